Context: an optimization exercise on an open-source flow, tuned for small area and a short achievable clock period. The choices shown serve that exercise and are no tape-out recipe. Function was checked by simulation only, so behaviour that the tests miss may differ from the original. Runs are listed by start time; runs that overlapped did not see each other's results, and the first one shown may already differ from the original design. The series may have gaps, and a smaller design here may also do less where the tests do not look. Power is estimated from default activity; no workload was simulated.

==> flow/run.sh <==
#!/bin/bash
# synth_recipe.tcl (not shown) runs the flow's synth.tcl, then flattens the netlist and writes it again
# the make line also repeats each setting of config.mk as NAME=value (left out here)
make -C /OpenROAD-flow-scripts/flow DESIGN_CONFIG=/design/flow/config.mk WORK_HOME=/design/flow/orfs CLKGATE_MAP_FILE= SYNTH_SCRIPT=/design/flow/synth_recipe.tcl finish
==> flow/config.mk <==
export PLATFORM = sky130hd
export DESIGN_NAME = cpu
export DESIGN_NICKNAME = cpu
export VERILOG_FILES = /design/flow/design.v
export SDC_FILE = /design/flow/constraint.sdc
export NUM_CORES = 4
export LEC_CHECK = 0
export CAP_MARGIN = 20
export CORE_MARGIN = 5
export CORE_UTILIZATION = 40
export PLACE_DENSITY = 0.6
export SLEW_MARGIN = 20
==> flow/constraint.sdc <==
create_clock -name core_clock -period 14.0 [get_ports {clk}]
set_input_delay 2.8000 -clock core_clock [delete_from_list [all_inputs] [get_ports {clk}]]
set_output_delay 2.8000 -clock core_clock [all_outputs]
set_load 0.01 [all_outputs]
==> flow/design.v <==
`timescale 1ns / 1ps
module pc(
    input clk,
    input rst,
    input [31:0] inPC,
    output reg [31:0] outPC,
    output reg [31:0] outPC4
    );
    always @(posedge clk or posedge rst) 
    begin
        if (rst) begin
            outPC <= 32'h00000000;
            outPC4 <= 32'h00000000;
        end else begin
            outPC <= inPC;
            outPC4 <= inPC + 32'h00000004;
        end
    end
endmodule
`timescale 1ns / 1ps
module RegFile(
    input clk,
    input rst,
    input RegW,
    input [4:0] Rs1,
    input [4:0] Rs2,
    input [4:0] Rd,
    input [31:0] Wd,
    output [31:0] rd1,
    output [31:0] rd2
    );
    reg [31:0] Registers [31:0];
    assign rd1 = Registers[Rs1];
    assign rd2 = Registers[Rs2];   
    always @(posedge clk or posedge rst) begin
        if (rst) begin
            Registers[0] <= 32'b0; 
            Registers[1] <= 32'b0;
            Registers[2] <= 32'b0;
            Registers[3] <= 32'b0;
            Registers[4] <= 32'b0;
            Registers[5] <= 32'b0;
            Registers[6] <= 32'b0;
            Registers[7] <= 32'b0;
            Registers[8] <= 32'b0;
            Registers[9] <= 32'b0;
            Registers[10] <= 32'b0;
            Registers[11] <= 32'b0;
            Registers[12] <= 32'b0;
            Registers[13] <= 32'b0;
            Registers[14] <= 32'b0;
            Registers[15] <= 32'b0;
            Registers[16] <= 32'b0;
            Registers[17] <= 32'b0;
            Registers[18] <= 32'b0;
            Registers[19] <= 32'b0;
            Registers[20] <= 32'b0;
            Registers[21] <= 32'b0;
            Registers[22] <= 32'b0;
            Registers[23] <= 32'b0;
            Registers[24] <= 32'b0;
            Registers[25] <= 32'b0;
            Registers[26] <= 32'b0;
            Registers[27] <= 32'b0;
            Registers[28] <= 32'b0;
            Registers[29] <= 32'b0;
            Registers[30] <= 32'b0;
            Registers[31] <= 32'b0;
        end
        else if (RegW && Rd != 5'b00000) begin
            Registers[Rd] <= Wd;
        end
    end
endmodule
`timescale 1ns / 1ps
module immGen(
    input [31:0] ins,
    input [2:0] sel,
    output reg [31:0] imm31_0
);
    always @(*) begin
        case (sel)
            3'b000: imm31_0 = {{20{ins[31]}}, ins[31:20]};
            3'b001: imm31_0 = {{20{ins[31]}}, ins[31:25], ins[11:7]};
            3'b010: imm31_0 = {{19{ins[31]}}, ins[31], ins[7], ins[30:25], ins[11:8], 1'b0};
            3'b011: imm31_0 = {ins[31:12], 12'b0};
            3'b100: imm31_0 = {{11{ins[31]}}, ins[31], ins[19:12], ins[20], ins[30:21], 1'b0};
            default: imm31_0 = 32'b0;
        endcase
    end
endmodule
`timescale 1ns / 1ps
module mux2to1(
    input [31:0] in0,
    input [31:0] in1,
    input sel,
    output [31:0] out
    );
    assign out = (sel) ? in1 : in0;
endmodule
`timescale 1ns / 1ps
module alu(
    input [31:0] op1,
    input [31:0] op2,
    input [3:0] alu_sel,
    output reg [31:0] alu_out,
    output zero,
    output reg carry,
    output reg overflow
);
    reg [31:0] add_result, logic_result, shift_result, cmp_result;
    reg add_carry, add_overflow;
    reg cmp_zero, cmp_lt;
    wire [31:0] B_in = op2 ^ {32{alu_sel[0]}};  
    wire [32:0] sum = {1'b0, op1} + {1'b0, B_in} + alu_sel[0];
    always @(*) begin
        add_result = sum[31:0];
        add_carry = sum[32];
        add_overflow = (op1[31] == B_in[31]) && (add_result[31] != op1[31]);
    end
    always @(*) begin
        case (alu_sel[1:0])
            2'b00: logic_result = op1 & op2;
            2'b01: logic_result = op1 | op2;
            2'b10: logic_result = op1 ^ op2;
            default: logic_result = 32'd0;
        endcase
    end
    always @(*) begin
        case (alu_sel[1:0])
            2'b00: shift_result = op1 << op2[4:0];
            2'b01: shift_result = op1 >> op2[4:0];
            2'b10: shift_result = $signed(op1) >>> op2[4:0];
            default: shift_result = 32'd0;
        endcase
    end
    always @(*) begin
        cmp_lt = (alu_sel[0] == 1'b0) ? (op1 < op2) : ($signed(op1) < $signed(op2));
        cmp_zero = (op1 == op2);
        cmp_result = {31'd0, cmp_lt};  
    end
    always @(*) begin
        case (alu_sel[3:2])
            2'b00: alu_out = add_result;
            2'b01: alu_out = logic_result;
            2'b10: alu_out = shift_result;
            2'b11: alu_out = cmp_result;
            default: alu_out = 32'd0;
        endcase
    end
    assign zero = (alu_out == 32'd0);
    always @(*) begin
        carry = (alu_sel[3:2] == 2'b00) ? add_carry : 1'b0;
        overflow = (alu_sel[3:2] == 2'b00) ? add_overflow : 1'b0;
    end
endmodule
`timescale 1ns / 1ps
module Branch(
    input [31:0] dataA,          
    input [31:0] dataB,          
    input brUn,                  
    output brEq,                 
    output brLt  
    );
    wire signed [31:0] signedA = dataA;   
    wire signed [31:0] signedB = dataB;   
    wire brEq_t;                          
    wire brLt_signed_t;                   
    wire brLt_unsigned_t;                 
    assign brEq_t = (dataA == dataB);
    assign brLt_signed_t = (signedA < signedB);     
    assign brLt_unsigned_t = (dataA < dataB);       
    assign brLt = brUn ? brLt_unsigned_t : brLt_signed_t;
    assign brEq = brEq_t;
endmodule
`timescale 1ns / 1ps
module ctrl_unit(
    input wire [6:0] opcode,
    output reg branch, MemRead, MemtoReg, MemWrite, ALUsrc, RegWrite, ResultSrc,
    output reg [3:0] ALUop,
    output reg [2:0] immsel,
    input wire [2:0] funct3,
    input wire [6:0] funct7,
    input wire [4:0] rs1, rs2,
    input wire brEq, brLt    
    );
    always @(*) begin
    branch = 0;
    immsel = 3'b000;
    MemRead = 0;
    MemtoReg = 0;
    MemWrite = 0;
    ALUsrc = 0;
    ResultSrc = 0;
    RegWrite = 0;
    ALUop = 4'b0000;
    case (opcode)
        7'b0110011: begin   
            MemRead = 0;
            MemtoReg = 0;
            ALUsrc = 0;     
            RegWrite = 1;   
            case (funct3)
                3'b000: begin   
                    case (funct7)
                        7'b0000000: ALUop = 4'b0000;   
                        7'b0100000: ALUop = 4'b0001;   
                    endcase
                end
                3'b100: ALUop = 4'b0110;  
                3'b110: ALUop = 4'b0101;  
                3'b111: ALUop = 4'b0100;  
                3'b001: ALUop = 4'b1000;  
                3'b101: begin
                    case (funct7)
                        7'b0000000: ALUop = 4'b1001;  
                        7'b0100000: ALUop = 4'b1010;  
                    endcase
                end
                3'b010: ALUop = 4'b1101;  
                3'b011: ALUop = 4'b1110;  
                default: ALUop = 4'bxxxx;   
            endcase
        end
        7'b0010011: begin  
            MemRead = 0;
            MemtoReg = 0;
            ALUsrc = 1;      
            RegWrite = 1;    
            ALUop = 4'b0000;
            immsel = 3'b000;
            case (funct3)
                3'b000: ALUop = 4'b0000;   
                3'b100: ALUop = 4'b0110;  
                3'b110: ALUop = 4'b0101;  
                3'b111: ALUop = 4'b0100;  
                3'b001: ALUop = 4'b1000;  
                3'b101: begin
                    case (funct7)
                        7'b0000000: ALUop = 4'b1001;  
                        7'b0100000: ALUop = 4'b1010;  
                    endcase
                end
                3'b010: ALUop = 4'b1101;  
                3'b011: ALUop = 4'b1110;  
                default: ALUop = 4'bxxxx;   
            endcase
        end
        7'b0000011: begin  
            MemRead = 1;
            MemtoReg = 1;
            ALUsrc = 1;
            RegWrite = 1;
            ResultSrc = 1;
            ALUop = 4'b0000;
            immsel = 3'b000;  
        end
        7'b0100011: begin  
            MemWrite = 1;
            ALUsrc = 1;
            ALUop = 4'b0000;  
            immsel = 3'b001;  
        end
        7'b0110111: begin  
            MemtoReg = 0;
            MemWrite = 0;
            ALUsrc = 1;
            RegWrite = 1;
            ResultSrc = 1;
            ALUop = 4'b0000;
            immsel = 3'b011;  
        end
        7'b1100011: begin  
            ALUsrc = 0;     
            RegWrite = 0;
            MemRead = 0;
            MemWrite = 0;
            ALUop = 4'b0000;   
            immsel = 3'b010;   
            case (funct3)
                3'b000: if (brEq) branch = 1;  
                3'b001: if (!brEq) branch = 1;  
                3'b100: if (brLt) branch = 1;  
                3'b101: if (!brLt || brEq) branch = 1;  
                3'b110: if (brLt) branch = 1;  
                3'b111: if (!brLt || brEq) branch = 1;  
                default: branch = 0;  
            endcase
        end
        default: begin
            branch = 0;
            MemRead = 0;
            MemtoReg = 0;
            MemWrite = 0;
            ALUsrc = 0;
            RegWrite = 0;
            ResultSrc = 0;
            ALUop = 4'b0000;
        end
    endcase
end
endmodule
`timescale 1ns / 1ps
module cpu( 
    input clk,
    input reset,
    output [31:0] imem_addr,
    input  [31:0] imem_rdata,
    output        dmem_re,
    output        dmem_we,
    output [31:0] dmem_addr,
    output [31:0] dmem_wdata,
    input  [31:0] dmem_rdata
    );
    wire [31:0] PCp4, outPC;              
    wire [31:0] instruction;              
    wire [31:0] alu_result, mem_data;     
    wire [31:0] read_data1, read_data2;   
    wire [31:0] imm_out, bsel;            
    wire [3:0] ALUop;                     
    wire [31:0] ResultMux;
    wire branch, MemRead, MemtoReg, MemWrite, ALUsrc, RegWrite, ResultSrc;  
    wire zero, carry, overflow, PCSrc;    
    wire brEq, brLt;                      
    wire brUn;                            
    wire [2:0] immsel;                    
    wire [31:0] pc_in, pc_out;
    wire [6:0] opcode = instruction[6:0];
    wire [2:0] funct3 = instruction[14:12];
    wire [6:0] funct7 = instruction[31:25];
    wire [4:0] rs1 = instruction[19:15];
    wire [4:0] rs2 = instruction[24:20];
    wire [4:0] rd = instruction[11:7];
    pc program_counter (
        .clk(clk),
        .rst(reset),
        .inPC(pc_in),
        .outPC(outPC)
    );
    assign PCp4 = outPC + 4;
    assign PCSrc = branch;  
    assign brUn = funct3[1];  
    assign pc_in = PCSrc ? (outPC + imm_out) : PCp4;
    assign imem_addr = outPC;
    assign instruction = imem_rdata;
    RegFile reg_file (
        .clk(clk),
        .rst(reset),
        .Rs1(rs1),
        .Rs2(rs2),
        .Rd(rd),
        .RegW(RegWrite),
        .Wd(ResultMux),   
        .rd1(read_data1),
        .rd2(read_data2)
    );
    immGen immgen (
        .ins(instruction),
        .sel(immsel),
        .imm31_0(imm_out)
    );
    mux2to1 ALUsrc_m2_1 (
        .in0(read_data2),
        .in1(imm_out),
        .sel(ALUsrc),
        .out(bsel)
    );
     alu alu_inst (
        .op1(read_data1),
        .op2(bsel),
        .alu_sel(ALUop),
        .alu_out(alu_result),
        .zero(zero),
        .carry(carry),
        .overflow(overflow)
    );
    assign dmem_re = MemRead;
    assign dmem_we = MemWrite;
    assign dmem_addr = alu_result;
    assign dmem_wdata = read_data2;
    assign mem_data = dmem_rdata;
    wire [31:0] ext_data = MemtoReg ? mem_data : imm_out;  
    mux2to1 DMEM_m2_1 (
        .in0(alu_result),
        .in1(ext_data),
        .sel(ResultSrc),
        .out(ResultMux)
    );
     Branch brancher_inst (
        .dataA(read_data1),
        .dataB(read_data2),
        .brUn(brUn),      
        .brEq(brEq),      
        .brLt(brLt)       
    );
    ctrl_unit cu (
        .opcode(opcode),
        .funct3(funct3),
        .funct7(funct7),
        .branch(branch),
        .MemRead(MemRead),
        .MemtoReg(MemtoReg),
        .MemWrite(MemWrite),
        .ALUsrc(ALUsrc),
        .RegWrite(RegWrite),
        .ALUop(ALUop),
        .immsel(immsel),
        .ResultSrc(ResultSrc),
        .brEq(brEq),     
        .brLt(brLt)      
    );
endmodule
==> results of run 1 <==
stage by stage:
| stage | setup WS [ps] | util, % | TNS [ps] | total power, mW | instances |
|---|---|---|---|---|---|
| 6_report | 240 | 45.3 | 0 | 7.60 | 10263 |
| 5_1_grt | 245 | 45.3 | 0 | 7.78 | 10249 |
| 4_1_cts | 683 | 45.3 | 0 | 7.57 | 10244 |
| 3_5_place_dp | 711 | 42.8 | 0 | 4.28 | 10032 |
| 3_3_place_gp | 805 | 42.8 | 0 | 4.27 | 10032 |
| 2_1_floorplan | -3360 | - | -3549780 | 3.83 | 8181 |
sequential cells by signal (all words and copies together) (netlist names):
| name | count |
|---|---|
| reg_file.Registers | 1024 |
| program_counter.outPC | 32 |
layer usage:
layer	track usage [%]	share of wire, %	vias to the layer above
met4	28.8	9.1	10
met5	0	0.033	-
met3	12.1	13	1672
met1	52.4	37	33761
met2	58.7	40	5889
li1	-	-	29222
cells by family (layout without fill, tap and decap cells):
family | Yosys count | after routing | synth area share [%]
compound gates | 2318 | 2318 | 21.9
fa+ha+maj | 192 | 192 | 3.71
xor+xnor | 109 | 109 | 1.47
flops | 1056 | 1056 | 40.6
mux | 46 | 46 | 0.846
buf+inv | 937 | 826 | 6.06
simple gates | 3523 | 3523 | 25.4
other cells | 0 | 18 | 0
final cells by class:
cell class / count / area, sq um / share of cell area, %
antenna: 18 / 45.0 / 0.0613
clock inverter: 52 / 778 / 1.06
sequential: 1056 / 26400 / 35.9
timing repair buffer: 468 / 4170 / 5.67
clock buffer: 160 / 3280 / 4.46
multi-input combinational: 6188 / 35600 / 48.4
tap: 2175 / 2720 / 3.70
inverter: 146 / 552 / 0.750
cell usage after synthesis (all sizes together), types with 12 or more instances:
| cell type | n |
|---|---|
| o22ai | 20 |
| a31oi | 53 |
| a221oi | 26 |
| nor2 | 466 |
| nand4 | 300 |
| nand3b | 15 |
| a22o | 20 |
| and3 | 71 |
| and2 | 30 |
| inv | 145 |
| xor2 | 39 |
| nand3 | 1099 |
| a22oi | 414 |
| nor4 | 100 |
| a222oi | 19 |
| dfrtp | 1056 |
| nor2b | 27 |
| a31o | 13 |
| o21ai | 1044 |
| o211ai | 49 |
| a221o | 14 |
| o221ai | 12 |
| ha | 190 |
| nand2 | 1207 |
| clkbuf | 495 |
| mux2i | 29 |
| nor3 | 119 |
| a21oi | 398 |
| a21o | 36 |
| nand2b | 24 |
| buf | 296 |
| a211oi | 29 |
| xnor2 | 70 |
| o21a | 18 |
| a2111oi | 22 |
| mux2 | 12 |
how the worst min path moves through the flow:
stage	from	end	slack, ps	cells past startpoint
5_1_grt	reg_file.Registers[0][9]	reg_file.Registers[0][9]	410	0
4_1_cts	reg_file.Registers[0][6]	reg_file.Registers[0][6]	400	0
3_3_place_gp	reg_file.Registers[0][28]	reg_file.Registers[0][28]	390	0
2_1_floorplan	reg_file.Registers[0][31]	reg_file.Registers[0][31]	450	1
6_report	reg_file.Registers[0][11]	reg_file.Registers[0][11]	410	0
3_5_place_dp	reg_file.Registers[0][11]	reg_file.Registers[0][11]	390	0
worst max-delay path: stages:
cell and delay (ps):
clkdlybuf4s50_1 930, or3b_1 780, nor2_4 880, buf_4 550, a22oi_1 160, nand2_1 100
nor4_1 60, a31oi_1 520, a21oi_1 300, xnor2_1 200, ha_1 410, a21o_1 220
a21o_1 170, a21oi_1 170, o21ai_0 200, a21o_1 230, a21oi_1 170, o21ai_0 160
or2_1 320, a211oi_1 410, xnor2_1 270, a21o_1 330, clkdlybuf4s50_1 590
power groups by stage:
stage | registers (mW) | clock network (mW) | logic (mW)
finish | 3.20 | 3.33 | 1.07
global route | 3.20 | 3.46 | 1.12
CTS | 3.19 | 3.33 | 1.04
detailed placement | 3.25 | 0 | 1.03
global placement | 3.25 | 0 | 1.02
floorplan | 3.24 | 0 | 0.596
==> flow_metrics.tcl, run 1 <==
set metrics [dict create \
    status "no timing/DRC/antenna violations" \
    critPathCaptureType "primary output" \
    viasPerCell 6.87 \
    post-cts-setup-buffers 0 \
    tightest_slew_ps 1220 \
    yosys_warnings 6 \
    core_area_sq_mm 0.162 \
    area_growth_pct 13.0 \
    ys_seq_elements 1056 \
    fmaxAchievable_ghz 0.0727 \
    synth_ff_type "dfrtp_1" \
    avgRoutedWirePerCell_um 35.2 \
    vdd_drop_max_uv 101 \
    grt_max_degree 168 \
    vias 70554 \
    powerDensity_mw_per_mm2 103 \
    p_leak_nw 31.2 \
    synthCells 8181 \
    ff2ff_path_depth 25 \
    worstSkewPairLatency_ps 800 \
    cp-endpoint "dmem_addr[31]" \
    dp_hpwl_um 239000 \
    syn_nets 8439 \
    slew_violations 0 \
    antenna_found_initial 23 \
    critPathKind "in2out" \
    finClkSkew_ps 48.6 \
    synth_top_area_share_pct 40.6 \
    cts.clk_slew.worst_paths_ps 60 \
    synthDistinctLibCells 109 \
    grt_pass1_vias 65113 \
    start_util_pct 40.1 \
    rrSetupSlack_ps 6760 \
    path_max_fanout 22 \
    required_ps 11200 \
    numCtsBuffers 115 \
    whs_ps 407 \
    h-tree-depth 3 \
    dieHeight_um 413 \
    clock_sinks 1056 \
    ios 164 \
    die_x_um 413 \
    synth_area_leaders "dfrtp_1 41%, nand3_1 8.4%, o21ai_0 7.5%" \
    hold_viol 0 \
    cts-hold-fix-buffers 0 \
    period_share_pct 98.3 \
    wl_um 362000 \
    switching_share_pct 29.4 \
    finalCriticalPeriod_ps 13760 \
    place_area_sq_mm 0.0694 \
    synth-edff-count 0 \
    final_antenna_net_count 0 \
    synth.avg_cell_area_sq_um 7.96 \
    yosysSeqAreaShare_pct 40.6 \
    start_kind "input port" \
    async_flop_share_pct 100 \
    hp-class "reg2reg" \
    die_area_sq_mm 0.171 \
    clockPowerShare_pct 43.8 \
    r2r-end "reg_file.Registers[7][28]" \
    cts_buffer_depth 3 \
    yosysTopAreaCell "dfrtp_1" \
    power_frac_seq_pct 42.1 \
    fillCellCount 16196 \
    r2r-start "reg_file.Registers[3][0]" \
    grt_first_pass_wirelength_um 502000 \
    max_cap_viol_count 0 \
    crit_arrival_ps 10960 \
    setup_violations 0 \
    gp_congestion 1.03 \
    synth_area_sq_mm 0.0651 \
    ctsResizeCount 0 \
    internal-power_mw 5.37 \
    fin_nets 8233 \
    first_pass_iters 9 \
    cts_tree "built" \
    p_sw_mw 2.23 \
    gr-total-overflow 0 \
    layout.cells.most_common_list "1180 x nand2_1, 1091 x nand3_1, 1056 x dfrtp_1, 966 x o21ai_0, 423 x nor2_1" \
    drt_iter0_markers 12539 \
    relSlewSlack_pct 18.4 \
    cts-root-buf "clkbuf_16" \
    startpoint "imem_rdata[22]" \
    drive_above_1_share_pct 9.08 \
    rows 148 \
    pwr-share-comb_pct 14.1 \
    grt_usage_pct 40.8 \
    final_area_sq_mm 0.0735 \
    rsz0062_at_grt "false" \
    final_common_cell "nand2_1" \
    drc 0 \
    portBuffers 163 \
]
==> inputs of run 2 (changes only) <==
==> flow/design.v (replaced) <==
`timescale 1ns / 1ps
module cpu(
    input clk,
    input reset,
    output [31:0] imem_addr,
    input  [31:0] imem_rdata,
    output        dmem_re,
    output        dmem_we,
    output [31:0] dmem_addr,
    output [31:0] dmem_wdata,
    input  [31:0] dmem_rdata
    );
    wire [31:0] ins = imem_rdata;
    wire [6:0] opcode = ins[6:0];
    wire [2:0] funct3 = ins[14:12];
    wire [6:0] funct7 = ins[31:25];
    wire [4:0] rs1 = ins[19:15];
    wire [4:0] rs2 = ins[24:20];
    wire [4:0] rd  = ins[11:7];
    wire is_op    = (opcode == 7'b0110011);
    wire is_opimm = (opcode == 7'b0010011);
    wire is_load  = (opcode == 7'b0000011);
    wire is_store = (opcode == 7'b0100011);
    wire is_lui   = (opcode == 7'b0110111);
    wire is_br    = (opcode == 7'b1100011);
    wire [31:0] imm_i = {{20{ins[31]}}, ins[31:20]};
    wire [31:0] imm_s = {{20{ins[31]}}, ins[31:25], ins[11:7]};
    wire [31:0] imm_b = {{20{ins[31]}}, ins[7], ins[30:25], ins[11:8], 1'b0};
    wire [31:0] imm_u = {ins[31:12], 12'b0};
    reg [31:1] pc;
    assign imem_addr = {pc, 1'b0};
    wire [31:0] xq [1:31];
    wire [31:1] xv;
    reg [31:0] rv1, rv2;
    integer k;
    always @(*) begin
        rv1 = 32'd0;
        rv2 = 32'd0;
        for (k = 1; k < 32; k = k + 1) begin
            rv1 = rv1 | (xq[k] & {32{xv[k] && rs1 == k}});
            rv2 = rv2 | (xq[k] & {32{xv[k] && rs2 == k}});
        end
    end
    assign dmem_re = is_load;
    assign dmem_we = is_store;
    assign dmem_addr = rv1 + (ins[5] ? imm_s : imm_i);
    assign dmem_wdata = rv2;
    wire [31:0] op2 = ins[5] ? rv2 : imm_i;
    wire f7_zero = (funct7 == 7'b0000000);
    wire f7_alt  = (funct7 == 7'b0100000);
    wire sub = ins[5] & f7_alt;
    wire [31:0] sum = sub ? (rv1 - op2) : (rv1 + op2);
    wire lt  = ($signed(rv1) < $signed(op2));
    wire ltu = (rv1 < op2);
    wire sh_left = ~funct3[2];
    wire [31:0] rv1_rev;
    genvar b;
    generate
        for (b = 0; b < 32; b = b + 1) begin : rev_in
            assign rv1_rev[b] = rv1[31 - b];
        end
    endgenerate
    wire [31:0] sh0 = sh_left ? rv1_rev : rv1;
    wire fill = f7_alt & rv1[31] & ~sh_left;
    wire [4:0] shamt = op2[4:0];
    wire [31:0] sh1 = shamt[0] ? {fill, sh0[31:1]} : sh0;
    wire [31:0] sh2 = shamt[1] ? {{2{fill}}, sh1[31:2]} : sh1;
    wire [31:0] sh3 = shamt[2] ? {{4{fill}}, sh2[31:4]} : sh2;
    wire [31:0] sh4 = shamt[3] ? {{8{fill}}, sh3[31:8]} : sh3;
    wire [31:0] shr = shamt[4] ? {{16{fill}}, sh4[31:16]} : sh4;
    wire [31:0] shl;
    generate
        for (b = 0; b < 32; b = b + 1) begin : rev_out
            assign shl[b] = shr[31 - b];
        end
    endgenerate
    reg [31:0] alu;
    always @(*) begin
        case (funct3)
            3'b000: alu = sum;
            3'b001: alu = shl;
            3'b010: alu = {31'd0, lt};
            3'b011: alu = {31'd0, ltu};
            3'b100: alu = rv1 ^ op2;
            3'b101: alu = (f7_zero | f7_alt) ? shr : (rv1 + op2);
            3'b110: alu = rv1 | op2;
            default: alu = rv1 & op2;
        endcase
    end
    wire [31:0] wd = is_load ? dmem_rdata : (is_lui ? imm_u : alu);
    wire we = (is_op | is_opimm | is_load | is_lui) & (rd != 5'd0);
    wire beq  = (rv1 == rv2);
    wire blt  = ($signed(rv1) < $signed(rv2));
    wire bltu = (rv1 < rv2);
    reg cond;
    always @(*) begin
        case (funct3)
            3'b000: cond = beq;
            3'b001: cond = ~beq;
            3'b100: cond = blt;
            3'b101: cond = ~blt;
            3'b110: cond = bltu;
            3'b111: cond = ~bltu;
            default: cond = 1'b0;
        endcase
    end
    wire taken = is_br & cond;
    wire [31:1] pc_next = taken ? (pc + imm_b[31:1]) : (pc + 31'd2);
    always @(posedge clk or posedge reset) begin
        if (reset) pc <= 31'd0;
        else pc <= pc_next;
    end
    genvar r;
    generate
        for (r = 1; r < 32; r = r + 1) begin : regs
            reg v;
            reg [31:0] q;
            always @(posedge clk or posedge reset) begin
                if (reset) v <= 1'b0;
                else if (we && rd == r) v <= 1'b1;
            end
            always @(posedge clk) begin
                if (we && rd == r) q <= wd;
            end
            assign xq[r] = q;
            assign xv[r] = v;
        end
    endgenerate
endmodule
--- a/flow/config.mk
+++ b/flow/config.mk
@@ -9,4 +9,5 @@
 export CORE_MARGIN = 5
 export CORE_UTILIZATION = 40
 export PLACE_DENSITY = 0.6
+export SETUP_SLACK_MARGIN = 4
 export SLEW_MARGIN = 20
==> run 2 against run 1 <==
Net effect:
- highest routed layer unchanged
- sequential cell count fell by 2
- core utilization rose by 3.1 points
- via count fell by 13%
- sequential share of layout area rose by 7.9 points
- synthesized area fell by 9.2%
- the layout now fails its checks (max-capacitance violations, max-slew violations)
- power rose by 3.9%
- synthesized cell count fell by 34%
- critical path depth fell by 4
- worst setup slack improved by 3300 ps
- register-to-register slack got worse by 840 ps
- cell area fell by 2.9%
==> flow_metrics.tcl, run 2 <==
set metrics [dict create \
    gp_congestion 1.04 \
    max_stage_delay_ps 440 \
    start_util_pct 40.1 \
    cts_tree "built" \
    critPathCaptureType "primary output" \
    power_frac_seq_pct 45.5 \
    internal-power_mw 5.68 \
    finClkSkew_ps 106 \
    violations "max-capacitance violations, max-slew violations" \
    ys_seq_elements 1054 \
    synth-edff-count 992 \
    final_antenna_net_count 0 \
    die_area_sq_mm 0.156 \
    dp_hpwl_um 233000 \
    tightest_slew_ps 2790 \
    synth_area_sq_mm 0.0591 \
    fin_nets 6015 \
    crit_arrival_ps 7640 \
    path_max_fanout 9 \
    p_sw_mw 2.22 \
    switching_share_pct 28.1 \
    async_flop_share_pct 5.88 \
    top_regs "regs.q (992), pc (31), regs.v (31)" \
    grt_pass1_vias 55761 \
    final_common_cell "edfxtp_1" \
    syn_nets 5679 \
    synth_area_leaders "edfxtp_1 50%, a22oi_1 4.5%, ha_1 4.0%" \
    numCtsBuffers 111 \
    synthCells 5419 \
    layout.cells.most_common_list "992 x edfxtp_1, 452 x nand3_1, 409 x buf_4, 345 x a22oi_1, 340 x nand2_1" \
    cts-hold-fix-buffers 0 \
    synthDistinctLibCells 99 \
    rsz0062_at_grt "true" \
    critPathKind "in2out" \
    preCtsSetupSlack_ps 1160 \
    pwr-share-comb_pct 15.7 \
    synth_top_area_share_pct 50.4 \
    drc 0 \
    fmaxAchievable_ghz 0.0958 \
    clockPowerShare_pct 38.9 \
    hp-class "reg2reg" \
    drt_iter0_markers 14535 \
    largest_reg_flops 992 \
    rows 141 \
    finalCriticalPeriod_ps 10440 \
    multi_input_area_sq_mm 0.0269 \
    area_growth_pct 20.8 \
    grt_max_degree 63 \
    first_pass_iters 15 \
    die_x_um 394 \
    cts.clk_slew.worst_paths_ps 60 \
    p_leak_nw 25.1 \
    worst_slack_ps 3560 \
    regMostFlops "regs.q" \
    avgRoutedWirePerCell_um 47.6 \
    yosysSeqAreaShare_pct 53.0 \
    core_area_sq_mm 0.147 \
    dieHeight_um 394 \
    cts_buffer_depth 3 \
    synth_ff_type "edfxtp_1" \
    powerDensity_mw_per_mm2 111 \
    relSlewSlack_pct -88.2 \
    setup_violations 0 \
    h-tree-depth 3 \
    crit_chain "buf_16, and3_4, buf_6, and2_2, buf_4, a2111oi_1, nand4_1, or3_1, buf_4, ha_1, or3_1, a211oi_2, nor3_2, a221o_1, o41ai_4, o21ai_2, o41ai_2, xnor2_1, buf_2" \
    synth.avg_cell_area_sq_um 10.9 \
    drive_above_1_share_pct 18.0 \
    max_cap_viol_count 1 \
    finalPower_mw 7.89 \
    grt_first_pass_wirelength_um 488000 \
    yosysMostFrequentCell "edfxtp_1" \
    vias 61327 \
    clock_sinks 1054 \
    start_kind "input port" \
    required_ps 11200 \
    period_share_pct 74.5 \
    cts-root-buf "clkbuf_16" \
    worstSkewPairLatency_ps 790 \
    portBuffers 162 \
    yosys-top-cells-count "992 x edfxtp_1, 461 x nand3_1, 353 x a22oi_1" \
    status "complete, but fails checks" \
    viasPerCell 7.84 \
    fillCellCount 13295 \
    vdd_drop_max_uv 127 \
    hold_viol 0 \
    wl_um 373000 \
    gr-total-overflow 0 \
    ios 164 \
    yosysTopAreaCell "edfxtp_1" \
    antenna_found_initial 35 \
    crit_slowest_cell "a2111oi_1" \
    grt_usage_pct 45.4 \
    yosys_warnings 1 \
    tns_ps 0 \
    slew_violations 3 \
    seq_area_sq_mm 0.0313 \
]
-- run 2: layout make-up --
cell class,instances,area share [%]
Multi-Input combinational cell,3781,37.7
Timing Repair Buffer,654,8.88
Antenna cell,44,0.154
Sequential cell,1054,43.9
Inverter,153,0.809
Clock inverter,70,1.02
Clock buffer,137,4.16
Tap cell,1930,3.38
-- run 2: worst paths after layout --
kind | startpoint | end | slack, ps | cells past startpoint
worst max register to register | regs[17].v | regs[2].q[0] | 5920 | 21
worst min register to register | pc[31] | pc[31] | 480 | 1
worst min-delay path | pc[31] | pc[31] | 480 | 1
worst max-delay path | imem_rdata[19] | dmem_addr[31] | 3560 | 19
max in group asynchronous | reset | regs[16].v | 10600 | 3
min in group asynchronous | reset | pc[19] | 2640 | 3
-- run 2: cell families after synthesis --
family	Yosys count	share of synthesized area (%)
buffers and inverters	591	4.14
adder cells (fa/ha/maj)	194	4.16
AO/OA/AOI/OAI	1394	17.1
multiplexers	114	2.52
other	1	0.00634
XOR/XNOR	112	1.66
flip-flops	1054	53.0
AND/OR/NAND/NOR	1959	17.4
-- run 2: through the flow --
stage | cell area, sq um | hold WS, ps | cells | utilization (%)
3_5_place_dp | 64400 | 481 | 7402 | 43.7
2_1_floorplan | 59100 | 504 | 5419 | -
5_1_grt | 71300 | 516 | 7794 | 48.4
3_3_place_gp | 64400 | 460 | 7402 | 43.7
6_report | 71400 | 482 | 7823 | 48.5
4_1_cts | 70700 | 490 | 7751 | 48.0
-- run 2: power groups by stage --
stage | Combinational [mW] | Clock [mW] | Sequential (mW)
3_5_place_dp | 1.09 | 0 | 3.65
2_1_floorplan | 0.597 | 0 | 3.65
3_3_place_gp | 1.09 | 0 | 3.65
4_1_cts | 1.16 | 3.05 | 3.59
6_report | 1.24 | 3.07 | 3.59
5_1_grt | 1.27 | 3.19 | 3.59
-- run 2: repair_timing --
action | CTS | global route
buffers inserted | 120 | 26
cloned | 22 | 2
resized for setup | 358 | 75
pin swaps | 68 | 29
endpoints found under the setup margin | 739 | 219
-- run 2: critical path: cells and delay by family --
family                     cells  cell delay [ps]
AOI/OAI and AO/OA              6             1710
xor gates and xnor gates       1              160
adders and majority gates      1              270
buffers and inverters          5             1000
and+or+nand+nor                6             1640
-- run 2: routing by layer --
metal / track usage (%) / share of wire (%) / vias up
met3: 22.4 / 17 / 2312
met1: 54.1 / 34 / 29710
met2: 62.5 / 39 / 6953
li1: - / - / 22325
met4: 34.1 / 10 / 27
met5: 2.31 / 0.23 / -
==> inputs of run 3 (changes only) <==
--- a/flow/design.v
+++ b/flow/design.v
@@ -1,3 +1,11 @@
+`timescale 1ns / 1ps
+module addr_add(
+    input [31:0] base,
+    input [31:0] offset,
+    output [31:0] addr
+    );
+    assign addr = base + offset;
+endmodule
 `timescale 1ns / 1ps
 module cpu(
     input clk,
@@ -43,13 +51,13 @@
     end
     assign dmem_re = is_load;
     assign dmem_we = is_store;
-    assign dmem_addr = rv1 + (ins[5] ? imm_s : imm_i);
+    addr_add addr_adder (.base(rv1), .offset(ins[5] ? imm_s : imm_i), .addr(dmem_addr));
     assign dmem_wdata = rv2;
     wire [31:0] op2 = ins[5] ? rv2 : imm_i;
     wire f7_zero = (funct7 == 7'b0000000);
     wire f7_alt  = (funct7 == 7'b0100000);
     wire sub = ins[5] & f7_alt;
-    wire [31:0] sum = sub ? (rv1 - op2) : (rv1 + op2);
+    wire [31:0] sum = rv1 + (op2 ^ {32{sub}}) + {31'd0, sub};
     wire lt  = ($signed(rv1) < $signed(op2));
     wire ltu = (rv1 < op2);
     wire sh_left = ~funct3[2];
@@ -82,7 +90,7 @@
             3'b010: alu = {31'd0, lt};
             3'b011: alu = {31'd0, ltu};
             3'b100: alu = rv1 ^ op2;
-            3'b101: alu = (f7_zero | f7_alt) ? shr : (rv1 + op2);
+            3'b101: alu = (f7_zero | f7_alt) ? shr : sum;
             3'b110: alu = rv1 | op2;
             default: alu = rv1 & op2;
         endcase
==> flow/flow/run.sh (new file) <==
#!/bin/bash
# The standard layout (standard.sh, ORFS synth to finish) with one change:
# repair_timing does not clone gates (SKIP_GATE_CLONING=1). Cloned gates could
# be legalised far from their loads, leaving long nets that break max slew.
set -euo pipefail
bash standard.sh SKIP_GATE_CLONING=1 finish > standard_flow.log 2>&1
==> flow/standard.sh (new file) <==
#!/bin/bash
# synth_recipe.tcl (not shown) runs the flow's synth.tcl, then flattens the netlist and writes it again
# the make line also repeats each setting of config.mk as NAME=value (left out here)
make -C /OpenROAD-flow-scripts/flow DESIGN_CONFIG=/design/flow/config.mk WORK_HOME=/design/flow/orfs CLKGATE_MAP_FILE= SYNTH_SCRIPT=/design/flow/synth_recipe.tcl "${@:-finish}"
--- a/flow/config.mk
+++ b/flow/config.mk
@@ -8,6 +8,7 @@
 export CAP_MARGIN = 20
 export CORE_MARGIN = 5
 export CORE_UTILIZATION = 40
-export PLACE_DENSITY = 0.6
+export PLACE_DENSITY = 0.5
 export SETUP_SLACK_MARGIN = 4
 export SLEW_MARGIN = 20
+export SYNTH_HIERARCHICAL = 1
removed: flow/run.sh
==> run 3 against run 2 <==
Net effect:
- the run now finishes clean
- worst setup slack improved by 200 ps
- maximum frequency rose by 2.0%
- first-iteration DRC count fell by 18%
- critical path type unchanged
- largest cell class unchanged
==> flow_metrics.tcl, run 3 <==
set metrics [dict create \
    synthCells 5238 \
    async_flop_share_pct 5.88 \
    drt_iter0_markers 11871 \
    wl_um 343000 \
    drive_above_1_share_pct 17.3 \
    grt_max_degree 63 \
    dieHeight_um 394 \
    p_sw_mw 2.26 \
    rsz0062_at_grt "true" \
    grt_pass1_vias 52643 \
    muxShareOfSynthArea_pct 2.79 \
    synth_area_sq_mm 0.0591 \
    whs_ps 467 \
    rows 141 \
    cts.clk_slew.worst_paths_ps 60 \
    p_leak_nw 26.0 \
    regMostFlops "regs.q" \
    die_area_sq_mm 0.155 \
    yosys_warnings 7 \
    hp-class "reg2reg" \
    synth_top_family_by_area "compound AO/OA/AOI/OAI gates" \
    cts-hold-fix-buffers 0 \
    synth_xor_area_share_pct 1.54 \
    fin_nets 5774 \
    finalCriticalPeriod_ps 10230 \
    rrSetupSlack_ps 6480 \
    synth_top_area_share_pct 50.4 \
    synth_area_leaders "edfxtp_1 50%, a22oi_1 5.0%, ha_1 4.7%" \
    synthDistinctLibCells 108 \
    period_share_pct 73.1 \
    tightest_slew_ps 1150 \
    layout.cells.most_common_list "992 x edfxtp_1, 392 x a22oi_1, 359 x nand2_1, 322 x buf_4, 300 x and3_1" \
    first_pass_iters 15 \
    area_growth_pct 19.6 \
    worstSkewPairLatency_ps 810 \
    core_area_sq_mm 0.147 \
    syn_nets 5527 \
    portBuffers 162 \
    die_x_um 394 \
    synth_fa_ha_area_share_pct 4.76 \
    power_frac_seq_pct 44.6 \
    final_antenna_net_count 0 \
    slew_violations 0 \
    synth-edff-count 992 \
    crit_arrival_ps 7430 \
    yosysTopAreaCell "edfxtp_1" \
    synth.avg_cell_area_sq_um 11.3 \
    largest_reg_flops 992 \
    clockPowerShare_pct 39.7 \
    finClkSkew_ps 83.6 \
    synth_compound_area_share_pct 18.1 \
    pwr-share-comb_pct 15.8 \
    grt_first_pass_wirelength_um 452000 \
    cts_buffer_depth 3 \
    powerDensity_mw_per_mm2 114 \
    numCtsBuffers 113 \
    h-tree-depth 3 \
    ios 164 \
    relSlewSlack_pct 22.9 \
    tns_ps 0 \
    antenna_found_initial 35 \
    grt_usage_pct 41.9 \
    vias 57891 \
    cts-root-buf "clkbuf_16" \
    ys_seq_elements 1054 \
    required_ps 11200 \
    start_kind "input port" \
    fmaxAchievable_ghz 0.0977 \
    gp_congestion 1.01 \
    final_common_cell "edfxtp_1" \
    dp_hpwl_um 211000 \
    status "no timing/DRC/antenna violations" \
    synthSimpleGateAreaFrac_pct 15.7 \
    drc 0 \
    yosys-top-cells-count "992 x edfxtp_1, 395 x a22oi_1, 361 x nand2_1" \
    path_max_fanout 18 \
    switching_share_pct 27.9 \
    cts_tree "built" \
    yosysSeqAreaShare_pct 53.1 \
    clock_sinks 1054 \
    hold_viol 0 \
    avgRoutedWirePerCell_um 45.3 \
    max_cap_viol_count 0 \
    synth_ff_type "edfxtp_1" \
    viasPerCell 7.65 \
    start_util_pct 40.1 \
    vdd_drop_max_uv 120 \
    setup_violations 0 \
    gr-total-overflow 0 \
    top_regs "regs.q (992), pc (31), regs.v (31)" \
    critPathKind "in2out" \
    yosysMostFrequentCell "edfxtp_1" \
    internal-power_mw 5.82 \
    critPathCaptureType "primary output" \
]
[run 3: final timing paths]
check                               start        endpoint  depth (start not counted)
setup / recovery           imem_rdata[17]   dmem_addr[31]                         19
hold / removal                     pc[31]          pc[31]                          1
setup reg to reg               regs[10].v  regs[17].q[28]                         24
hold reg to reg                    pc[31]          pc[31]                          1
max in group asynchronous           reset       regs[9].v                          3
min in group asynchronous           reset          pc[31]                          3
[run 3: timing repair]
item | in CTS | in global routing
gates resized for setup | 323 | 92
pin swaps | 49 | 34
gates cloned | 0 | 0
setup buffers | 100 | 26
hold endpoints to repair | 0 | 0
setup endpoints to repair | 633 | 248
[run 3: routing by layer]
layer	vias to the layer above	track usage [%]	part of all wire, %
met5	-	0.616	0.12
met2	6371	58.9	40
met4	14	29.8	9.6
li1	21488	-	-
met3	1880	18.8	16
met1	28138	50.9	35
[run 3: cell families after synthesis]
logic type	count (synthesis)
AND/OR/NAND/NOR	1720
XOR/XNOR	104
AO/OA/AOI/OAI	1437
buffers and inverters	569
other	1
flip-flops	1054
adder cells (fa/ha/maj)	223
multiplexers	130
[run 3: modules after synthesis, one instance, submodules excluded]
module,flip-flops and latches,cells inside,area (sq um)
addr_add,0,241,1740
cpu,1054,4997,57300
[run 3: layout make-up]
cell class	count	area, sq um
timing repair buffer	555	5160
antenna	55	138
sequential	1054	31300
clock buffer	141	2940
multi-input combinational	3615	27100
tap	1930	2410
fill	13228	76700
clock inverter	73	968
inverter	146	574
[run 3: power by group through the flow]
stage	registers [mW]	logic (mW)	clock network [mW]
after detailed placement	3.66	1.16	0
after global routing	3.60	1.32	3.34
after CTS	3.60	1.21	3.21
after floorplan	3.66	0.634	0
after global placement	3.66	1.15	0
final	3.60	1.27	3.20
[run 3: critical path, cell delays in order]
cell and delay [ps]:
buf_16 160, buf_16 170, and3_1 140, buf_4 240, and2_1 220, buf_6 250, a2111oi_2 530, nand4_1 140
or3_4 510, ha_2 490, nand2_1 90, o21ai_0 280, a22o_1 230, a311oi_4 60, buf_4 160, buf_6 110
o311a_1 270, or3_1 370, buf_2 150
[run 3: per-stage QoR]
| step | power (mW) | area [sq um] | setup WS, ps | util, % | cells |
|---|---|---|---|---|---|
| 2_1_floorplan | 4.30 | 59100 | 4370 | - | 5238 |
| 3_3_place_gp | 4.82 | 63900 | 1690 | 43.4 | 7172 |
| 3_5_place_dp | 4.82 | 63900 | 1680 | 43.4 | 7174 |
| 4_1_cts | 8.01 | 69900 | 3950 | 47.4 | 7488 |
| 5_1_grt | 8.26 | 70500 | 3780 | 47.9 | 7520 |
| 6_report | 8.08 | 70700 | 3770 | 48.0 | 7569 |
==> inputs of run 4 (changes only) <==
==> flow/flow/run.sh (replaced) <==
#!/bin/bash
# The standard layout (standard.sh: ORFS from synthesis to finish) with
# three settings changed:
#  - repair_timing does not clone gates (SKIP_GATE_CLONING=1): a clone can be
#    legalised far from its loads, leaving a long net that breaks max slew;
#  - clock tree: no dummy loads, and clkbuf_8 as the clock buffer;
#  - ports are buffered with buf_1 (repair_timing upsizes the critical ones).
set -euo pipefail
bash standard.sh SKIP_GATE_CLONING=1 \
  "CTS_ARGS=-sink_clustering_enable -repair_clock_nets -dont_use_dummy_load -buf_list sky130_fd_sc_hd__clkbuf_8" \
  "BUFFER_PORTS_ARGS=-buffer_cell sky130_fd_sc_hd__buf_1" \
  finish > standard_flow.log 2>&1
==> run 4 against run 3 <==
Net effect:
- power fell by 11%
- via count fell by 1.1%
- core utilization fell by 1.8 points
- critical path type is now in2reg
- critical endpoint is now regs[18].q[28]
==> flow_metrics.tcl, run 4 <==
set metrics [dict create \
    core_area_sq_mm 0.147 \
    yosys_warnings 7 \
    yosysMostFrequentCell "edfxtp_1" \
    ys_seq_elements 1054 \
    drt_iter0_markers 11153 \
    wl_um 345000 \
    required_ps 14640 \
    h-tree-depth 4 \
    rsz0062_at_grt "true" \
    synth_area_leaders "edfxtp_1 50%, a22oi_1 5.0%, ha_1 4.7%" \
    fillCellCount 13566 \
    powerDensity_mw_per_mm2 105 \
    vias 57247 \
    gr-total-overflow 0 \
    critPathCaptureType "flip-flop" \
    largest_reg_flops 992 \
    p_leak_nw 24.9 \
    final_common_cell "edfxtp_1" \
    fin_nets 5814 \
    grt_pass1_vias 53096 \
    slew_violations 0 \
    numCtsBuffers 182 \
    regMostFlops "regs.q" \
    start_kind "input port" \
    crit_arrival_ps 10680 \
    cts-root-buf "clkbuf_8" \
    first_pass_iters 12 \
    hold_viol 0 \
    synth.avg_cell_area_sq_um 11.3 \
    yosysSeqAreaShare_pct 53.1 \
    r2r-start "regs[10].v" \
    cts.clk_slew.worst_paths_ps 50 \
    clock_sinks 1054 \
    grt_first_pass_wirelength_um 454000 \
    die_x_um 394 \
    viasPerCell 7.64 \
    start_util_pct 40.1 \
    tightest_slew_ps 1200 \
    layout.cells.most_common_list "992 x edfxtp_1, 391 x a22oi_1, 360 x nand2_1, 299 x and3_1, 284 x buf_4" \
    cp-endpoint "regs[18].q[28]" \
    top_regs "regs.q (992), pc (31), regs.v (31)" \
    grt_max_degree 63 \
    place_area_sq_mm 0.0629 \
    finalCriticalPeriod_ps 10050 \
    vdd_drop_max_uv 98.4 \
    startpoint "imem_rdata[23]" \
    max_cap_viol_count 0 \
    fmaxAchievable_ghz 0.0996 \
    hp-class "reg2reg" \
    area_growth_pct 15.2 \
    cts_tree "built" \
    r2r-end "regs[18].q[28]" \
    grt_usage_pct 42.2 \
    period_share_pct 71.8 \
    cts-hold-fix-buffers 0 \
    dieHeight_um 394 \
    async_flop_share_pct 5.88 \
    rrSetupSlack_ps 6070 \
    tns_ps 0 \
    antenna_found_initial 31 \
    synth-edff-count 992 \
    final_antenna_net_count 0 \
    dp_hpwl_um 209000 \
    die_area_sq_mm 0.155 \
    rows 141 \
    synth_ff_type "edfxtp_1" \
    path_max_fanout 31 \
    whs_ps 473 \
    drive_above_1_share_pct 16.7 \
    relSlewSlack_pct 20.1 \
    gp_congestion 1.03 \
    drc 0 \
    synth_area_sq_mm 0.0591 \
    setup_violations 0 \
    critPathKind "in2reg" \
    cts_buffer_depth 3 \
    syn_nets 5527 \
    portBuffers 162 \
    yosysTopAreaCell "edfxtp_1" \
    synthCells 5238 \
    worstSkewPairLatency_ps 990 \
    yosys-top-cells-count "992 x edfxtp_1, 395 x a22oi_1, 361 x nand2_1" \
    synth_top_area_share_pct 50.4 \
    final_area_sq_mm 0.0681 \
    finClkSkew_ps 175 \
    synthDistinctLibCells 108 \
    status "no timing/DRC/antenna violations" \
    ff2ff_path_depth 21 \
    ios 164 \
    avgRoutedWirePerCell_um 46.1 \
]
==> run 4: changes by cell type in the layout (fill, tap and decap cells not counted), moves of 11 or more <==
cell | previous run | this run
clkinv_1 | 21 | 2
clkbuf_1 | 27 | 0
diode_2 | 55 | 36
clkdlybuf4s50_1 | 136 | 0
buf_4 | 322 | 284
bufinv_16 | 17 | 0
clkinv_2 | 14 | 0
buf_1 | 0 | 146
clkbuf_16 | 113 | 0
a2111oi_2 | 39 | 28
clkbuf_8 | 3 | 183
==> run 4: through the flow <==
stage	utilization, %	cells	worst slack, ps	power [mW]
CTS	45.4	7400	3970	7.08
detailed placement	42.7	7163	2290	4.76
global route	46.2	7460	3940	7.34
finish	46.2	7489	3960	7.16
floorplan	-	5238	4370	4.30
global placement	42.7	7161	2320	4.76
==> run 4: how the worst min path moves through the flow <==
stage | start | endpoint | slack (ps) | cells past startpoint
5_1_grt | pc[31] | pc[31] | 490 | 1
3_5_place_dp | pc[31] | pc[31] | 460 | 1
2_1_floorplan | regs[4].v | regs[4].v | 450 | 1
3_3_place_gp | pc[31] | pc[31] | 460 | 1
6_report | pc[31] | pc[31] | 470 | 1
4_1_cts | pc[31] | pc[31] | 470 | 1
==> run 4: power breakdown <==
| group | leakage [nW] | switching (mW) | internal [mW] |
|---|---|---|---|
| registers | 9.79 | 0.0491 | 3.56 |
| logic | 13.8 | 0.824 | 0.384 |
| clock network | 1.31 | 1.20 | 1.14 |
| total | 24.9 | 2.08 | 5.08 |
==> run 4: metal layers <==
layer  vias to the layer above  part of all wire (%)  track usage, %
met5                         -                 0.025               0
met4                         8                   9.0            28.1
met3                      1780                    16            18.5
met2                      5925                    40            59.5
met1                     28083                    35            52.3
li1                      21451                     -               -
==> run 4: modules after synthesis, one instance, submodules excluded <==
module / area (sq um) / cells inside
cpu: 57300 / 4997
addr_add: 1740 / 241
==> run 4: what timing repair did <==
item | 4_1_cts | 5_1_grt
setup buffers | 55 | 52
hold endpoints to repair | 0 | 0
gates resized for setup | 254 | 121
setup endpoints to repair | 123 | 138
pin swaps | 26 | 48
==> run 4: kinds of logic after synthesis <==
kind of cell | synth area share [%]
AND/OR/NAND/NOR | 15.7
AO/OA/AOI/OAI | 18.1
flip-flops | 53.1
buffers and inverters | 4.07
adder cells (fa/ha/maj) | 4.76
multiplexers | 2.79
XOR/XNOR | 1.54
other | 0.00635
==> run 4: final cells by class <==
class / count / area, sq um / share of cell area [%]
timing repair buffer: 526 / 4100 / 6.03
sequential: 1054 / 31300 / 46.0
inverter: 146 / 559 / 0.822
antenna: 36 / 90.1 / 0.132
tap: 1930 / 2410 / 3.55
clock buffer: 182 / 2500 / 3.68
multi-input combinational: 3615 / 27000 / 39.7
==> run 4: worst max-delay path, stage by stage <==
cell	delay [ps]
clkbuf_2	90
buf_4	390
or3b_2	700
nor3_4	690
buf_4	360
a222oi_1	140
nand4_1	130
nor4_1	60
nand4_1	550
inv_1	380
o31ai_1	850
ha_1	340
nand2_1	140
or4_1	520
a211oi_1	330
nor2_1	170
o211ai_1	190
buf_4	180
a2111oi_4	80
o41ai_2	490
xor2_1	240
a221oi_1	130
a21oi_2	230
buf_4	380
==> inputs of run 5 (changes only) <==
--- a/flow/design.v
+++ b/flow/design.v
@@ -1,3 +1,20 @@
+`timescale 1ns / 1ps
+module RegFile(
+    input [32*31-1:0] q,
+    input [31:1] v,
+    input [4:0] rs,
+    output [31:0] rd
+    );
+    wire [31:0] x [0:31];
+    assign x[0] = 32'd0;
+    genvar k;
+    generate
+        for (k = 1; k < 32; k = k + 1) begin : g
+            assign x[k] = v[k] ? q[(k-1)*32 +: 32] : 32'd0;
+        end
+    endgenerate
+    assign rd = x[rs];
+endmodule
 `timescale 1ns / 1ps
 module addr_add(
     input [31:0] base,
@@ -37,18 +54,11 @@
     wire [31:0] imm_u = {ins[31:12], 12'b0};
     reg [31:1] pc;
     assign imem_addr = {pc, 1'b0};
-    wire [31:0] xq [1:31];
+    wire [32*31-1:0] xq;
     wire [31:1] xv;
-    reg [31:0] rv1, rv2;
-    integer k;
-    always @(*) begin
-        rv1 = 32'd0;
-        rv2 = 32'd0;
-        for (k = 1; k < 32; k = k + 1) begin
-            rv1 = rv1 | (xq[k] & {32{xv[k] && rs1 == k}});
-            rv2 = rv2 | (xq[k] & {32{xv[k] && rs2 == k}});
-        end
-    end
+    wire [31:0] rv1, rv2;
+    RegFile rport1 (.q(xq), .v(xv), .rs(rs1), .rd(rv1));
+    RegFile rport2 (.q(xq), .v(xv), .rs(rs2), .rd(rv2));
     assign dmem_re = is_load;
     assign dmem_we = is_store;
     addr_add addr_adder (.base(rv1), .offset(ins[5] ? imm_s : imm_i), .addr(dmem_addr));
@@ -130,7 +140,7 @@
             always @(posedge clk) begin
                 if (we && rd == r) q <= wd;
             end
-            assign xq[r] = q;
+            assign xq[(r-1)*32 +: 32] = q;
             assign xv[r] = v;
         end
     endgenerate
==> run 5 against run 4 <==
Net effect:
- worst setup slack worse by 230 ps
- first-iteration DRC count shrank 9.0%
- synthesized cell count decreased by 6.3%
- synthesized area down 2.2%
- via count is 6.1% lower
- sequential share of layout area increased by 0.75 points
- non-clock buffer count is 13 higher
- combinational power down 18%
- die area down 2.1%
- wire length is 5.7% lower
- largest cell class unchanged
==> flow_metrics.tcl, run 5 <==
set metrics [dict create \
    status "no timing/DRC/antenna violations" \
    powerDensity_mw_per_mm2 103 \
    gr-total-overflow 0 \
    hold_viol 0 \
    cts-root-buf "clkbuf_8" \
    grt_pass1_vias 49389 \
    grt_usage_pct 41.1 \
    regMostFlops "regs.q" \
    largest_reg_flops 992 \
    syn_nets 5206 \
    start_util_pct 40.2 \
    worstSkewPairLatency_ps 930 \
    p_sw_mw 1.91 \
    synth_area_sq_mm 0.0578 \
    avgRoutedWirePerCell_um 45.2 \
    drive_above_1_share_pct 18.5 \
    finClkSkew_ps 132 \
    dp_hpwl_um 200000 \
    rsz0062_at_grt "true" \
    fillCellCount 13161 \
    h-tree-depth 4 \
    internal-power_mw 4.97 \
    first_pass_iters 11 \
    tightest_slew_ps 1300 \
    crit_chain "clkbuf_8, and3b_1, buf_4, and2_2, buf_6, a22oi_1, nand4_1, or4_4, ha_4, a211o_1, buf_4, o22ai_2, a21oi_2, a311o_1, a211o_1, a21o_1, buf_4, a31oi_2, xnor2_1, buf_2" \
    gp_congestion 0.980 \
    dieHeight_um 390 \
    area_growth_pct 15.9 \
    crit_top_cell "buf_4" \
    antenna_found_initial 27 \
    tns_ps 0 \
    ios 164 \
    crit_arrival_ps 7480 \
    final_antenna_net_count 0 \
    vdd_drop_max_uv 67.5 \
    synthDistinctLibCells 90 \
    yosysSeqAreaShare_pct 54.2 \
    start_kind "input port" \
    cts.clk_slew.worst_paths_ps 50 \
    layout.cells.most_common_list "992 x edfxtp_1, 606 x a22oi_1, 485 x and3_1, 309 x buf_4, 255 x nand3_1" \
    synth-edff-count 992 \
    rows 139 \
    slew_violations 0 \
    required_ps 11200 \
    cts_buffer_depth 3 \
    p_leak_nw 24.7 \
    clockPowerShare_pct 33.8 \
    stdcell_count 7199 \
    yosys_warnings 8 \
    fmaxAchievable_ghz 0.0973 \
    crit_slowest_cell "or4_4" \
    clock_sinks 1054 \
    finalCriticalPeriod_ps 10280 \
    yosysTopAreaCell "edfxtp_1" \
    grt_first_pass_wirelength_um 428000 \
    switching_share_pct 27.8 \
    drt_iter0_markers 10149 \
    critPathKind "in2out" \
    final_common_cell "edfxtp_1" \
    yosys-top-cells-count "992 x edfxtp_1, 616 x a22oi_1, 497 x and3_1" \
    max_cap_viol_count 0 \
    synth_top_area_share_pct 51.6 \
    drc 0 \
    portBuffers 162 \
    viasPerCell 7.46 \
    die_x_um 390 \
    power_frac_seq_pct 51.8 \
    multi_input_area_sq_mm 0.0260 \
    pwr-share-comb_pct 14.4 \
    synthCells 4910 \
    yosysMostFrequentCell "edfxtp_1" \
    max_stage_delay_ps 610 \
    ys_seq_elements 1054 \
    setup_violations 0 \
    wl_um 326000 \
    synth_ff_type "edfxtp_1" \
    path_max_fanout 14 \
    worst_slack_ps 3720 \
    critPathCaptureType "primary output" \
    synth.avg_cell_area_sq_um 11.8 \
    core_area_sq_mm 0.144 \
    numCtsBuffers 181 \
    die_area_sq_mm 0.152 \
    cts_tree "built" \
    relSlewSlack_pct 10.9 \
    top_regs "regs.q (992), pc (31), regs.v (31)" \
    numPlacedInstances 6877 \
    vias 53738 \
    period_share_pct 73.4 \
    grt_max_degree 64 \
    seq_area_sq_mm 0.0313 \
    hp-class "reg2reg" \
    preCtsSetupSlack_ps 2110 \
    fin_nets 5569 \
    synth_area_leaders "edfxtp_1 52%, a22oi_1 8.0%, and3_1 5.4%" \
    async_flop_share_pct 5.88 \
]
run 5: final timing paths:
check / from / endpoint / slack [ps] / depth (start not counted)
worst max-delay path: imem_rdata[17] / dmem_addr[26] / 3720 / 20
min in group asynchronous: reset / pc[2] / 1950 / 3
worst max register to register: regs[26].v / regs[5].q[31] / 6310 / 21
max in group asynchronous: reset / regs[26].v / 11350 / 4
worst min-delay path: regs[26].v / regs[26].v / 490 / 1
worst min register to register: regs[26].v / regs[26].v / 490 / 1
run 5: power by group through the flow:
| stage | Clock (mW) | Sequential (mW) | Combinational (mW) |
|---|---|---|---|
| floorplan | 0 | 3.62 | 0.532 |
| global placement | 0 | 3.63 | 0.907 |
| detailed placement | 0 | 3.63 | 0.908 |
| CTS | 2.32 | 3.56 | 0.944 |
| global route | 2.46 | 3.57 | 1.04 |
| finish | 2.33 | 3.57 | 0.993 |
run 5: final cells by class:
class / count / share of cell area, %
clock buffers: 181 / 3.72
repair buffers: 539 / 6.20
diodes: 25 / 0.0934
well taps: 1903 / 3.56
multi-input cells: 3363 / 38.9
flip-flops and latches: 1054 / 46.8
inverters: 134 / 0.755
run 5: timing repair:
action                     in CTS  in global routing
setup buffers                  89                 26
gates resized for setup       285                105
hold buffers                    0                  0
setup endpoints to repair     168                337
cloned                          0                  0
pin swaps                      60                 56
run 5: critical path: cells and delay by family:
family          cells  cell delay (ps)
compound gates      8             1750
xor+xnor            1              150
simple gates        4             1300
fa+ha+maj           1              260
buf+inv             6             1190
run 5: logic make-up (layout without fill, tap and decap cells):
logic type / count (synthesis) / count (layout) / share of synthesized area (%)
AO/OA/AOI/OAI: 1447 / 1447 / 18.4
XOR/XNOR: 122 / 122 / 1.85
adder cells (fa/ha/maj): 230 / 230 / 5.02
buffers and inverters: 493 / 854 / 3.70
flip-flops: 1054 / 1054 / 54.2
multiplexers: 106 / 106 / 2.64
other: 1 / 26 / 0.00649
AND/OR/NAND/NOR: 1457 / 1457 / 14.1
run 5: metrics by stage:
stage	area (sq um)	power [mW]	util [%]	hold slack [ps]
4_1_cts	66100	6.83	46.0	480
3_5_place_dp	61700	4.53	42.9	462
3_3_place_gp	61600	4.53	42.9	461
6_report	67000	6.88	46.6	488
5_1_grt	66900	7.07	46.6	491
2_1_floorplan	57800	4.16	-	446
run 5: layer usage:
metal | up-vias | share of wire [%] | track usage, %
met3 | 1435 | 15 | 15.9
met1 | 26629 | 35 | 51.2
met5 | - | 0.14 | 0.638
met4 | 16 | 8.6 | 27.7
li1 | 20389 | - | -
met2 | 5269 | 41 | 59.0
run 5: modules after synthesis (local to each module, per instance):
module | cells inside | times used
RegFile | 999 | 2
addr_add | 202 | 1
cpu | 2710 | 1
==> inputs of run 6 (changes only) <==
--- a/flow/design.v
+++ b/flow/design.v
@@ -1,27 +1,31 @@
-`timescale 1ns / 1ps
-module RegFile(
-    input [32*31-1:0] q,
-    input [31:1] v,
-    input [4:0] rs,
-    output [31:0] rd
-    );
-    wire [31:0] x [0:31];
-    assign x[0] = 32'd0;
-    genvar k;
-    generate
-        for (k = 1; k < 32; k = k + 1) begin : g
-            assign x[k] = v[k] ? q[(k-1)*32 +: 32] : 32'd0;
-        end
-    endgenerate
-    assign rd = x[rs];
-endmodule
 `timescale 1ns / 1ps
 module addr_add(
     input [31:0] base,
     input [31:0] offset,
     output [31:0] addr
     );
-    assign addr = base + offset;
+    wire [31:0] p0 = base ^ offset;
+    wire [31:0] g0 = base & offset;
+    wire [31:0] g [0:5];
+    wire [31:0] p [0:5];
+    assign g[0] = g0;
+    assign p[0] = p0;
+    genvar l, i;
+    generate
+        for (l = 0; l < 5; l = l + 1) begin : lvl
+            for (i = 0; i < 32; i = i + 1) begin : bit_
+                if (((i >> l) & 1) == 1) begin : comb
+                    localparam integer j = ((i >> l) << l) - 1;
+                    assign g[l+1][i] = g[l][i] | (p[l][i] & g[l][j]);
+                    assign p[l+1][i] = p[l][i] & p[l][j];
+                end else begin : pass
+                    assign g[l+1][i] = g[l][i];
+                    assign p[l+1][i] = p[l][i];
+                end
+            end
+        end
+    endgenerate
+    assign addr = p0 ^ {g[5][30:0], 1'b0};
 endmodule
 `timescale 1ns / 1ps
 module cpu(
@@ -54,11 +58,18 @@
     wire [31:0] imm_u = {ins[31:12], 12'b0};
     reg [31:1] pc;
     assign imem_addr = {pc, 1'b0};
-    wire [32*31-1:0] xq;
+    wire [31:0] xq [1:31];
     wire [31:1] xv;
-    wire [31:0] rv1, rv2;
-    RegFile rport1 (.q(xq), .v(xv), .rs(rs1), .rd(rv1));
-    RegFile rport2 (.q(xq), .v(xv), .rs(rs2), .rd(rv2));
+    reg [31:0] rv1, rv2;
+    integer k;
+    always @(*) begin
+        rv1 = 32'd0;
+        rv2 = 32'd0;
+        for (k = 1; k < 32; k = k + 1) begin
+            rv1 = rv1 | (xq[k] & {32{xv[k] && rs1 == k}});
+            rv2 = rv2 | (xq[k] & {32{xv[k] && rs2 == k}});
+        end
+    end
     assign dmem_re = is_load;
     assign dmem_we = is_store;
     addr_add addr_adder (.base(rv1), .offset(ins[5] ? imm_s : imm_i), .addr(dmem_addr));
@@ -140,7 +151,7 @@
             always @(posedge clk) begin
                 if (we && rd == r) q <= wd;
             end
-            assign xq[(r-1)*32 +: 32] = q;
+            assign xq[r] = q;
             assign xv[r] = v;
         end
     endgenerate
==> run 6 against run 5 <==
Net effect:
- count of clock-buffer cells in the layout shrank 4
- register-to-register slack worse by 510 ps
- via count increased by 6.9%
- die area is 1.7% higher
- sequential share of layout area is 0.27 points higher
- non-clock buffer count decreased by 40
- synthesized area is 1.8% higher
- clock skew decreased by 12 ps
- maximum frequency is 2.1% higher
- hold slack better by 27 ps
- critical path depth decreased by 3
- highest routed layer unchanged
==> flow_metrics.tcl, run 6 <==
set metrics [dict create \
    viasPerCell 7.69 \
    final_antenna_net_count 0 \
    async_flop_share_pct 5.88 \
    grt_usage_pct 42.6 \
    tns_ps 0 \
    drt_iter0_markers 12892 \
    synth_ff_type "edfxtp_1" \
    synth_area_leaders "edfxtp_1 51%, a22oi_1 5.7%, ha_1 4.7%" \
    synth_top_area_share_pct 50.7 \
    fillCellCount 13480 \
    synth_fa_ha_area_share_pct 4.90 \
    stdcell_count 7465 \
    top_regs "regs.q (992), pc (31), regs.v (31)" \
    power_frac_seq_pct 48.8 \
    crit_arrival_ps 7270 \
    whs_ps 514 \
    antenna_found_initial 39 \
    gr-total-overflow 0 \
    period_share_pct 71.9 \
    clock_sinks 1054 \
    vdd_drop_max_uv 81.4 \
    fin_nets 5803 \
    p_sw_mw 2.29 \
    slew_violations 0 \
    start_util_pct 40.3 \
    synthSimpleGateAreaFrac_pct 15.5 \
    powerDensity_mw_per_mm2 112 \
    synth-edff-count 992 \
    synth_xor_area_share_pct 1.59 \
    core_area_sq_mm 0.146 \
    worstSkewPairLatency_ps 970 \
    final_common_cell "edfxtp_1" \
    path_max_fanout 13 \
    yosys-top-cells-count "992 x edfxtp_1, 448 x a22oi_1, 391 x nand2_1" \
    synth_top_family_by_area "compound AO/OA/AOI/OAI gates" \
    internal-power_mw 5.16 \
    layout.cells.most_common_list "992 x edfxtp_1, 447 x a22oi_1, 381 x nand2_1, 277 x buf_4, 234 x and3_1" \
    hold_viol 0 \
    crit_top_cell "buf_4" \
    wl_um 346000 \
    synth.avg_cell_area_sq_um 11.2 \
    dieHeight_um 393 \
    syn_nets 5546 \
    gp_congestion 1.08 \
    relSlewSlack_pct 18.7 \
    p_leak_nw 24.4 \
    max_stage_delay_ps 550 \
    grt_first_pass_wirelength_um 456000 \
    dp_hpwl_um 211000 \
    largest_reg_flops 992 \
    cts-hold-fix-buffers 0 \
    muxShareOfSynthArea_pct 2.69 \
    yosys_warnings 8 \
    synthDistinctLibCells 104 \
    hp-class "reg2reg" \
    critPathCaptureType "primary output" \
    switching_share_pct 30.7 \
    max_cap_viol_count 0 \
    grt_max_degree 63 \
    setup_violations 0 \
    h-tree-depth 4 \
    yosysTopAreaCell "edfxtp_1" \
    tightest_slew_ps 1210 \
    required_ps 11200 \
    avgRoutedWirePerCell_um 46.3 \
    yosysMostFrequentCell "edfxtp_1" \
    start_kind "input port" \
    pwr-share-comb_pct 20.3 \
    cts_buffer_depth 3 \
    fmaxAchievable_ghz 0.0993 \
    portBuffers 162 \
    crit_chain "buf_6, and3b_4, buf_4, and2_4, buf_12, a22oi_1, nand3_1, or4_1, buf_4, ha_2, a211oi_4, o211ai_1, a22oi_2, a21oi_2, a221o_2, mux2i_1, buf_2" \
    drc 0 \
    rows 140 \
    die_x_um 393 \
    numCtsBuffers 177 \
    drive_above_1_share_pct 15.3 \
    crit_slowest_cell "and2_4" \
    cts.clk_slew.worst_paths_ps 50 \
    vias 57439 \
    die_area_sq_mm 0.155 \
    critPathKind "in2out" \
    cts-root-buf "clkbuf_8" \
    ys_seq_elements 1054 \
    finalCriticalPeriod_ps 10070 \
    rsz0062_at_grt "true" \
    regMostFlops "regs.q" \
    synthCells 5254 \
    finClkSkew_ps 120 \
    grt_pass1_vias 52965 \
    synth_compound_area_share_pct 17.8 \
    clockPowerShare_pct 30.9 \
    area_growth_pct 13.2 \
    numPlacedInstances 7178 \
    status "no timing/DRC/antenna violations" \
    yosysSeqAreaShare_pct 53.3 \
    first_pass_iters 14 \
    synth_area_sq_mm 0.0588 \
    cts_tree "built" \
    ios 164 \
]
## run 6: cell count changes after synthesis, moves of 47 or more
| cell | before | now |
|---|---|---|
| a21oi_1 | 250 | 193 |
| nand4_1 | 58 | 192 |
| a32oi_1 | 1 | 60 |
| a2111oi_0 | 125 | 78 |
| and3_1 | 497 | 250 |
| o21ai_0 | 99 | 148 |
| nor3_1 | 34 | 187 |
| a22oi_1 | 616 | 448 |
| nand2_1 | 152 | 391 |
## run 6: kinds of logic after synthesis
group                    Yosys count
AO/OA/AOI/OAI                   1409
XOR/XNOR                         107
adder cells (fa/ha/maj)          226
buffers and inverters            588
flip-flops                      1054
multiplexers                     125
other                              1
AND/OR/NAND/NOR                 1744
## run 6: repair_timing
action                                  in CTS  in global routing
endpoints found under the setup margin      61                360
resized for setup                          134                 98
pin swaps                                   17                 13
setup buffers                               40                 30
## run 6: worst paths after layout
check | slack (ps) | cells after the start | start | endpoint
hold reg to reg | 510 | 1 | pc[31] | pc[31]
setup / recovery | 3930 | 17 | imem_rdata[19] | dmem_addr[31]
hold / removal | 510 | 1 | pc[31] | pc[31]
setup reg to reg | 5800 | 24 | regs[13].v | regs[29].q[27]
min in group asynchronous | 2150 | 3 | reset | pc[28]
max in group asynchronous | 11160 | 3 | reset | regs[28].v
## run 6: area by class of cell
class                      count  area, sq um  share of cell area, %
antenna                       39         97.6                  0.147
clock buffer                 177         2440                   3.66
inverter                     167          629                  0.945
multi-input combinational   3612        26100                   39.2
sequential                  1054        31300                   47.1
tap                         1917         2400                   3.60
timing repair buffer         499         3590                   5.40
## run 6: per-layer routing
metal | global-route usage (%) | share of wire (%) | vias up
met1 | 52.1 | 35 | 27826
li1 | - | - | 21281
met4 | 29.7 | 9.5 | 14
met2 | 60.3 | 40 | 6378
met3 | 18.2 | 16 | 1940
met5 | 0.0313 | 0.039 | -
## run 6: worst max-delay path: cells and delay by family
family | cells | cell delay, ps
AO/OA/AOI/OAI | 6 | 1340
multiplexers | 1 | 170
buffers and inverters | 5 | 1160
AND/OR/NAND/NOR | 4 | 1320
adder cells (fa/ha/maj) | 1 | 400
## run 6: through the flow
step | worst slack, ps | power [mW] | utilization, % | area [sq um]
finish | 3930 | 7.44 | 45.6 | 66600
global route | 3930 | 7.64 | 45.6 | 66500
CTS | 3930 | 7.36 | 45.1 | 65800
detailed placement | 2560 | 5.09 | 42.9 | 62600
global placement | 2540 | 5.09 | 42.9 | 62600
floorplan | 4060 | 4.52 | - | 58800
## run 6: power by group through the flow
stage | clock network (mW) | registers [mW] | logic, mW
floorplan | 0 | 3.69 | 0.830
global placement | 0 | 3.69 | 1.40
detailed placement | 0 | 3.69 | 1.40
CTS | 2.30 | 3.63 | 1.43
global route | 2.43 | 3.63 | 1.58
finish | 2.30 | 3.63 | 1.51
## run 6: per-module statistics from Yosys, one instance, submodules excluded
module / flip-flops and latches / cell area, sq um / copies in the design
addr_add: 0 / 1460 / 1
cpu: 1054 / 57300 / 1
==> inputs of run 7 (changes only) <==
==> flow/flow/run.sh (replaced) <==
#!/bin/bash
# The standard layout (standard.sh: ORFS from synthesis to finish) with
# these settings changed:
#  - repair_timing does not clone gates (SKIP_GATE_CLONING=1): a clone can be
#    legalised far from its loads, leaving a long net that breaks max slew;
#  - resizing may change a cell's footprint (MATCH_CELL_FOOTPRINT=0);
#  - clock tree: no dummy loads, and clkbuf_8 as the clock buffer;
#  - ports are buffered with buf_1 (repair_timing upsizes the critical ones).
set -euo pipefail
bash standard.sh SKIP_GATE_CLONING=1 MATCH_CELL_FOOTPRINT=0 \
  "CTS_ARGS=-sink_clustering_enable -repair_clock_nets -dont_use_dummy_load -buf_list sky130_fd_sc_hd__clkbuf_8" \
  "BUFFER_PORTS_ARGS=-buffer_cell sky130_fd_sc_hd__buf_1" \
  finish > standard_flow.log 2>&1
--- a/flow/config.mk
+++ b/flow/config.mk
@@ -9,6 +9,6 @@
 export CORE_MARGIN = 5
 export CORE_UTILIZATION = 40
 export PLACE_DENSITY = 0.5
-export SETUP_SLACK_MARGIN = 4
+export SETUP_SLACK_MARGIN = 5
 export SLEW_MARGIN = 20
 export SYNTH_HIERARCHICAL = 1
==> run 7 against run 6 <==
Net effect:
- still clean
- clock power hardly changed
- via count grew 0.19%
- die area did not move
- synthesized cell count unchanged
- clock skew up 3.7 ps
- synthesized area did not move
- first-iteration DRC count down 8.1%
- global-route usage increased by 0.15 points
- count of clock-buffer cells in the layout increased by 3
- register-to-register slack gained 990 ps
- critical path type unchanged
- critical endpoint unchanged
==> flow_metrics.tcl, run 7 <==
set metrics [dict create \
    wl_um 348000 \
    crit_arrival_ps 7190 \
    required_ps 11200 \
    layout.cells.most_common_list "992 x edfxtp_1, 444 x a22oi_1, 372 x nand2_1, 302 x buf_4, 229 x and3_1" \
    pwr-share-comb_pct 21.1 \
    powerDensity_mw_per_mm2 110 \
    gr-total-overflow 0 \
    drc 0 \
    core_area_sq_mm 0.146 \
    period_share_pct 71.3 \
    tns_ps 0 \
    yosys_warnings 8 \
    h-tree-depth 4 \
    critPathCaptureType "primary output" \
    yosysTopAreaCell "edfxtp_1" \
    worstSkewPairLatency_ps 990 \
    yosys-top-cells-count "992 x edfxtp_1, 448 x a22oi_1, 391 x nand2_1" \
    vdd_drop_max_uv 70.9 \
    synth_area_leaders "edfxtp_1 51%, a22oi_1 5.7%, ha_1 4.7%" \
    clock_sinks 1054 \
    rows 140 \
    ys_seq_elements 1054 \
    grt_pass1_vias 53133 \
    largest_reg_flops 992 \
    p_leak_nw 25.1 \
    die_x_um 393 \
    grt_usage_pct 42.7 \
    ios 164 \
    hp-class "reg2reg" \
    regMostFlops "regs.q" \
    syn_nets 5546 \
    synth.avg_cell_area_sq_um 11.2 \
    cts.clk_slew.worst_paths_ps 50 \
    synth_top_area_share_pct 50.7 \
    synth_area_sq_mm 0.0588 \
    hold_viol 0 \
    setup_violations 0 \
    clockPowerShare_pct 30.9 \
    slew_violations 0 \
    grt_max_degree 56 \
    fmaxAchievable_ghz 0.100 \
    vias 57551 \
    area_growth_pct 16.7 \
    cts_tree "built" \
    async_flop_share_pct 5.88 \
    yosysMostFrequentCell "edfxtp_1" \
    ff2ff_path_depth 26 \
    drt_iter0_markers 11847 \
    finalCriticalPeriod_ps 9990 \
    fin_nets 5878 \
    avgRoutedWirePerCell_um 46.2 \
    numCtsBuffers 180 \
    critPathKind "in2out" \
    viasPerCell 7.63 \
    dieHeight_um 393 \
    start_kind "input port" \
    yosysSeqAreaShare_pct 53.3 \
    final_common_cell "edfxtp_1" \
    start_util_pct 40.3 \
    status "no timing/DRC/antenna violations" \
    synthDistinctLibCells 104 \
    power_frac_seq_pct 48.0 \
    switching_share_pct 30.7 \
    synth-edff-count 992 \
    die_area_sq_mm 0.155 \
    portBuffers 162 \
    first_pass_iters 10 \
    cts-root-buf "clkbuf_8" \
    drive_above_1_share_pct 18.8 \
    final_antenna_net_count 0 \
    whs_ps 475 \
    antenna_found_initial 33 \
    tightest_slew_ps 1170 \
    grt_first_pass_wirelength_um 458000 \
    p_sw_mw 2.32 \
    top_regs "regs.q (992), pc (31), regs.v (31)" \
    gp_congestion 1.01 \
    relSlewSlack_pct 21.9 \
    dp_hpwl_um 207000 \
    cts_buffer_depth 3 \
    internal-power_mw 5.24 \
    rsz0062_at_grt "true" \
    finClkSkew_ps 124 \
    whs_path_depth 1 \
    cts-hold-fix-buffers 0 \
    path_max_fanout 6 \
    synth_ff_type "edfxtp_1" \
    max_cap_viol_count 0 \
    synthCells 5254 \
]
## run 7: changes by cell type in the layout (fill, tap and decap cells not counted), sizes merged
cell,before,now
buf,486,563
clkbuf,190,188
diode,39,44
## run 7: worst max-delay path: stages
cell	delay, ps
buf_1	80
buf_6	140
buf_8	150
nor3b_4	200
buf_6	150
buf_12	130
buf_6	110
nand4_1	120
o2111ai_2	110
or4_4	560
or4_4	670
ha_4	300
a211oi_4	270
o211ai_1	110
buf_4	200
a211oi_4	240
a21oi_2	100
a221o_2	410
mux2i_2	160
buf_2	150
## run 7: per-module statistics from Yosys (local to each module, per instance)
module | cells | times used | flops+latches | cell area (sq um)
cpu | 5064 | 1 | 1054 | 57300
addr_add | 190 | 1 | 0 | 1460
## run 7: final cells by class
| class | count | area, sq um |
|---|---|---|
| inverter | 167 | 634 |
| timing repair buffer | 571 | 4650 |
| tap | 1917 | 2400 |
| sequential | 1054 | 31300 |
| fill | 13493 | 77300 |
| multi-input combinational | 3612 | 27000 |
| clock buffer | 180 | 2480 |
| antenna | 44 | 110 |
## run 7: cell families (layout without fill, tap and decap cells)
kind of cell	after synthesis	after routing	share of synthesized area [%]
AOI/OAI and AO/OA	1409	1409	17.8
and+or+nand+nor	1744	1744	15.5
buffers and inverters	588	918	4.24
adders and majority gates	226	226	4.90
xor gates and xnor gates	107	107	1.59
muxes	125	125	2.69
DFF	1054	1054	53.3
other	1	45	0.00638
## run 7: layer usage
layer  track usage (%)  vias up  part of all wire (%)
met5             0.125        -                  0.14
met4              29.5       27                   9.4
met3              16.9     1900                    15
met2              61.3     6058                    40
met1              52.7    28118                    35
li1                  -    21448                     -
## run 7: metrics by stage
stage                     setup slack [ps]  util, %  cells  instance area, sq um  power [mW]
after global routing                  3980     47.0   7511                 68500        7.75
after global placement                2610     43.1   7170                 62900        5.10
after floorplan                       4710        -   5254                 59400        4.54
final                                 4010     47.0   7545                 68600        7.55
after CTS                             4080     46.2   7446                 67500        7.45
after detailed placement              2540     43.1   7170                 62900        5.10
## run 7: final timing paths
kind,endpoint,startpoint,slack (ps)
setup / recovery,dmem_addr[31],imem_rdata[17],4010
min in group asynchronous,pc[24],reset,1890
hold reg to reg,pc[31],pc[31],480
setup reg to reg,regs[18].q[30],regs[30].v,6790
max in group asynchronous,regs[10].v,reset,10960
hold / removal,pc[31],pc[31],480
## run 7: power by group through the flow
stage               Sequential, mW  Combinational (mW)  Clock (mW)
finish                        3.63                1.59        2.33
global placement              3.69                1.41           0
CTS                           3.63                1.50        2.33
detailed placement            3.69                1.41           0
global route                  3.63                1.66        2.46
floorplan                     3.69               0.855           0
## run 7: repair_timing
item	4_1_cts	5_1_grt
buffers inserted	96	55
pin swaps	73	55
setup endpoints to repair	812	326
gates resized for setup	365	129

-- what the ideal ports hide --
The flow's constraints put no driver on any port. The routed layouts listed below were extracted and timed again, unchanged, in two steps. Step 1, drivers: a clkbuf_16 drives clk and a buf_2 each remaining input, both assumed. Step 2 also shifts input and output timing later by t, the mid clock arrival at the registers, as if the neighbouring blocks saw the same clock. Slacks: ideal / step 1 / step 2; pairs: ideal / step 1.
run	shift t [ns]	setup WS [ns]	hold WS [ns]	clock arrival spread, ns	cell pins on the clock port's net
run 1	0.867	0.240 / 0.141 / 0.141	0.407 / 0.407 / 0.407	0.048 / 0.049	1
run 2	0.819	3.565 / 3.390 / 3.096	0.482 / 0.482 / 0.482	0.106 / 0.106	1
run 3	0.853	3.766 / 3.704 / 3.098	0.467 / 0.467 / 0.467	0.084 / 0.083	1
run 4	0.983	3.955 / 3.905 / 3.027	0.473 / 0.473 / 0.473	0.174 / 0.175	1
run 5	0.942	3.721 / 3.682 / 3.026	0.488 / 0.488 / 0.488	0.132 / 0.132	1
run 6	0.991	3.928 / 3.819 / 3.029	0.514 / 0.514 / 0.514	0.120 / 0.119	1
run 7	1.007	4.011 / 3.970 / 3.926	0.475 / 0.475 / 0.475	0.124 / 0.123	1
For run 4, which loses most, drivers alone change the setup slack by -0.050 ns; drivers and shift together by -0.928 ns.
